Source: an optimization exercise on an open RTL-to-GDS flow (aim: small area and a short achievable clock period). Production flows keep margins and buffers that such runs may drop. Function was checked by simulation only, so behaviour that the tests miss may differ from the original. Order is by start time. A run may have started before the one above it ended, and the first run may already hold edits. Some runs may be left out. An edit can pass the tests and still lose a function that they never use. Power is estimated from default activity; no workload was simulated.

$ cat config.mk
export PLATFORM = sky130hd
export DESIGN_NAME = Processor
export DESIGN_NICKNAME = Processor
export VERILOG_FILES = /design/flow/design.v
export SDC_FILE = /design/flow/constraint.sdc
export NUM_CORES = 4
export LEC_CHECK = 0
export CAP_MARGIN = 20
export CORE_MARGIN = 2
export CORE_UTILIZATION = 30
export PLACE_DENSITY = 0.4
export SLEW_MARGIN = 20
$ cat constraint.sdc
create_clock -name core_clock -period 30.0 [get_ports {clk}]
set_input_delay 6.0000 -clock core_clock [delete_from_list [all_inputs] [get_ports {clk}]]
set_output_delay 6.0000 -clock core_clock [all_outputs]
set_load 0.01 [all_outputs]
$ cat design.v
`timescale 1ns / 1ps
module carry_lookahead_adder(
    input [3:0] a,
    input [3:0] b,
    input cin,
    output [3:0] sum,
    output cout
    );
	wire [3:0] t;
	wire [3:0] d;
	wire [3:0] c;
	assign t[0]=a[0]&b[0],t[1]=a[1]&b[1],t[2]=a[2]&b[2],t[3]=a[3]&b[3]; 
	assign d[0]=a[0]^b[0],d[1]=a[1]^b[1],d[2]=a[2]^b[2],d[3]=a[3]^b[3]; 
	assign c[0]=cin,c[1]=t[0]|(d[0]&cin),c[2]=t[1]|(d[1]&t[0])|(d[1]&d[0]&cin),c[3]=t[2]|(d[2]&t[1])|(d[2]&d[1]&t[0])|(d[2]&d[1]&d[0]&cin),
	cout=t[3]|(d[3]&t[2])|(d[3]&d[2]&t[1])|(d[3]&d[2]&d[1]&t[0])|(d[3]&d[2]&d[1]&d[0]&cin);  
	assign sum[0]=d[0]^c[0],sum[1]=d[1]^c[1],sum[2]=d[2]^c[2],sum[3]=d[3]^c[3];  
endmodule
`timescale 1ns / 1ps
module hybrid_adder(
    input [31:0] a,
    input [31:0] b,
    input cin,
    output [31:0] sum,
    output cout
    );
	wire c1,c2,c3,c4,c5,c6,c7;
	carry_lookahead_adder a1(.a(a[3:0]),.b(b[3:0]),.cin(cin),.sum(sum[3:0]),.cout(c1));  
	carry_lookahead_adder a2(.a(a[7:4]),.b(b[7:4]),.cin(c1),.sum(sum[7:4]),.cout(c2));
	carry_lookahead_adder a3(.a(a[11:8]),.b(b[11:8]),.cin(c2),.sum(sum[11:8]),.cout(c3));
	carry_lookahead_adder a4(.a(a[15:12]),.b(b[15:12]),.cin(c3),.sum(sum[15:12]),.cout(c4));
	carry_lookahead_adder a5(.a(a[19:16]),.b(b[19:16]),.cin(c4),.sum(sum[19:16]),.cout(c5));
	carry_lookahead_adder a6(.a(a[23:20]),.b(b[23:20]),.cin(c5),.sum(sum[23:20]),.cout(c6));
	carry_lookahead_adder a7(.a(a[27:24]),.b(b[27:24]),.cin(c6),.sum(sum[27:24]),.cout(c7));
	carry_lookahead_adder a8(.a(a[31:28]),.b(b[31:28]),.cin(c7),.sum(sum[31:28]),.cout(cout));
endmodule
`timescale 1ns / 1ps
module hybrid_adder_64(
    input [63:0] a,
    input [63:0] b,
    input cin,
    output [63:0] sum,
    output cout
    );
	 wire c1;
	 hybrid_adder f1(a[31:0],b[31:0],cin,sum[31:0],c1);
	 hybrid_adder f2(a[63:32],b[63:32],c1,sum[63:32],cout);
endmodule
`timescale 1ns / 1ps
module array_multiplier(a, b, y);
	parameter width = 32;
	input [width-1:0] a, b;
	output [2*width-1:0] y;
	wire [2*width*width-1:0] partials;
	genvar i;
	assign partials[2*width-1 : 0] = a[0] ? b : 0;
	generate for (i = 1; i < width; i = i+1) begin:gen
		 assign partials[2*width*(i+1)-1 : 2*width*i] = (a[i] ? b << i : 0) +
												  partials[2*width*i-1 : 2*width*(i-1)];
	end endgenerate
	assign y = partials[2*width*width-1 : 2*width*(width-1)];
endmodule
`timescale 1ns / 1ps
module signed_multiplier(
    input [31:0] a,
    input [31:0] b,
    output [63:0] product
    );
	wire [63:0] P1;
	wire [63:0] P2;
	wire [63:0] P3;
	wire [63:0] P4;
	wire [63:0] P5;
	wire [63:0] P6;
	assign P1=((a[31]&b[31])<<62);
	assign P2 = (a[31]?((b[30:0]<<31)):64'd0);
	assign P3 = (b[31]?((a[30:0]<<31)):64'd0);
	array_multiplier m1({1'b0,a[30:0]},{1'b0,b[30:0]},P4);
	wire c1,c2,c3;
	hybrid_adder_64 h1(P2,P3,1'b0,P5,c1);
	hybrid_adder_64 h2(P1,((~P5)+1),1'b0,P6,c2);
	hybrid_adder_64 h3(P4,P6,1'b0,product,c3);
endmodule
`timescale 1ns / 1ps
module ALU(
    input signed [31:0] a,
    input signed [31:0] b,
    input [5:0] opcode,
    output reg [31:0] result,
	 output reg [31:0] high,
    output reg carryFlag,
    output reg zFlag,
    output reg signFlag,
    output reg overflowFlag
    );
	wire [31:0] sum;
	wire cout;
	wire [63:0] product;
	wire [63:0] signed_product;
	hybrid_adder fastAdder(a,b,1'b0,sum,cout);
	array_multiplier multiplier(a,b,product);
	signed_multiplier m1(a,b,signed_product);
	always @(*) begin
		high=(opcode==6'd2)?signed_product[63:32]:product[63:32];
	end
	always @(*) begin
		if(opcode==6'd0) begin
			carryFlag = cout;
			result = sum;
			zFlag=(result==0);
			signFlag=(result[31]==1);
			overflowFlag=((a[31]^b[31])^result[31])^carryFlag;
		end
		else if(opcode==6'd1) begin
			result = product[31:0];
			carryFlag=0;
			zFlag=(product==0);
			signFlag=0;
			overflowFlag=0;
		end
		else if(opcode==6'd2) begin
			result=signed_product[31:0];
			carryFlag=0;
			zFlag=(signed_product==0);
			signFlag=0;
			overflowFlag=0;
		end
		else if(opcode==6'd3) begin
			result=~b+1;
			carryFlag=0;
			zFlag=(result==0);
			signFlag=(result[31]==1);
			overflowFlag=0;
		end
		else if(opcode==6'd4) begin
			carryFlag = cout;
			result = sum;
			zFlag=(result==0);
			signFlag=(result[31]==1);
			overflowFlag=((a[31]^b[31])^result[31])^carryFlag;
		end
		else if(opcode==6'd5) begin
			result=~b+1;
			carryFlag=0;
			zFlag=(result==0);
			signFlag=(result[31]==1);
			overflowFlag=0;
		end
		else if(opcode==6'd6) begin
			result=a&b;
			carryFlag=0;
			zFlag=(result==0);
			signFlag=(result[31]==1);
			overflowFlag=0;
		end
		else if(opcode==6'd7) begin
			result=a^b;
			carryFlag=0;
			zFlag=(result==0);
			signFlag=(result[31]==1);
			overflowFlag=0;
		end
		else if(opcode==6'd8) begin
			result=a<<b;
			carryFlag=0;
			zFlag=(result==0);
			signFlag=(result[31]==1);
			overflowFlag=0;
		end
		else if(opcode==6'd9) begin
			result=a>>b;
			carryFlag=0;
			zFlag=(result==0);
			signFlag=(result[31]==1);
			overflowFlag=0;
		end
		else if(opcode==6'd10) begin
			result=a<<b;
			carryFlag=0;
			zFlag=(result==0);
			signFlag=(result[31]==1);
			overflowFlag=0;
		end
		else if(opcode==6'd11) begin
			result=a>>b;
			carryFlag=0;
			zFlag=(result==0);
			signFlag=(result[31]==1);
			overflowFlag=0;
		end
		else if(opcode==6'd12) begin
			result=a>>>b;
			carryFlag=0;
			zFlag=(result==0);
			signFlag=(result[31]==1);
			overflowFlag=0;
		end
		else if(opcode==6'd13) begin
			result=a>>>b;
			carryFlag=0;
			zFlag=(result==0);
			signFlag=(result[31]==1);
			overflowFlag=0;
		end
		else if(opcode==6'd16) begin  
			carryFlag = cout;
			result = sum;
			zFlag=(result==0);
			signFlag=(result[31]==1);
			overflowFlag=((a[31]^b[31])^result[31])^carryFlag;
		end
		else if(opcode==6'd32) begin  
			carryFlag = cout;
			result = sum;
			zFlag=(result==0);
			signFlag=(result[31]==1);
			overflowFlag=((a[31]^b[31])^result[31])^carryFlag;
		end
		else begin
			result=32'd0;
			carryFlag=0;
			zFlag=1;
			signFlag=0;
			overflowFlag=0;
		end
	end
endmodule
`timescale 1ns / 1ps
module mux4to1(
    input [31:0] d0,
    input [31:0] d1,
    input [31:0] d2,
    input [31:0] d3,
    input [1:0] select,
    output reg [31:0] out
    );
	always @(*) begin
		if(select==2'b00)
			out=d0;
		else if(select==2'b01)
			out=d1;
		else if(select==2'b10)
			out=d2;
		else
			out=d3;
	end
endmodule
`timescale 1ns / 1ps
module Control(
    input [5:0] opcode,
    output reg [1:0] RegWrite,  
    output reg MemRead,  
    output reg MemWrite,  
    output reg MemtoReg,  
    output reg [1:0] ALUSrc,  
    output reg RegDst  
	);
	always @(*) begin
		if(opcode[5:4]==2'b00) begin
			MemRead=0;
			MemWrite=0;
			MemtoReg=0;
			RegDst=0;
			if(opcode[3:0]==4'b0001) begin
				RegWrite=2'b10;
				ALUSrc=2'b00;	
			end
			else if(opcode[3:0]==4'b0010) begin
				RegWrite=2'b10;
				ALUSrc=2'b00;
			end
			else if(opcode[3:0]==4'b0100) begin
				RegWrite=2'b01;
				ALUSrc=2'b10;
			end
			else if(opcode[3:0]==4'b0101) begin
				RegWrite=2'b01;
				ALUSrc=2'b10;
			end
			else if(opcode[3:0]==4'b1000) begin
				RegWrite=2'b01;
				ALUSrc=2'b01;
			end
			else if(opcode[3:0]==4'b1001) begin
				RegWrite=2'b01;
				ALUSrc=2'b01;
			end
			else if(opcode[3:0]==4'b1100) begin
				RegWrite=2'b01;
				ALUSrc=2'b01;
			end
			else begin
				RegWrite=2'b01;
				ALUSrc=2'b00;			
			end
		end
		else if(opcode[5:4]==2'b01) begin
			RegWrite=2'b01;
			MemRead=1;
			MemWrite=0;
			MemtoReg=1;
			ALUSrc=2'b11;
			RegDst=1;
		end
		else if(opcode[5:4]==2'b10) begin
			RegWrite=0;
			MemRead=0;
			MemWrite=1;
			MemtoReg=0;
			ALUSrc=2'b11;
			RegDst=0;
		end
		else if(opcode[5:4]==2'b11) begin
			RegWrite=0;
			MemRead=0;
			MemWrite=0;
			MemtoReg=0;
			ALUSrc=0;
			RegDst=0;
			if(opcode[3:0]==4'b1010) begin
				RegWrite=2'b11;
			end
		end
		else begin
			RegWrite=0;
			MemRead=0;
			MemWrite=0;
			MemtoReg=0;
			ALUSrc=0;
			RegDst=0;
		end
	end
endmodule
`timescale 1ns / 1ps
module InstructionDecode(
	 input rst,
    input [31:0] instruction,
    output [5:0] opcode,
    output [4:0] rsAdd,
    output [4:0] rtAdd,
    output [4:0] shift,
    output [20:0] immediate,
    output [25:0] label,
	 output [15:0] offset
    );
	assign opcode=rst?6'b000000:instruction[31:26];
	assign rsAdd=rst?5'b00000:instruction[25:21];
	assign rtAdd=rst?5'b00000:instruction[20:16];
	assign shift=rst?5'b00000:instruction[20:16];
	assign immediate=rst?21'b000000000000000000000:instruction[20:0];
	assign label=rst?26'b00000000000000000000000000:instruction[25:0];
	assign offset=rst?26'b00000000000000000000000000:instruction[15:0];
endmodule
`timescale 1ns / 1ps
module branch(
    input [5:0] opcode,
    input [25:0] label,
	 input [31:0] rsVal,
    input carryFlag,
    input zFlag,
    input overflowFlag,
    input signFlag,
    input [11:0] pc,
	 input [31:0] raDataOld,
	 output reg [31:0] raDataNew,
    output reg [11:0] pcLabel,
    output reg isBranch,
    input rst
    );
	always @(*) begin
		raDataNew={20'd0,(pc+12'd4)};  
		if(rst) begin
			pcLabel=0;
			isBranch=0;
		end
		else begin
			if(opcode==6'd48) begin
				pcLabel=label[11:0];
				isBranch=1;
			end
			else if(opcode==6'd49) begin
				pcLabel=rsVal[11:0];
				isBranch=1;
			end
			else if(opcode==6'd50) begin
				pcLabel=(zFlag==1)?label[11:0]:0;
				isBranch=(zFlag==1);
			end
			else if(opcode==6'd51) begin
				pcLabel=(zFlag==0)?label[11:0]:0;
				isBranch=(zFlag==0);
			end
			else if(opcode==6'd52) begin
				pcLabel=(carryFlag==1)?label[11:0]:0;
				isBranch=(carryFlag==1);
			end
			else if(opcode==6'd53) begin
				pcLabel=(carryFlag==0)?label[11:0]:0;
				isBranch=(carryFlag==0);
			end
			else if(opcode==6'd54) begin
				pcLabel=(signFlag==1)?label[11:0]:0;
				isBranch=(signFlag==1);
			end
			else if(opcode==6'd55) begin
				pcLabel=(signFlag==0)?label[11:0]:0;
				isBranch=(signFlag==0);
			end
			else if(opcode==6'd56) begin
				pcLabel=(overflowFlag==1)?label[11:0]:0;
				isBranch=(overflowFlag==1);
			end
			else if(opcode==6'd57) begin
				pcLabel=(overflowFlag==0)?label[11:0]:0;
				isBranch=(overflowFlag==0);
			end
			else if(opcode==6'd58) begin
				pcLabel=label[11:0];
				isBranch=1;
			end
			else if(opcode==6'd59) begin
				pcLabel=raDataOld[11:0];
				isBranch=1;
			end
			else begin
				pcLabel=0;
				isBranch=0;
			end
		end
	end
endmodule
`timescale 1ns / 1ps
module PC_change(
    input clk,
    input rst,
    input isBranch,
    input [11:0] label,
    output reg [11:0] pc
    );
	always @(posedge clk or posedge rst) begin
		if(rst) begin
			pc<=12'd0;
		end
		else begin
			if(isBranch)
				pc<=label;  
			else
				pc<=pc+12'd4;  
		end
	end
endmodule
`timescale 1ns / 1ps
module RegisterBank32(
    input rst,
    input clk,
    input [4:0] readAddA,
    output [31:0] readDataA,
    input [4:0] readAddB,
    output [31:0] readDataB,
    input [1:0] RegWrite,
    input [4:0] writeAdd,
    input [31:0] writeData,  
	 input [31:0] highData,  
	 input [31:0] raDataIn,
	 output [31:0] raDataOut,
	 output [31:0] rOut,
	 input [4:0] dbgAdd,
	 output [31:0] dbgData
    );
	reg [31:0] R[31:0];
	assign readDataA=rst?32'd0:R[readAddA];
	assign readDataB=rst?32'd0:R[readAddB];
	assign raDataOut=rst?32'd0:R[31];   
	assign rOut=rst?32'd0:R[9];  
	assign dbgData=rst?32'd0:R[dbgAdd];
	always @(posedge clk or posedge rst) begin
		if(rst) begin
			R[0]<=32'd0;R[1]<=32'd0;R[2]<=32'd0;R[3]<=32'd0;R[4]<=32'd0;R[5]<=32'd0;R[6]<=32'd0;R[7]<=32'd0;
			R[8]<=32'd0;R[9]<=32'd0;R[10]<=32'd0;R[11]<=32'd0;R[12]<=32'd0;R[13]<=32'd0;R[14]<=32'd0;R[15]<=32'd0;
			R[16]<=32'd0;R[17]<=32'd0;R[18]<=32'd0;R[19]<=32'd0;R[20]<=32'd0;R[21]<=32'd0;R[22]<=32'd0;R[23]<=32'd0;
			R[24]<=32'd0;R[25]<=32'd0;R[26]<=32'd0;R[27]<=32'd0;R[28]<=32'd0;R[29]<=32'd0;R[30]<=32'd0;R[31]<=32'd0;
		end
		else begin
			if(RegWrite==2'b01)
				R[writeAdd]<=writeData;
			else if(RegWrite==2'b10) begin  
				R[19]<=highData;  
				R[20]<=writeData;  
			end
			else if(RegWrite==2'b11) begin
				R[31]<=raDataIn;
			end
		end
	end	
endmodule
`timescale 1ns / 1ps
module DataMemory(
    input clk,
    input rst,
    input [31:0] address,
    output [31:0] readData,
    input [31:0] writeData,
    input MemRead,
    input MemWrite,
    input [2:0] dbgAdd,
    output [31:0] dbgData
    );
	 integer i;
	 reg [31:0] Mem[7:0];
	 assign readData=MemRead?Mem[address[4:2]]:32'd0;
	 assign dbgData=Mem[dbgAdd];
	 always @(posedge clk or posedge rst) begin
		if(rst) begin
			Mem[0]<=32'd7;
			Mem[1]<=32'd8;
			Mem[2]<=32'd5;
			Mem[3]<=32'd4;
			Mem[4]<=32'd1;
			Mem[5]<=32'd3;
			Mem[6]<=32'd2;
			Mem[7]<=32'd5;
		end
		else begin
			if(MemWrite)
				Mem[address[4:2]]<=writeData;
		end
	 end
endmodule
`timescale 1ns / 1ps
module Processor(
    input clk,
    input rst,
    input [31:0] instr,  
    input [5:0] dbgSel,  
    output [11:0] pc,  
    output [31:0] dbgData,
    output [31:0] rOut
);
	wire [31:0] regDbg;
	wire [31:0] memDbg;
	wire isBranch;
	wire [11:0] pcLabel;
	wire [31:0] instruction;
	wire [5:0] opcode;
	wire [4:0] rsAdd;
	wire [4:0] rtAdd;
	wire [4:0] shift;
	wire [20:0] immediate;
	wire [25:0] label;
	wire [15:0] offset;
	wire [4:0] writeAddReg;  
	wire [31:0] writeDataReg;  
	wire [31:0] highData;
	wire [31:0] raDataIn;
	wire [31:0] raDataOut;
	wire [31:0] rsData;
	wire [31:0] rtData;
	wire [1:0] RegWrite;  
	wire MemRead;  
	wire MemWrite;  
	wire MemtoReg;  
	wire [1:0] ALUSrc;  
	wire RegDst;  
	wire carryFlag;
	wire zFlag;
	wire signFlag;
	wire overflowFlag;
	reg carryFlagPrev;
	reg zFlagPrev;
	reg signFlagPrev;
	reg overflowFlagPrev;
	wire [31:0] aluSecond;
	wire [31:0] aluResult;
	wire [31:0] memReadData;
	always @(posedge clk or posedge rst) begin
		if(rst) begin
			overflowFlagPrev<=0;
			carryFlagPrev<=0;
			zFlagPrev<=0;
			signFlagPrev<=0;
		end
		else begin
			overflowFlagPrev<=overflowFlag;
			carryFlagPrev<=carryFlag;
			zFlagPrev<=zFlag;
			signFlagPrev<=signFlag;
		end
	end
	PC_change  pc_assign(
		.clk(clk), 
		.rst(rst), 
		.isBranch(isBranch), 
		.label(pcLabel), 
		.pc(pc)
	);
	assign instruction=instr;
	InstructionDecode instrDecode (
		.rst(rst), 
		.instruction(instruction), 
		.opcode(opcode), 
		.rsAdd(rsAdd), 
		.rtAdd(rtAdd), 
		.shift(shift), 
		.immediate(immediate), 
		.label(label),
		.offset(offset)
	);
	Control ctrl (
		.opcode(opcode), 
		.RegWrite(RegWrite), 
		.MemRead(MemRead), 
		.MemWrite(MemWrite), 
		.MemtoReg(MemtoReg), 
		.ALUSrc(ALUSrc), 
		.RegDst(RegDst)
	);
	branch brnch (
		.opcode(opcode), 
		.label(label), 
		.rsVal(rsData), 
		.carryFlag(carryFlagPrev), 
		.zFlag(zFlagPrev), 
		.overflowFlag(overflowFlagPrev), 
		.signFlag(signFlagPrev), 
		.pc(pc), 
		.raDataOld(raDataOut), 
		.raDataNew(raDataIn), 
		.pcLabel(pcLabel), 
		.isBranch(isBranch), 
		.rst(rst)
	);
	assign writeDataReg=MemtoReg?memReadData:aluResult;
	assign writeAddReg=RegDst?rtAdd:rsAdd;
	RegisterBank32 regBank (
		.rst(rst), 
		.clk(clk), 
		.readAddA(rsAdd), 
		.readDataA(rsData), 
		.readAddB(rtAdd), 
		.readDataB(rtData), 
		.RegWrite(RegWrite), 
		.writeAdd(writeAddReg), 
		.writeData(writeDataReg),
		.highData(highData),
		.raDataIn(raDataIn),
		.raDataOut(raDataOut),
		.rOut(rOut),
		.dbgAdd(dbgSel[4:0]),
		.dbgData(regDbg)
	);
	mux4to1 alu_mux(rtData,{{27{shift[4]}},shift},{{11{immediate[20]}},immediate},{{16{offset[15]}},offset},ALUSrc,aluSecond);
	ALU alu (
		.a(rsData), 
		.b(aluSecond), 
		.opcode(opcode), 
		.result(aluResult), 
		.high(highData), 
		.carryFlag(carryFlag), 
		.zFlag(zFlag), 
		.signFlag(signFlag), 
		.overflowFlag(overflowFlag)
	);
	DataMemory dataMem (
		.clk(clk), 
		.rst(rst), 
		.address(aluResult), 
		.readData(memReadData), 
		.writeData(rtData), 
		.MemRead(MemRead), 
		.MemWrite(MemWrite),
		.dbgAdd(dbgSel[2:0]),
		.dbgData(memDbg)
	);
	assign dbgData=(dbgSel[5]==1'b0)?regDbg:((dbgSel[4:3]==2'b00)?memDbg:32'd0);
endmodule
$ cat run.sh
#!/bin/bash
# synth_recipe.tcl (not shown) runs the flow's synth.tcl, then flattens the netlist and writes it again
# the make line also repeats each setting of config.mk as NAME=value (left out here)
make -C /OpenROAD-flow-scripts/flow DESIGN_CONFIG=/design/flow/config.mk WORK_HOME=/design/flow/orfs CLKGATE_MAP_FILE= SYNTH_SCRIPT=/design/flow/synth_recipe.tcl finish
==> impl_metrics.tcl, run 1 <==
set metrics [dict create \
    run_status "timing/DRC/antenna clean" \
    synth_flop_cell "dfrtp_1" \
    pwr-share-clk_pct 19.3 \
    finalSetupTns_ns 0 \
    drv_cap 0 \
    tightest_slew_ns 1.37 \
    cts_tree "yes" \
    place_area_um2 157000 \
    finClkSkew_ns 0.111 \
    synthCells 17200 \
    clock_latency_ns 0.93 \
    cts_hold_buf 0 \
    area_growth_pct 11.1 \
    cts_buffers 163 \
    reg2reg_slack_ns 10.55 \
    placed_cells 23200 \
    cp_max_fo 38 \
    clock-sinks 1296 \
    first_pass_iters 14 \
    drt_iter0_markers 25400 \
    num_vias 150000 \
    synth-seq-cells 1296 \
    worst_path_most_repeated_cell "fa_1" \
    slowest_delay_ns 0.94 \
    gr-total-overflow 0 \
    synth.largest_area_cell "fa_1" \
    cts_buffer_depth 4 \
    grt_pass1_vias 144000 \
    routabilityCongestion 1.06 \
    rsz0062_at_grt "no" \
    critPathSlowestCell "and4bb_4" \
    critPathArrivalTime_ns 27.44 \
    p_comb_share_pct 56.0 \
    grt_first_pass_wirelength_mm 1330 \
    setup_viol 0 \
    path_delay_family "compound AO/OA/AOI/OAI gates" \
    dieArea_um2 493000 \
    viasPerCell 6.37 \
    fin_cells 23500 \
    path_buf_inv 14 \
    start_kind "input port" \
    core_area_um2 486000 \
    hold-worst-slack_ns 0.494 \
    pre_cts_ws_ns 2.92 \
    seq_power_share_pct 24.7 \
    wirelength_mm 1000 \
    wl_per_cell_um 42.6 \
    finalHoldViolCount 0 \
    slew_headroom_pct 7.65 \
    switching_power_uw 5780 \
    path_clk_slew_ns 0.06 \
    setup_ws_ns 3.38 \
    synth_area_per_cell_um2 8.49 \
    crit_type "in -> reg" \
    h-tree-depth 4 \
    period_share_pct 88.7 \
    fin_nets 19200 \
    p_leak_uw 0.0727 \
    synth.most_common_cell "inv_1" \
    grt_use_total_pct 39.6 \
    synth_nets 19600 \
    post_cts_buffers 0 \
    drc_errors 0 \
    antenna_found_initial 138 \
    io_buffers 115 \
    max_freq_mhz 37.6 \
    endpoint_kind "register" \
    cts_root_buffer "clkbuf_16" \
    p_int_uw 5180 \
    drive_above_1_share_pct 9.43 \
    min_path_type "reg -> reg" \
    ant_nets 0 \
    ys_top_cells_by_area "fa_1 24%, dfrtp_1 22%, nand3_1 5.9%, inv_1 5.6%, nand2_1 5.0%" \
    ys_seq_area_share_pct 22.2 \
    dieHeight_um 702 \
    die_w_um 702 \
    synth_edf_count 0 \
    final_cell_area_um2 163000 \
    synth_top_cells_by_count "2162 x inv_1, 1942 x nand2_1, 1725 x fa_1" \
    synth_top_area_share_pct 23.6 \
    ys_types 128 \
    yosysWarnings 10 \
    io_pins 116 \
    rows 256 \
    grt_max_degree 133 \
    required_ns 30.82 \
    cts_resized 0 \
    ir_drop_mv 0.0902 \
    powerDensity_nw_per_um2 67.5 \
    fillers 51500 \
    synthArstFlopShare_pct 100 \
    start_util_pct 30.1 \
    swShare_pct 52.8 \
    dpl.hpwl_mm 725 \
    fin_crit_ns 26.62 \
    slew_violations 0 \
    syn_area_um2 146000 \
]
[state kept, by name, summed over array words and instances (netlist names)]
signal,cells
pc_assign.pc,12
regBank.R,1024
carryFlagPrev,1
zFlagPrev,1
dataMem.Mem,256
overflowFlagPrev,1
signFlagPrev,1
[metal layers]
| layer | vias up | share of wire (%) | global-route usage, % |
|---|---|---|---|
| li1 | 58700 | - | - |
| met1 | 76800 | 41 | 53.6 |
| met2 | 11300 | 39 | 53.0 |
| met3 | 2941 | 13 | 14.6 |
| met4 | 53 | 7.6 | 24.0 |
| met5 | - | 0.059 | 0.0294 |
[stage by stage]
step | power, uW | utilization [%]
floorplan | 5640 | -
global route | 11300 | 33.4
CTS | 10700 | 33.4
finish | 11000 | 33.4
detailed placement | 8580 | 32.3
global placement | 8590 | 32.3
[final cells by class]
class	count	area, um^2	share of cell area [%]
clock buffers	221	4680	2.88
inverters	2197	8260	5.08
clock inverters	60	737	0.453
diodes	65	163	0.100
well taps	6450	8070	4.97
repair buffers	802	6500	4.00
flip-flops and latches	1296	32400	20.0
multi-input cells	12400	102000	62.6
[layout by cell type (no fill, tap or decap), types with 134 or more instances in the layout]
cell / instances
o21ai_1: 776
a22oi_1: 188
buf_4: 670
a221oi_1: 257
nand2_1: 1904
and3_1: 176
clkbuf_16: 166
nand3_1: 1719
nand4_1: 513
dfrtp_1: 1283
ha_1: 569
xnor2_1: 161
mux2_2: 235
nor4_1: 134
nor2_1: 840
a22o_1: 246
a21oi_1: 402
o21ai_0: 652
fa_1: 1725
nor3_1: 147
inv_1: 2153
[power by group through the flow]
stage	logic [uW]	registers, uW	clock network [uW]
2_1_floorplan	3290	2350	0
3_3_place_gp	5900	2680	0
3_5_place_dp	5900	2680	0
4_1_cts	5930	2650	2130
5_1_grt	6450	2700	2200
6_report	6140	2710	2120
[worst register-to-register path: cells and delay by family (launching register included)]
family,cells,cell delay (ns)
simple gates,23,6.39
buf+inv,4,0.99
flops,1,0.63
xor+xnor,1,0.14
compound gates,16,6.42
fa+ha+maj,12,4.79
[worst paths after layout]
| path | start | cells after the start | endpoint |
|---|---|---|---|
| max in group asynchronous | rst | 7 | regBank.R[15][27]$_DFFE_PP0P_ |
| setup / recovery | instr[18] | 63 | zFlagPrev$_DFF_PP0_ |
| hold / removal | dataMem.Mem[2][10]$_DFFE_PP0P_ | 1 | dataMem.Mem[2][10]$_DFFE_PP0P_ |
| hold reg to reg | dataMem.Mem[2][10]$_DFFE_PP0P_ | 1 | dataMem.Mem[2][10]$_DFFE_PP0P_ |
| setup reg to reg | regBank.R[31][9]$_DFFE_PP0P_ | 56 | zFlagPrev$_DFF_PP0_ |
| min in group asynchronous | rst | 2 | regBank.R[31][8]$_DFFE_PP0P_ |
[cells by family (layout without fill, tap and decap cells)]
| group | Yosys count | after routing | share of synthesized area, % |
|---|---|---|---|
| compound gates | 3593 | 3593 | 16.3 |
| simple gates | 5929 | 5929 | 19.3 |
| mux | 352 | 352 | 2.69 |
| buf+inv | 3510 | 3280 | 9.58 |
| other cells | 0 | 65 | 0 |
| xor+xnor | 244 | 244 | 1.46 |
| fa+ha+maj | 2295 | 2295 | 28.5 |
| flops | 1296 | 1296 | 22.2 |
==> run 2: too many edits to list; what changed since run 1 <==
design.v: 674 -> 3084 lines; modules unchanged: 0
  booth_mul33: new, 2819 lines, shown in part
  ALU: edited, 143 -> 57 lines
  PC_change: edited, 19 -> 40 lines
  RegisterBank32: edited, 43 -> 49 lines
  DataMemory: edited, 32 -> 48 lines
  Processor: edited, 146 -> 65 lines
  removed: carry_lookahead_adder, hybrid_adder, hybrid_adder_64, array_multiplier, signed_multiplier, mux4to1, Control, InstructionDecode, branch
  code outside the modules changed too, not shown
==> module booth_mul33 as of run 2, first 156 of 2819 lines <==
module booth_mul33(
    input [32:0] a,
    input [32:0] b,
    output [63:0] p
    );
	wire s1;
	wire c2;
	wire s3;
	wire c4;
	wire s5;
	wire c6;
	wire s7;
	wire c8;
	wire s9;
	wire c10;
	wire s11;
	wire c12;
	wire s13;
	wire c14;
	wire s15;
	wire c16;
	wire s17;
	wire c18;
	wire s19;
	wire c20;
	wire s21;
	wire c22;
	wire s23;
	wire c24;
	wire s25;
	wire c26;
	wire s27;
	wire c28;
	wire s29;
	wire c30;
	wire s31;
	wire c32;
	wire s33;
	wire c34;
	wire s35;
	wire c36;
	wire s37;
	wire c38;
	wire s39;
	wire c40;
	wire s41;
	wire c42;
	wire s43;
	wire c44;
	wire s45;
	wire c46;
	wire s47;
	wire c48;
	wire s49;
	wire c50;
	wire s51;
	wire c52;
	wire s53;
	wire c54;
	wire s55;
	wire c56;
	wire s57;
	wire c58;
	wire s59;
	wire c60;
	wire s61;
	wire c62;
	wire s63;
	wire c64;
	wire s65;
	wire c66;
	wire s67;
	wire c68;
	wire s69;
	wire c70;
	wire s71;
	wire c72;
	wire s73;
	wire c74;
	wire s75;
	wire c76;
	wire s77;
	wire c78;
	wire s79;
	wire c80;
	wire s81;
	wire c82;
	wire s83;
	wire c84;
	wire s85;
	wire c86;
	wire s87;
	wire c88;
	wire s89;
	wire c90;
	wire s91;
	wire c92;
	wire s93;
	wire c94;
	wire s95;
	wire c96;
	wire s97;
	wire c98;
	wire s99;
	wire c100;
	wire s101;
	wire c102;
	wire s103;
	wire c104;
	wire s105;
	wire c106;
	wire s107;
	wire c108;
	wire s109;
	wire c110;
	wire s111;
	wire c112;
	wire s113;
	wire c114;
	wire s115;
	wire c116;
	wire s117;
	wire c118;
	wire s119;
	wire c120;
	wire s121;
	wire c122;
	wire s123;
	wire c124;
	wire s125;
	wire c126;
	wire s127;
	wire c128;
	wire s129;
	wire c130;
	wire s131;
	wire c132;
	wire s133;
	wire c134;
	wire s135;
	wire c136;
	wire s137;
	wire c138;
	wire s139;
	wire c140;
	wire s141;
	wire c142;
	wire s143;
	wire c144;
	wire s145;
	wire c146;
	wire s147;
	wire c148;
	wire s149;
	wire c150;
	wire s151;
==> module ALU as of run 2 <==
module ALU(
    input [5:0] op,
    input [31:0] instr,
    input [31:0] a,
    input [31:0] b,
    output [31:0] result,
    output [63:0] prod,
    output carryFlag,
    output zFlag,
    output signFlag,
    output overflowFlag
    );
	wire opLow  = (op[5:4] == 2'b00);
	wire isAdd  = (opLow & (op[3:0] == 4'd0 || op[3:0] == 4'd4)) || op == 6'd16 || op == 6'd32;
	wire isNeg  = opLow & (op[3:0] == 4'd3 || op[3:0] == 4'd5);
	wire isAnd  = opLow & (op[3:0] == 4'd6);
	wire isXor  = opLow & (op[3:0] == 4'd7);
	wire isSh   = opLow & (op[3:2] == 2'b10 || op[3:1] == 3'b110);
	wire isMul  = opLow & (op[3:0] == 4'd1 || op[3:0] == 4'd2);
	wire [31:0] imm = {{11{instr[20]}}, instr[20:0]};
	wire [31:0] off = {{16{instr[15]}}, instr[15:0]};
	wire useB   = opLow & ~op[2];
	wire useImm = opLow & op[2];
	wire [31:0] bsel = useB ? b : (useImm ? imm : off);
	wire [31:0] x = isNeg ? 32'd0 : a;
	wire [31:0] y = bsel ^ {32{isNeg}};
	wire [32:0] sum = {1'b0, x} + {1'b0, y} + {32'd0, isNeg};
	wire shImm  = ~op[1] & ~(op[3] & op[2] & op[0]);  
	wire [31:0] amt = shImm ? {{27{instr[20]}}, instr[20:16]} : b;
	wire big    = |amt[31:5];
	wire left   = ~op[2] & ~op[0];                     
	wire arith  = op[2];                               
	wire fill   = arith & a[31];
	wire [31:0] ain;
	wire [31:0] sr;
	wire [31:0] shRes;
	genvar i;
	generate for (i = 0; i < 32; i = i + 1) begin : rev
		assign ain[i] = left ? a[31-i] : a[i];
	end endgenerate
	wire signed [32:0] sx = {fill, ain};
	wire signed [32:0] sxs = sx >>> amt[4:0];
	assign sr = big ? {32{fill}} : sxs[31:0];
	generate for (i = 0; i < 32; i = i + 1) begin : rev2
		assign shRes[i] = left ? sr[31-i] : sr[i];
	end endgenerate
	assign result = ({32{isAdd | isNeg}} & sum[31:0])
	              | ({32{isAnd}} & (a & b))
	              | ({32{isXor}} & (a ^ b))
	              | ({32{isSh}} & shRes);
	wire sgn = (op[1:0] == 2'b10);
	booth_mul33 mul (.a({sgn & a[31], a}), .b({sgn & b[31], b}), .p(prod));
	assign carryFlag    = isAdd & sum[32];
	assign overflowFlag = isAdd & (a[31] ^ bsel[31] ^ sum[31] ^ sum[32]);
	assign signFlag     = result[31];
	assign zFlag        = isMul ? (~|a | ~|b) : ~|result;
endmodule
==> module PC_change as of run 2 <==
module PC_change(
    input clk,
    input rst,
    input [5:0] op,
    input [11:0] label,
    input [11:0] rsVal,
    input [11:0] raVal,
    input cFlag,
    input zFlag,
    input sFlag,
    input vFlag,
    output reg [11:0] pc
    );
	reg flag;
	always @(*) begin
		case (op[2:1])
			2'b01: flag = zFlag;    
			2'b10: flag = cFlag;    
			2'b11: flag = sFlag;    
			default: flag = vFlag;  
		endcase
	end
	wire isBr    = (op[5:4] == 2'b11);
	wire toLabel = isBr & ((op[3:0] == 4'd0) | (op[3:0] == 4'd10) |
	               ((op[3:0] >= 4'd2) & (op[3:0] <= 4'd9) & (flag ^ op[0])));
	wire toRs    = isBr & (op[3:0] == 4'd1);
	wire toRa    = isBr & (op[3:0] == 4'd11);
	always @(posedge clk or posedge rst) begin
		if (rst)
			pc <= 12'd0;
		else if (toLabel)
			pc <= label;
		else if (toRs)
			pc <= rsVal;
		else if (toRa)
			pc <= raVal;
		else
			pc <= pc + 12'd4;
	end
endmodule
==> module RegisterBank32 as of run 2 <==
module RegisterBank32(
    input clk,
    input rst,
    input [4:0] readAddA,
    output reg [31:0] readDataA,
    input [4:0] readAddB,
    output reg [31:0] readDataB,
    input we,
    input [4:0] writeAdd,
    input [31:0] writeData,
    input mulWe,           
    input [31:0] mulHigh,
    input [31:0] mulLow,
    output [31:0] r31,
    output [31:0] rOut,
    input [5:0] dbgAdd,    
    output reg [31:0] dbgData
    );
	reg [31:0] R [0:31];
	reg [31:0] valid;
	wire [31:0] wsel;
	genvar g;
	generate for (g = 0; g < 32; g = g + 1) begin : wr
		assign wsel[g] = (we & (writeAdd == g)) | (mulWe & (g == 19 || g == 20));
		always @(posedge clk) begin
			if (wsel[g])
				R[g] <= (mulWe && g == 19) ? mulHigh : ((mulWe && g == 20) ? mulLow : writeData);
		end
	end endgenerate
	always @(posedge clk or posedge rst) begin
		if (rst)
			valid <= 32'd0;
		else
			valid <= valid | wsel;
	end
	integer i;
	always @(*) begin
		readDataA = 32'd0;
		readDataB = 32'd0;
		dbgData = 32'd0;
		for (i = 0; i < 32; i = i + 1) begin
			readDataA = readDataA | ({32{valid[i] & (readAddA == i)}} & R[i]);
			readDataB = readDataB | ({32{valid[i] & (readAddB == i)}} & R[i]);
			dbgData   = dbgData   | ({32{valid[i] & (dbgAdd == i)}} & R[i]);
		end
	end
	assign r31  = {32{valid[31]}} & R[31];
	assign rOut = {32{valid[9]}} & R[9];
endmodule
==> module DataMemory as of run 2 <==
module DataMemory(
    input clk,
    input rst,
    input [2:0] addr,
    output reg [31:0] readData,
    input [31:0] writeData,
    input write,
    input [5:0] dbgAdd,    
    output reg [31:0] dbgData
    );
	reg [31:0] M [0:7];
	reg [7:0] written;
	function [3:0] init;
		input [2:0] w;
		case (w)
			3'd0: init = 4'd7;
			3'd1: init = 4'd8;
			3'd2: init = 4'd5;
			3'd3: init = 4'd4;
			3'd4: init = 4'd1;
			3'd5: init = 4'd3;
			3'd6: init = 4'd2;
			default: init = 4'd5;
		endcase
	endfunction
	genvar g;
	generate for (g = 0; g < 8; g = g + 1) begin : wr
		always @(posedge clk) begin
			if (write && addr == g)
				M[g] <= writeData;
		end
	end endgenerate
	always @(posedge clk or posedge rst) begin
		if (rst)
			written <= 8'd0;
		else if (write)
			written[addr] <= 1'b1;
	end
	integer i;
	always @(*) begin
		readData = 32'd0;
		dbgData = 32'd0;
		for (i = 0; i < 8; i = i + 1) begin
			readData = readData | ({32{addr == i}} & (written[i] ? M[i] : {28'd0, init(i)}));
			dbgData  = dbgData  | ({32{dbgAdd == 6'd32 + i}} & (written[i] ? M[i] : {28'd0, init(i)}));
		end
	end
endmodule
==> module Processor as of run 2 <==
module Processor(
    input clk,
    input rst,
    input [31:0] instr,  
    input [5:0] dbgSel,  
    output [11:0] pc,  
    output [31:0] dbgData,
    output [31:0] rOut
);
	wire [5:0] op = instr[31:26];
	wire [4:0] rs = instr[25:21];
	wire [4:0] rt = instr[20:16];
	wire opLow   = (op[5:4] == 2'b00);
	wire isMul   = opLow & (op[3:0] == 4'd1 || op[3:0] == 4'd2);
	wire isLw    = (op == 6'd16);
	wire isSw    = (op == 6'd32);
	wire isLoad  = (op[5:4] == 2'b01);
	wire isStore = (op[5:4] == 2'b10);
	wire isCall  = (op == 6'd58);
	wire [31:0] A, B, R31;
	wire [31:0] aluRes;
	wire [63:0] prod;
	wire cFlag, zFlag, sFlag, vFlag;
	wire [31:0] memRead;
	ALU alu (
		.op(op), .instr(instr), .a(A), .b(B),
		.result(aluRes), .prod(prod),
		.carryFlag(cFlag), .zFlag(zFlag), .signFlag(sFlag), .overflowFlag(vFlag)
	);
	reg cPrev, zPrev, sPrev, vPrev;
	always @(posedge clk or posedge rst) begin
		if (rst) begin
			cPrev <= 1'b0; zPrev <= 1'b0; sPrev <= 1'b0; vPrev <= 1'b0;
		end else begin
			cPrev <= cFlag; zPrev <= zFlag; sPrev <= sFlag; vPrev <= vFlag;
		end
	end
	wire [11:0] pcNext;
	PC_change pcu (
		.clk(clk), .rst(rst), .op(op), .label(instr[11:0]), .rsVal(A[11:0]),
		.raVal(R31[11:0]), .cFlag(cPrev), .zFlag(zPrev), .sFlag(sPrev), .vFlag(vPrev),
		.pc(pc)
	);
	wire        we    = (opLow & ~isMul) | isLoad | isCall;
	wire [4:0]  wAdd  = isLoad ? rt : (isCall ? 5'd31 : rs);
	wire [31:0] wData = isLoad ? memRead : (isCall ? {20'd0, pc + 12'd4} : aluRes);
	wire [31:0] regDbg;
	RegisterBank32 regs (
		.clk(clk), .rst(rst),
		.readAddA(rs), .readDataA(A),
		.readAddB(rt), .readDataB(B),
		.we(we), .writeAdd(wAdd), .writeData(wData),
		.mulWe(isMul), .mulHigh(prod[63:32]), .mulLow(prod[31:0]),
		.r31(R31), .rOut(rOut),
		.dbgAdd(dbgSel), .dbgData(regDbg)
	);
	wire [31:0] memDbg;
	DataMemory dmem (
		.clk(clk), .rst(rst),
		.addr(aluRes[4:2]), .readData(memRead),
		.writeData(B), .write(isStore),
		.dbgAdd(dbgSel), .dbgData(memDbg)
	);
	assign dbgData = regDbg | memDbg;
endmodule
removed: run.sh
==> flow/run.sh (new file) <==
#!/bin/bash
set -euo pipefail
export SETUP_SLACK_MARGIN=${FLOW_SETUP_MARGIN:-15}
bash standard.sh > standard.log 2>&1
==> standard.sh (new file) <==
#!/bin/bash
# synth_recipe.tcl (not shown) runs the flow's synth.tcl, then flattens the netlist and writes it again
# the make line also repeats each setting of config.mk as NAME=value (left out here)
make -C /OpenROAD-flow-scripts/flow DESIGN_CONFIG=/design/flow/config.mk WORK_HOME=/design/flow/orfs CLKGATE_MAP_FILE= SYNTH_SCRIPT=/design/flow/synth_recipe.tcl "${@:-finish}"
--- a/config.mk
+++ b/config.mk
@@ -6,7 +6,9 @@
 export NUM_CORES = 4
 export LEC_CHECK = 0
+export ABC_AREA = 1
 export CAP_MARGIN = 20
 export CORE_MARGIN = 2
-export CORE_UTILIZATION = 30
-export PLACE_DENSITY = 0.4
+export CORE_UTILIZATION = 60
+export PLACE_DENSITY = 0.7
 export SLEW_MARGIN = 20
+export TNS_END_PERCENT = 0
==> run 2 against run 1 <==
- the flow now stops in global routing
- area after synthesis is 28% lower
- synthesized cell count is 22% lower
==> impl_metrics.tcl, run 2 <==
set metrics [dict create \
    start_util_pct 60.2 \
    synth_flop_cell "edfxtp_1" \
    synth.most_common_cell "nand2_1" \
    synthCells 13400 \
    synth_nets 14100 \
    clock-sinks 1336 \
    synth_top_area_share_pct 36.3 \
    grt_first_pass_wirelength_mm 1200 \
    pre_cts_ws_ns 12.26 \
    gr-total-overflow 2409 \
    grt_max_degree 61 \
    haltStage "global routing" \
    h-tree-depth 4 \
    synth_area_per_cell_um2 7.88 \
    dieHeight_um 424 \
    yosysWarnings 6 \
    run_status "stopped before the end" \
    cts_root_buffer "clkbuf_16" \
    synth.largest_area_cell "edfxtp_1" \
    ys_top_cells_by_area "edfxtp_1 36%, nand2_1 12%, fa_1 8.8%, nand3_1 8.3%, xor2_1 4.6%" \
    cts_buffer_depth 3 \
    synth-seq-cells 1336 \
    die_w_um 424 \
    cts_buffers 149 \
    synthArstFlopShare_pct 4.19 \
    synth_top_cells_by_count "3286 x nand2_1, 1758 x nand3_1, 1280 x edfxtp_1" \
    grt_use_total_pct 92.9 \
    ys_types 64 \
    routabilityCongestion 1.38 \
    rows 154 \
    syn_area_um2 106000 \
    dpl.hpwl_mm 501 \
    tool.error "[ERROR GRT-0116] Global routing finished with congestion. Check the congestion regions in the DRC Viewer." \
    synth_edf_count 1280 \
    io_pins 116 \
    grt_pass1_vias 139000 \
    io_buffers 115 \
    ys_seq_area_share_pct 37.7 \
]
run 2: worst max path at each step:
stage               cells past startpoint                  endpoint       from
detailed placement                     43  regs.R[19][19]$_DFFE_PP_  instr[17]
CTS                                    16               dbgData[16]  dbgSel[0]
global placement                       39  regs.R[19][22]$_DFFE_PP_  instr[17]
floorplan                              11               dbgData[10]  dbgSel[4]
run 2: kinds of logic after synthesis:
kind of cell               after synthesis  share of synthesized area, %
buffers and inverters                 2155                          7.82
xor gates and xnor gates               614                          5.08
muxes                                    5                        0.0485
adders and majority gates              647                          11.0
AOI/OAI and AO/OA                     1900                          11.1
and+or+nand+nor                       6777                          27.3
DFF                                   1336                          37.7
run 2: metal layers:
metal	global-route usage, %	GRT overflow
met1	92.9	221
met2	98.8	975
met3	87.7	325
met4	92.9	842
met5	74.3	46
run 2: repair_timing:
action | CTS
pin swaps | 48
setup endpoints to repair | 1177
cloned | 9
resized for setup | 449
buffers inserted | 111
hold buffers | 0
run 2: through the flow:
step                      utilization, %  instance area [um^2]  cells
after detailed placement            63.6                112000  15600
after CTS                           68.0                119000  16000
after floorplan                        -                106000  13400
after global placement              63.6                112000  15600
==> inputs of run 3 (changes only) <==
--- a/design.v
+++ b/design.v
@@ -2826,4 +2826,5 @@
     input [31:0] b,
     output [31:0] result,
+    output [2:0] memAddr,   
     output [63:0] prod,
     output carryFlag,
@@ -2848,32 +2849,33 @@
 	wire [32:0] sum = {1'b0, x} + {1'b0, y} + {32'd0, isNeg};
 	wire shImm  = ~op[1] & ~(op[3] & op[2] & op[0]);  
-	wire [31:0] amt = shImm ? {{27{instr[20]}}, instr[20:16]} : b;
-	wire big    = |amt[31:5];
+	wire [4:0] n = shImm ? instr[20:16] : b[4:0];
+	wire big    = shImm ? instr[20] : |b[31:5];        
 	wire left   = ~op[2] & ~op[0];                     
 	wire arith  = op[2];                               
 	wire fill   = arith & a[31];
-	wire [31:0] ain;
-	wire [31:0] sr;
-	wire [31:0] shRes;
 	genvar i;
-	generate for (i = 0; i < 32; i = i + 1) begin : rev
-		assign ain[i] = left ? a[31-i] : a[i];
+	wire [31:0] oh = 32'd1 << n;
+	wire [31:0] pow;
+	assign pow[0] = oh[0];
+	generate for (i = 1; i < 32; i = i + 1) begin : pw
+		assign pow[i] = left ? oh[i] : oh[32-i];
 	end endgenerate
-	wire signed [32:0] sx = {fill, ain};
-	wire signed [32:0] sxs = sx >>> amt[4:0];
-	assign sr = big ? {32{fill}} : sxs[31:0];
-	generate for (i = 0; i < 32; i = i + 1) begin : rev2
-		assign shRes[i] = left ? sr[31-i] : sr[i];
-	end endgenerate
-	assign result = ({32{isAdd | isNeg}} & sum[31:0])
-	              | ({32{isAnd}} & (a & b))
-	              | ({32{isXor}} & (a ^ b))
-	              | ({32{isSh}} & shRes);
+	wire useHigh = ~left & (n != 5'd0);
+	wire [31:0] mask = left ? (32'hffffffff >> n) : (32'hffffffff << n);
+	wire [31:0] shRes = big ? {32{fill}} : (useHigh ? prod[63:32] : prod[31:0]);
+	wire shZero = big ? ~fill : ~|(a & mask);
+	wire [31:0] res0 = ({32{isAdd | isNeg}} & sum[31:0])
+	                 | ({32{isAnd}} & (a & b))
+	                 | ({32{isXor}} & (a ^ b));
+	assign result = res0 | ({32{isSh}} & shRes);
+	assign memAddr = {3{op == 6'd16 || op == 6'd32}} & sum[4:2];
 	wire sgn = (op[1:0] == 2'b10);
-	booth_mul33 mul (.a({sgn & a[31], a}), .b({sgn & b[31], b}), .p(prod));
+	wire [32:0] ma = {(isMul ? sgn : arith) & a[31], a};
+	wire [32:0] mb = isSh ? {1'b0, pow} : {sgn & b[31], b};
+	booth_mul33 mul (.a(ma), .b(mb), .p(prod));
 	assign carryFlag    = isAdd & sum[32];
 	assign overflowFlag = isAdd & (a[31] ^ bsel[31] ^ sum[31] ^ sum[32]);
 	assign signFlag     = result[31];
-	assign zFlag        = isMul ? (~|a | ~|b) : ~|result;
+	assign zFlag        = isMul ? (~|a | ~|b) : (isSh ? shZero : ~|res0);
 endmodule
 `timescale 1ns / 1ps
@@ -3042,7 +3044,8 @@
 	wire cFlag, zFlag, sFlag, vFlag;
 	wire [31:0] memRead;
+	wire [2:0] memAddr;
 	ALU alu (
 		.op(op), .instr(instr), .a(A), .b(B),
-		.result(aluRes), .prod(prod),
+		.result(aluRes), .memAddr(memAddr), .prod(prod),
 		.carryFlag(cFlag), .zFlag(zFlag), .signFlag(sFlag), .overflowFlag(vFlag)
 	);
@@ -3077,5 +3080,5 @@
 	DataMemory dmem (
 		.clk(clk), .rst(rst),
-		.addr(aluRes[4:2]), .readData(memRead),
+		.addr(memAddr), .readData(memRead),
 		.writeData(B), .write(isStore),
 		.dbgAdd(dbgSel), .dbgData(memDbg)
--- a/config.mk
+++ b/config.mk
@@ -9,6 +9,7 @@
 export CAP_MARGIN = 20
 export CORE_MARGIN = 2
-export CORE_UTILIZATION = 60
-export PLACE_DENSITY = 0.7
+export CORE_UTILIZATION = 50
+export CTS_CLUSTER_SIZE = 20
+export PLACE_DENSITY = 0.6
 export SLEW_MARGIN = 20
 export TNS_END_PERCENT = 0
==> run 3 against run 2 <==
- the run again fails in global routing
- synthesized cell count fell by 15%
- area after synthesis fell by 5.5%
==> impl_metrics.tcl, run 3 <==
set metrics [dict create \
    io_buffers 115 \
    synth_area_per_cell_um2 8.73 \
    synth-seq-cells 1336 \
    die_w_um 451 \
    synth_edf_count 1280 \
    io_pins 116 \
    dpl.hpwl_mm 474 \
    synth_nets 12100 \
    tool.error "[ERROR GRT-0232] Routing congestion too high. Check the congestion heatmap in the GUI." \
    synthCells 11400 \
    cts_buffers 149 \
    ys_top_cells_by_area "edfxtp_1 38%, fa_1 9.2%, nand2_1 7.3%, inv_1 6.2%, o22ai_1 6.2%" \
    ys_seq_area_share_pct 39.9 \
    worst-ep-kind "register data pin" \
    clock-sinks 1336 \
    h-tree-depth 4 \
    synthArstFlopShare_pct 4.19 \
    synth_flop_cell "edfxtp_1" \
    postGrtWorstEndpoint "regs.R[17][26]$_DFFE_PP_/D" \
    rows 164 \
    cts_root_buffer "clkbuf_16" \
    gr-total-overflow 4 \
    yosysWarnings 6 \
    haltStage "global routing" \
    synth_top_cells_by_count "1950 x nand2_1, 1659 x inv_1, 1280 x edfxtp_1" \
    grt_use_total_pct 75.7 \
    start_util_pct 50.2 \
    ys_types 83 \
    grt_max_degree 55 \
    synth_top_area_share_pct 38.5 \
    run_status "stopped before the end" \
    syn_area_um2 100000 \
    synth.largest_area_cell "edfxtp_1" \
    cts_buffer_depth 3 \
    synth.most_common_cell "nand2_1" \
    dieHeight_um 451 \
    routabilityCongestion 1.21 \
    cts_hold_buf 0 \
]
## run 3: per-layer routing
metal	overflow	global-route usage [%]
met1	0	76.2
met2	0	89.4
met3	0	63.1
met4	0	73.7
met5	4	38.7
## run 3: through the flow
stage | hold WS (ns) | cells | instance area, um^2 | util, % | setup WS [ns]
2_1_floorplan | 0.451 | 11400 | 100000 | - | 15.19
3_3_place_gp | 0.482 | 14100 | 106000 | 53.3 | 9.78
3_5_place_dp | 0.488 | 14100 | 106000 | 53.4 | 10.25
4_1_cts | 0.505 | 14700 | 120000 | 60.1 | 14.80
## run 3: how the worst max path moves through the flow
stage                    from                 endpoint  slack [ns]  cells past startpoint
CTS                 dbgSel[2]              dbgData[31]       14.80                     22
global placement    instr[18]  regs.R[9][28]$_DFFE_PP_        9.78                     47
floorplan           instr[16]  regs.R[0][28]$_DFFE_PP_       15.19                     44
detailed placement  instr[16]  regs.R[9][28]$_DFFE_PP_       10.25                     48
## run 3: repair_timing
| action | CTS |
|---|---|
| cloned | 34 |
| buffers inserted | 337 |
| pin swaps | 137 |
| setup endpoints to repair | 1057 |
| resized for setup | 1298 |
## run 3: logic make-up after synthesis
group	Yosys count	share of synthesized area (%)
fa+ha+maj	659	11.7
flops	1336	39.9
simple gates	3755	16.2
xor+xnor	635	5.57
buf+inv	2398	9.21
compound gates	2657	17.5
mux	6	0.0613
==> inputs of run 4 (changes only) <==
--- a/design.v
+++ b/design.v
@@ -1,3 +1,208 @@
 `timescale 1ns / 1ps
+module sk_add32(
+    input [31:0] a,
+    input [31:0] b,
+    input cin,
+    output [31:0] s,
+    output cout
+    );
+	wire [31:0] p = a ^ b;
+	wire [31:0] g0 = a & b;
+	wire c0g = g0[0] | (p[0] & cin);
+	wire G0_1 = g0[1] | (p[1] & c0g);
+	wire P0_1 = p[1] & p[0];
+	wire G0_3 = g0[3] | (p[3] & g0[2]);
+	wire P0_3 = p[3] & p[2];
+	wire G0_5 = g0[5] | (p[5] & g0[4]);
+	wire P0_5 = p[5] & p[4];
+	wire G0_7 = g0[7] | (p[7] & g0[6]);
+	wire P0_7 = p[7] & p[6];
+	wire G0_9 = g0[9] | (p[9] & g0[8]);
+	wire P0_9 = p[9] & p[8];
+	wire G0_11 = g0[11] | (p[11] & g0[10]);
+	wire P0_11 = p[11] & p[10];
+	wire G0_13 = g0[13] | (p[13] & g0[12]);
+	wire P0_13 = p[13] & p[12];
+	wire G0_15 = g0[15] | (p[15] & g0[14]);
+	wire P0_15 = p[15] & p[14];
+	wire G0_17 = g0[17] | (p[17] & g0[16]);
+	wire P0_17 = p[17] & p[16];
+	wire G0_19 = g0[19] | (p[19] & g0[18]);
+	wire P0_19 = p[19] & p[18];
+	wire G0_21 = g0[21] | (p[21] & g0[20]);
+	wire P0_21 = p[21] & p[20];
+	wire G0_23 = g0[23] | (p[23] & g0[22]);
+	wire P0_23 = p[23] & p[22];
+	wire G0_25 = g0[25] | (p[25] & g0[24]);
+	wire P0_25 = p[25] & p[24];
+	wire G0_27 = g0[27] | (p[27] & g0[26]);
+	wire P0_27 = p[27] & p[26];
+	wire G0_29 = g0[29] | (p[29] & g0[28]);
+	wire P0_29 = p[29] & p[28];
+	wire G0_31 = g0[31] | (p[31] & g0[30]);
+	wire P0_31 = p[31] & p[30];
+	wire G1_2 = g0[2] | (p[2] & G0_1);
+	wire P1_2 = p[2] & P0_1;
+	wire G1_3 = G0_3 | (P0_3 & G0_1);
+	wire P1_3 = P0_3 & P0_1;
+	wire G1_6 = g0[6] | (p[6] & G0_5);
+	wire P1_6 = p[6] & P0_5;
+	wire G1_7 = G0_7 | (P0_7 & G0_5);
+	wire P1_7 = P0_7 & P0_5;
+	wire G1_10 = g0[10] | (p[10] & G0_9);
+	wire P1_10 = p[10] & P0_9;
+	wire G1_11 = G0_11 | (P0_11 & G0_9);
+	wire P1_11 = P0_11 & P0_9;
+	wire G1_14 = g0[14] | (p[14] & G0_13);
+	wire P1_14 = p[14] & P0_13;
+	wire G1_15 = G0_15 | (P0_15 & G0_13);
+	wire P1_15 = P0_15 & P0_13;
+	wire G1_18 = g0[18] | (p[18] & G0_17);
+	wire P1_18 = p[18] & P0_17;
+	wire G1_19 = G0_19 | (P0_19 & G0_17);
+	wire P1_19 = P0_19 & P0_17;
+	wire G1_22 = g0[22] | (p[22] & G0_21);
+	wire P1_22 = p[22] & P0_21;
+	wire G1_23 = G0_23 | (P0_23 & G0_21);
+	wire P1_23 = P0_23 & P0_21;
+	wire G1_26 = g0[26] | (p[26] & G0_25);
+	wire P1_26 = p[26] & P0_25;
+	wire G1_27 = G0_27 | (P0_27 & G0_25);
+	wire P1_27 = P0_27 & P0_25;
+	wire G1_30 = g0[30] | (p[30] & G0_29);
+	wire P1_30 = p[30] & P0_29;
+	wire G1_31 = G0_31 | (P0_31 & G0_29);
+	wire P1_31 = P0_31 & P0_29;
+	wire G2_4 = g0[4] | (p[4] & G1_3);
+	wire P2_4 = p[4] & P1_3;
+	wire G2_5 = G0_5 | (P0_5 & G1_3);
+	wire P2_5 = P0_5 & P1_3;
+	wire G2_6 = G1_6 | (P1_6 & G1_3);
+	wire P2_6 = P1_6 & P1_3;
+	wire G2_7 = G1_7 | (P1_7 & G1_3);
+	wire P2_7 = P1_7 & P1_3;
+	wire G2_12 = g0[12] | (p[12] & G1_11);
+	wire P2_12 = p[12] & P1_11;
+	wire G2_13 = G0_13 | (P0_13 & G1_11);
+	wire P2_13 = P0_13 & P1_11;
+	wire G2_14 = G1_14 | (P1_14 & G1_11);
+	wire P2_14 = P1_14 & P1_11;
+	wire G2_15 = G1_15 | (P1_15 & G1_11);
+	wire P2_15 = P1_15 & P1_11;
+	wire G2_20 = g0[20] | (p[20] & G1_19);
+	wire P2_20 = p[20] & P1_19;
+	wire G2_21 = G0_21 | (P0_21 & G1_19);
+	wire P2_21 = P0_21 & P1_19;
+	wire G2_22 = G1_22 | (P1_22 & G1_19);
+	wire P2_22 = P1_22 & P1_19;
+	wire G2_23 = G1_23 | (P1_23 & G1_19);
+	wire P2_23 = P1_23 & P1_19;
+	wire G2_28 = g0[28] | (p[28] & G1_27);
+	wire P2_28 = p[28] & P1_27;
+	wire G2_29 = G0_29 | (P0_29 & G1_27);
+	wire P2_29 = P0_29 & P1_27;
+	wire G2_30 = G1_30 | (P1_30 & G1_27);
+	wire P2_30 = P1_30 & P1_27;
+	wire G2_31 = G1_31 | (P1_31 & G1_27);
+	wire P2_31 = P1_31 & P1_27;
+	wire G3_8 = g0[8] | (p[8] & G2_7);
+	wire P3_8 = p[8] & P2_7;
+	wire G3_9 = G0_9 | (P0_9 & G2_7);
+	wire P3_9 = P0_9 & P2_7;
+	wire G3_10 = G1_10 | (P1_10 & G2_7);
+	wire P3_10 = P1_10 & P2_7;
+	wire G3_11 = G1_11 | (P1_11 & G2_7);
+	wire P3_11 = P1_11 & P2_7;
+	wire G3_12 = G2_12 | (P2_12 & G2_7);
+	wire P3_12 = P2_12 & P2_7;
+	wire G3_13 = G2_13 | (P2_13 & G2_7);
+	wire P3_13 = P2_13 & P2_7;
+	wire G3_14 = G2_14 | (P2_14 & G2_7);
+	wire P3_14 = P2_14 & P2_7;
+	wire G3_15 = G2_15 | (P2_15 & G2_7);
+	wire P3_15 = P2_15 & P2_7;
+	wire G3_24 = g0[24] | (p[24] & G2_23);
+	wire P3_24 = p[24] & P2_23;
+	wire G3_25 = G0_25 | (P0_25 & G2_23);
+	wire P3_25 = P0_25 & P2_23;
+	wire G3_26 = G1_26 | (P1_26 & G2_23);
+	wire P3_26 = P1_26 & P2_23;
+	wire G3_27 = G1_27 | (P1_27 & G2_23);
+	wire P3_27 = P1_27 & P2_23;
+	wire G3_28 = G2_28 | (P2_28 & G2_23);
+	wire P3_28 = P2_28 & P2_23;
+	wire G3_29 = G2_29 | (P2_29 & G2_23);
+	wire P3_29 = P2_29 & P2_23;
+	wire G3_30 = G2_30 | (P2_30 & G2_23);
+	wire P3_30 = P2_30 & P2_23;
+	wire G3_31 = G2_31 | (P2_31 & G2_23);
+	wire P3_31 = P2_31 & P2_23;
+	wire G4_16 = g0[16] | (p[16] & G3_15);
+	wire P4_16 = p[16] & P3_15;
+	wire G4_17 = G0_17 | (P0_17 & G3_15);
+	wire P4_17 = P0_17 & P3_15;
+	wire G4_18 = G1_18 | (P1_18 & G3_15);
+	wire P4_18 = P1_18 & P3_15;
+	wire G4_19 = G1_19 | (P1_19 & G3_15);
+	wire P4_19 = P1_19 & P3_15;
+	wire G4_20 = G2_20 | (P2_20 & G3_15);
+	wire P4_20 = P2_20 & P3_15;
+	wire G4_21 = G2_21 | (P2_21 & G3_15);
+	wire P4_21 = P2_21 & P3_15;
+	wire G4_22 = G2_22 | (P2_22 & G3_15);
+	wire P4_22 = P2_22 & P3_15;
+	wire G4_23 = G2_23 | (P2_23 & G3_15);
+	wire P4_23 = P2_23 & P3_15;
+	wire G4_24 = G3_24 | (P3_24 & G3_15);
+	wire P4_24 = P3_24 & P3_15;
+	wire G4_25 = G3_25 | (P3_25 & G3_15);
+	wire P4_25 = P3_25 & P3_15;
+	wire G4_26 = G3_26 | (P3_26 & G3_15);
+	wire P4_26 = P3_26 & P3_15;
+	wire G4_27 = G3_27 | (P3_27 & G3_15);
+	wire P4_27 = P3_27 & P3_15;
+	wire G4_28 = G3_28 | (P3_28 & G3_15);
+	wire P4_28 = P3_28 & P3_15;
+	wire G4_29 = G3_29 | (P3_29 & G3_15);
+	wire P4_29 = P3_29 & P3_15;
+	wire G4_30 = G3_30 | (P3_30 & G3_15);
+	wire P4_30 = P3_30 & P3_15;
+	wire G4_31 = G3_31 | (P3_31 & G3_15);
+	wire P4_31 = P3_31 & P3_15;
+	assign s[0] = p[0] ^ cin;
+	assign s[1] = p[1] ^ c0g;
+	assign s[2] = p[2] ^ G0_1;
+	assign s[3] = p[3] ^ G1_2;
+	assign s[4] = p[4] ^ G1_3;
+	assign s[5] = p[5] ^ G2_4;
+	assign s[6] = p[6] ^ G2_5;
+	assign s[7] = p[7] ^ G2_6;
+	assign s[8] = p[8] ^ G2_7;
+	assign s[9] = p[9] ^ G3_8;
+	assign s[10] = p[10] ^ G3_9;
+	assign s[11] = p[11] ^ G3_10;
+	assign s[12] = p[12] ^ G3_11;
+	assign s[13] = p[13] ^ G3_12;
+	assign s[14] = p[14] ^ G3_13;
+	assign s[15] = p[15] ^ G3_14;
+	assign s[16] = p[16] ^ G3_15;
+	assign s[17] = p[17] ^ G4_16;
+	assign s[18] = p[18] ^ G4_17;
+	assign s[19] = p[19] ^ G4_18;
+	assign s[20] = p[20] ^ G4_19;
+	assign s[21] = p[21] ^ G4_20;
+	assign s[22] = p[22] ^ G4_21;
+	assign s[23] = p[23] ^ G4_22;
+	assign s[24] = p[24] ^ G4_23;
+	assign s[25] = p[25] ^ G4_24;
+	assign s[26] = p[26] ^ G4_25;
+	assign s[27] = p[27] ^ G4_26;
+	assign s[28] = p[28] ^ G4_27;
+	assign s[29] = p[29] ^ G4_28;
+	assign s[30] = p[30] ^ G4_29;
+	assign s[31] = p[31] ^ G4_30;
+	assign cout = G4_31;
+endmodule
+`timescale 1ns / 1ps
 module booth_mul33(
     input [32:0] a,
@@ -2820,167 +3025,55 @@
 endmodule
 `timescale 1ns / 1ps
-module ALU(
-    input [5:0] op,
-    input [31:0] instr,
-    input [31:0] a,
-    input [31:0] b,
-    output [31:0] result,
-    output [2:0] memAddr,   
-    output [63:0] prod,
-    output carryFlag,
-    output zFlag,
-    output signFlag,
-    output overflowFlag
-    );
-	wire opLow  = (op[5:4] == 2'b00);
-	wire isAdd  = (opLow & (op[3:0] == 4'd0 || op[3:0] == 4'd4)) || op == 6'd16 || op == 6'd32;
-	wire isNeg  = opLow & (op[3:0] == 4'd3 || op[3:0] == 4'd5);
-	wire isAnd  = opLow & (op[3:0] == 4'd6);
-	wire isXor  = opLow & (op[3:0] == 4'd7);
-	wire isSh   = opLow & (op[3:2] == 2'b10 || op[3:1] == 3'b110);
-	wire isMul  = opLow & (op[3:0] == 4'd1 || op[3:0] == 4'd2);
-	wire [31:0] imm = {{11{instr[20]}}, instr[20:0]};
-	wire [31:0] off = {{16{instr[15]}}, instr[15:0]};
-	wire useB   = opLow & ~op[2];
-	wire useImm = opLow & op[2];
+module Processor(
+    input clk,
+    input rst,
+    input [31:0] instr,  
+    input [5:0] dbgSel,  
+    output reg [11:0] pc,  
+    output [31:0] dbgData,
+    output [31:0] rOut
+);
+	genvar g;
+	integer i;
+	reg        pV;           
+	reg        isAdd, isNeg, isAnd, isXor, isSh, isMul, isLoad, isStore, isCall;
+	reg        useB, useImm, left, arith, lsAddr, wrReg;
+	reg [4:0]  pD;           
+	reg [20:0] pImm;         
+	reg [32:0] pA;           
+	reg [32:0] pB;           
+	reg [4:0]  pN;           
+	reg        pBig;         
+	wire [31:0] imm = {{11{pImm[20]}}, pImm[20:0]};
+	wire [31:0] off = {{16{pImm[15]}}, pImm[15:0]};
+	wire [31:0] a = pA[31:0];
+	wire [31:0] b = pB[31:0];
 	wire [31:0] bsel = useB ? b : (useImm ? imm : off);
 	wire [31:0] x = isNeg ? 32'd0 : a;
 	wire [31:0] y = bsel ^ {32{isNeg}};
-	wire [32:0] sum = {1'b0, x} + {1'b0, y} + {32'd0, isNeg};
-	wire shImm  = ~op[1] & ~(op[3] & op[2] & op[0]);  
-	wire [4:0] n = shImm ? instr[20:16] : b[4:0];
-	wire big    = shImm ? instr[20] : |b[31:5];        
-	wire left   = ~op[2] & ~op[0];                     
-	wire arith  = op[2];                               
-	wire fill   = arith & a[31];
-	genvar i;
-	wire [31:0] oh = 32'd1 << n;
-	wire [31:0] pow;
-	assign pow[0] = oh[0];
-	generate for (i = 1; i < 32; i = i + 1) begin : pw
-		assign pow[i] = left ? oh[i] : oh[32-i];
-	end endgenerate
-	wire useHigh = ~left & (n != 5'd0);
-	wire [31:0] mask = left ? (32'hffffffff >> n) : (32'hffffffff << n);
-	wire [31:0] shRes = big ? {32{fill}} : (useHigh ? prod[63:32] : prod[31:0]);
-	wire shZero = big ? ~fill : ~|(a & mask);
+	wire [32:0] sum;
+	sk_add32 adder (.a(x), .b(y), .cin(isNeg), .s(sum[31:0]), .cout(sum[32]));
+	wire [63:0] prod;
+	booth_mul33 mul (.a(pA), .b(pB), .p(prod));
+	wire fill    = arith & a[31];
+	wire useHigh = ~left & (pN != 5'd0);
+	wire [31:0] mask = left ? (32'hffffffff >> pN) : (32'hffffffff << pN);
+	wire [31:0] shRes = pBig ? {32{fill}} : (useHigh ? prod[63:32] : prod[31:0]);
+	wire shZero = pBig ? ~fill : ~|(a & mask);
 	wire [31:0] res0 = ({32{isAdd | isNeg}} & sum[31:0])
 	                 | ({32{isAnd}} & (a & b))
 	                 | ({32{isXor}} & (a ^ b));
-	assign result = res0 | ({32{isSh}} & shRes);
-	assign memAddr = {3{op == 6'd16 || op == 6'd32}} & sum[4:2];
-	wire sgn = (op[1:0] == 2'b10);
-	wire [32:0] ma = {(isMul ? sgn : arith) & a[31], a};
-	wire [32:0] mb = isSh ? {1'b0, pow} : {sgn & b[31], b};
-	booth_mul33 mul (.a(ma), .b(mb), .p(prod));
-	assign carryFlag    = isAdd & sum[32];
-	assign overflowFlag = isAdd & (a[31] ^ bsel[31] ^ sum[31] ^ sum[32]);
-	assign signFlag     = result[31];
-	assign zFlag        = isMul ? (~|a | ~|b) : (isSh ? shZero : ~|res0);
-endmodule
-`timescale 1ns / 1ps
-module PC_change(
-    input clk,
-    input rst,
-    input [5:0] op,
-    input [11:0] label,
-    input [11:0] rsVal,
-    input [11:0] raVal,
-    input cFlag,
-    input zFlag,
-    input sFlag,
-    input vFlag,
-    output reg [11:0] pc
-    );
-	reg flag;
-	always @(*) begin
-		case (op[2:1])
-			2'b01: flag = zFlag;    
-			2'b10: flag = cFlag;    
-			2'b11: flag = sFlag;    
-			default: flag = vFlag;  
-		endcase
-	end
-	wire isBr    = (op[5:4] == 2'b11);
-	wire toLabel = isBr & ((op[3:0] == 4'd0) | (op[3:0] == 4'd10) |
-	               ((op[3:0] >= 4'd2) & (op[3:0] <= 4'd9) & (flag ^ op[0])));
-	wire toRs    = isBr & (op[3:0] == 4'd1);
-	wire toRa    = isBr & (op[3:0] == 4'd11);
-	always @(posedge clk or posedge rst) begin
-		if (rst)
-			pc <= 12'd0;
-		else if (toLabel)
-			pc <= label;
-		else if (toRs)
-			pc <= rsVal;
-		else if (toRa)
-			pc <= raVal;
-		else
-			pc <= pc + 12'd4;
-	end
-endmodule
-`timescale 1ns / 1ps
-module RegisterBank32(
-    input clk,
-    input rst,
-    input [4:0] readAddA,
-    output reg [31:0] readDataA,
-    input [4:0] readAddB,
-    output reg [31:0] readDataB,
-    input we,
-    input [4:0] writeAdd,
-    input [31:0] writeData,
-    input mulWe,           
-    input [31:0] mulHigh,
-    input [31:0] mulLow,
-    output [31:0] r31,
-    output [31:0] rOut,
-    input [5:0] dbgAdd,    
-    output reg [31:0] dbgData
-    );
-	reg [31:0] R [0:31];
-	reg [31:0] valid;
-	wire [31:0] wsel;
-	genvar g;
-	generate for (g = 0; g < 32; g = g + 1) begin : wr
-		assign wsel[g] = (we & (writeAdd == g)) | (mulWe & (g == 19 || g == 20));
-		always @(posedge clk) begin
-			if (wsel[g])
-				R[g] <= (mulWe && g == 19) ? mulHigh : ((mulWe && g == 20) ? mulLow : writeData);
-		end
-	end endgenerate
-	always @(posedge clk or posedge rst) begin
-		if (rst)
-			valid <= 32'd0;
-		else
-			valid <= valid | wsel;
-	end
-	integer i;
-	always @(*) begin
-		readDataA = 32'd0;
-		readDataB = 32'd0;
-		dbgData = 32'd0;
-		for (i = 0; i < 32; i = i + 1) begin
-			readDataA = readDataA | ({32{valid[i] & (readAddA == i)}} & R[i]);
-			readDataB = readDataB | ({32{valid[i] & (readAddB == i)}} & R[i]);
-			dbgData   = dbgData   | ({32{valid[i] & (dbgAdd == i)}} & R[i]);
-		end
-	end
-	assign r31  = {32{valid[31]}} & R[31];
-	assign rOut = {32{valid[9]}} & R[9];
-endmodule
-`timescale 1ns / 1ps
-module DataMemory(
-    input clk,
-    input rst,
-    input [2:0] addr,
-    output reg [31:0] readData,
-    input [31:0] writeData,
-    input write,
-    input [5:0] dbgAdd,    
-    output reg [31:0] dbgData
-    );
-	reg [31:0] M [0:7];
+	wire [31:0] aluRes = res0 | ({32{isSh}} & shRes);
+	wire [2:0] memAddr = {3{lsAddr}} & sum[4:2];
+	wire cFlag = pV & isAdd & sum[32];
+	wire vFlag = pV & isAdd & (a[31] ^ bsel[31] ^ sum[31] ^ sum[32]);
+	wire sFlag = pV & aluRes[31];
+	wire zFlag = pV & (isMul ? (~|a | ~|b) : (isSh ? shZero : ~|res0));
+	reg [31:0] Mn [0:7];     
 	reg [7:0] written;
+	wire [31:0] M [0:7];
+	generate for (g = 0; g < 8; g = g + 1) begin : md
+		assign M[g] = ~Mn[g];
+	end endgenerate
 	function [3:0] init;
 		input [2:0] w;
@@ -2996,9 +3089,9 @@
 		endcase
 	endfunction
-	genvar g;
-	generate for (g = 0; g < 8; g = g + 1) begin : wr
+	wire pSt = pV & isStore;    
+	generate for (g = 0; g < 8; g = g + 1) begin : mw
 		always @(posedge clk) begin
-			if (write && addr == g)
-				M[g] <= writeData;
+			if (pSt && memAddr == g)
+				Mn[g] <= ~b;
 		end
 	end endgenerate
@@ -3006,82 +3099,136 @@
 		if (rst)
 			written <= 8'd0;
-		else if (write)
-			written[addr] <= 1'b1;
+		else if (pSt)
+			written[memAddr] <= 1'b1;
 	end
-	integer i;
+	reg [31:0] memRead;
 	always @(*) begin
-		readData = 32'd0;
-		dbgData = 32'd0;
-		for (i = 0; i < 8; i = i + 1) begin
-			readData = readData | ({32{addr == i}} & (written[i] ? M[i] : {28'd0, init(i)}));
-			dbgData  = dbgData  | ({32{dbgAdd == 6'd32 + i}} & (written[i] ? M[i] : {28'd0, init(i)}));
-		end
+		memRead = 32'd0;
+		for (i = 0; i < 8; i = i + 1)
+			memRead = memRead | ({32{memAddr == i}} & (written[i] ? M[i] : {28'd0, init(i)}));
 	end
-endmodule
-`timescale 1ns / 1ps
-module Processor(
-    input clk,
-    input rst,
-    input [31:0] instr,  
-    input [5:0] dbgSel,  
-    output [11:0] pc,  
-    output [31:0] dbgData,
-    output [31:0] rOut
-);
-	wire [5:0] op = instr[31:26];
+	wire dbgMem = (dbgSel[5:3] == 3'b100);
+	reg [31:0] memDbg;
+	always @(*) begin
+		memDbg = {32{dbgMem & pSt & (dbgSel[2:0] == memAddr)}} & b;
+		for (i = 0; i < 8; i = i + 1)
+			memDbg = memDbg | ({32{dbgMem & (dbgSel[2:0] == i) & ~(pSt & memAddr == i)}} &
+			                   (written[i] ? M[i] : {28'd0, init(i)}));
+	end
+	wire        pWr  = pV & wrReg;              
+	wire        pMul = pV & isMul;              
+	wire [31:0] pW   = isMul ? prod[31:0] : (isLoad ? memRead : (isCall ? b : aluRes));
+	wire [31:0] pHi  = prod[63:32];
+	wire [31:0] ovr;
+	generate for (g = 0; g < 32; g = g + 1) begin : ov
+		assign ovr[g] = (pWr & (pD == g)) | (pMul & (g == 19));
+	end endgenerate
+	reg [31:0] Rn [0:31];    
+	reg [31:0] valid;
+	wire [31:0] R [0:31];
+	generate for (g = 0; g < 32; g = g + 1) begin : rd
+		assign R[g] = ~Rn[g];
+	end endgenerate
 	wire [4:0] rs = instr[25:21];
 	wire [4:0] rt = instr[20:16];
-	wire opLow   = (op[5:4] == 2'b00);
-	wire isMul   = opLow & (op[3:0] == 4'd1 || op[3:0] == 4'd2);
-	wire isLw    = (op == 6'd16);
-	wire isSw    = (op == 6'd32);
-	wire isLoad  = (op[5:4] == 2'b01);
-	wire isStore = (op[5:4] == 2'b10);
-	wire isCall  = (op == 6'd58);
-	wire [31:0] A, B, R31;
-	wire [31:0] aluRes;
-	wire [63:0] prod;
-	wire cFlag, zFlag, sFlag, vFlag;
-	wire [31:0] memRead;
-	wire [2:0] memAddr;
-	ALU alu (
-		.op(op), .instr(instr), .a(A), .b(B),
-		.result(aluRes), .memAddr(memAddr), .prod(prod),
-		.carryFlag(cFlag), .zFlag(zFlag), .signFlag(sFlag), .overflowFlag(vFlag)
-	);
-	reg cPrev, zPrev, sPrev, vPrev;
-	always @(posedge clk or posedge rst) begin
-		if (rst) begin
-			cPrev <= 1'b0; zPrev <= 1'b0; sPrev <= 1'b0; vPrev <= 1'b0;
-		end else begin
-			cPrev <= cFlag; zPrev <= zFlag; sPrev <= sFlag; vPrev <= vFlag;
+	reg [31:0] A, B, regDbg;
+	always @(*) begin
+		A      = ({32{pWr & (rs == pD)}} & pW) | ({32{pMul & (rs == 5'd19)}} & pHi);
+		B      = ({32{pWr & (rt == pD)}} & pW) | ({32{pMul & (rt == 5'd19)}} & pHi);
+		regDbg = ({32{pWr & (dbgSel == {1'b0, pD})}} & pW) | ({32{pMul & (dbgSel == 6'd19)}} & pHi);
+		for (i = 0; i < 32; i = i + 1) begin
+			A      = A      | ({32{valid[i] & ~ovr[i] & (rs == i)}} & R[i]);
+			B      = B      | ({32{valid[i] & ~ovr[i] & (rt == i)}} & R[i]);
+			regDbg = regDbg | ({32{valid[i] & ~ovr[i] & (dbgSel == i)}} & R[i]);
 		end
 	end
-	wire [11:0] pcNext;
-	PC_change pcu (
-		.clk(clk), .rst(rst), .op(op), .label(instr[11:0]), .rsVal(A[11:0]),
-		.raVal(R31[11:0]), .cFlag(cPrev), .zFlag(zPrev), .sFlag(sPrev), .vFlag(vPrev),
-		.pc(pc)
-	);
-	wire        we    = (opLow & ~isMul) | isLoad | isCall;
-	wire [4:0]  wAdd  = isLoad ? rt : (isCall ? 5'd31 : rs);
-	wire [31:0] wData = isLoad ? memRead : (isCall ? {20'd0, pc + 12'd4} : aluRes);
-	wire [31:0] regDbg;
-	RegisterBank32 regs (
-		.clk(clk), .rst(rst),
-		.readAddA(rs), .readDataA(A),
-		.readAddB(rt), .readDataB(B),
-		.we(we), .writeAdd(wAdd), .writeData(wData),
-		.mulWe(isMul), .mulHigh(prod[63:32]), .mulLow(prod[31:0]),
-		.r31(R31), .rOut(rOut),
-		.dbgAdd(dbgSel), .dbgData(regDbg)
-	);
-	wire [31:0] memDbg;
-	DataMemory dmem (
-		.clk(clk), .rst(rst),
-		.addr(memAddr), .readData(memRead),
-		.writeData(B), .write(isStore),
-		.dbgAdd(dbgSel), .dbgData(memDbg)
-	);
+	assign rOut = (pWr & (pD == 5'd9)) ? pW : ({32{valid[9]}} & R[9]);
+	wire [31:0] R31 = (pWr & (pD == 5'd31)) ? pW : ({32{valid[31]}} & R[31]);
 	assign dbgData = regDbg | memDbg;
+	generate for (g = 0; g < 32; g = g + 1) begin : rw
+		always @(posedge clk) begin
+			if (pWr && pD == g)
+				Rn[g] <= ~pW;
+			else if (pMul && g == 19)
+				Rn[g] <= ~pHi;
+		end
+	end endgenerate
+	always @(posedge clk or posedge rst) begin
+		if (rst)
+			valid <= 32'd0;
+		else
+			valid <= valid | ovr;
+	end
+	wire [5:0] op = instr[31:26];
+	always @(posedge clk or posedge rst) begin
+		if (rst)
+			pV <= 1'b0;
+		else
+			pV <= 1'b1;
+	end
+	wire cOpLow = (op[5:4] == 2'b00);
+	wire cMul   = cOpLow & (op[3:0] == 4'd1 || op[3:0] == 4'd2);
+	wire cSh    = cOpLow & (op[3:2] == 2'b10 || op[3:1] == 3'b110);
+	wire cLoad  = (op[5:4] == 2'b01);
+	wire cCall  = (op == 6'd58);
+	wire cSgn   = (op[1:0] == 2'b10);
+	wire cLeft  = ~op[2] & ~op[0];                    
+	wire cArith = op[2];                              
+	wire cShImm = ~op[1] & ~(op[3] & op[2] & op[0]);  
+	wire [4:0] cN = cShImm ? instr[20:16] : B[4:0];
+	wire [31:0] oh = 32'd1 << cN;
+	wire [31:0] pow;
+	assign pow[0] = oh[0];
+	generate for (g = 1; g < 32; g = g + 1) begin : pw
+		assign pow[g] = cLeft ? oh[g] : oh[32-g];
+	end endgenerate
+	always @(posedge clk) begin
+		isAdd   <= (cOpLow & (op[3:0] == 4'd0 || op[3:0] == 4'd4)) || op == 6'd16 || op == 6'd32;
+		isNeg   <= cOpLow & (op[3:0] == 4'd3 || op[3:0] == 4'd5);
+		isAnd   <= cOpLow & (op[3:0] == 4'd6);
+		isXor   <= cOpLow & (op[3:0] == 4'd7);
+		isSh    <= cSh;
+		isMul   <= cMul;
+		isLoad  <= cLoad;
+		isStore <= (op[5:4] == 2'b10);
+		isCall  <= cCall;
+		useB    <= cOpLow & ~op[2];
+		useImm  <= cOpLow & op[2];
+		left    <= cLeft;
+		arith   <= cArith;
+		lsAddr  <= (op == 6'd16 || op == 6'd32);
+		wrReg   <= cOpLow | cLoad | cCall;
+		pD      <= cMul ? 5'd20 : (cLoad ? rt : (cCall ? 5'd31 : rs));
+		pImm    <= instr[20:0];
+		pA      <= {(cMul ? cSgn : cArith) & A[31], A};
+		pB      <= cSh ? {1'b0, pow} : (cCall ? {21'd0, pc + 12'd4} : {cSgn & B[31], B});
+		pN      <= cN;
+		pBig    <= cShImm ? instr[20] : |B[31:5];
+	end
+	reg flag;
+	always @(*) begin
+		case (op[2:1])
+			2'b01: flag = zFlag;    
+			2'b10: flag = cFlag;    
+			2'b11: flag = sFlag;    
+			default: flag = vFlag;  
+		endcase
+	end
+	wire isBr    = (op[5:4] == 2'b11);
+	wire toLabel = isBr & ((op[3:0] == 4'd0) | (op[3:0] == 4'd10) |
+	               ((op[3:0] >= 4'd2) & (op[3:0] <= 4'd9) & (flag ^ op[0])));
+	wire toRs    = isBr & (op[3:0] == 4'd1);
+	wire toRa    = isBr & (op[3:0] == 4'd11);
+	always @(posedge clk or posedge rst) begin
+		if (rst)
+			pc <= 12'd0;
+		else if (toLabel)
+			pc <= instr[11:0];
+		else if (toRs)
+			pc <= A[11:0];
+		else if (toRa)
+			pc <= R31[11:0];
+		else
+			pc <= pc + 12'd4;
+	end
 endmodule
==> flow/run.sh (replaced) <==
#!/bin/bash
set -euo pipefail
export SETUP_SLACK_MARGIN=${FLOW_SETUP_MARGIN:-15}
sed 's/"\${@:-finish}"/MATCH_CELL_FOOTPRINT=0 "${@:-finish}"/' standard.sh > standard_nofp.sh
grep -q 'MATCH_CELL_FOOTPRINT=0' standard_nofp.sh
bash standard_nofp.sh > standard.log 2>&1
--- a/config.mk
+++ b/config.mk
@@ -9,7 +9,8 @@
 export CAP_MARGIN = 20
 export CORE_MARGIN = 2
-export CORE_UTILIZATION = 50
-export CTS_CLUSTER_SIZE = 20
-export PLACE_DENSITY = 0.6
+export CORE_UTILIZATION = 40
+export CTS_BUF_LIST = sky130_fd_sc_hd__clkbuf_8
+export CTS_CLUSTER_SIZE = 12
+export PLACE_DENSITY = 0.5
 export SLEW_MARGIN = 20
 export TNS_END_PERCENT = 0
==> run 4 against run 3 <==
- the run now finishes clean
- synthesized cell count increased by 2.3%
- area after synthesis increased by 3.4%
==> impl_metrics.tcl, run 4 <==
set metrics [dict create \
    start_kind "input port" \
    synthArstFlopShare_pct 3.67 \
    yosysWarnings 3 \
    period_share_pct 51.7 \
    grt_pass1_vias 107000 \
    endpoint_kind "output port" \
    grt_use_total_pct 55.5 \
    synth.most_common_cell "nand2_1" \
    grt_first_pass_wirelength_mm 979 \
    start_util_pct 40.2 \
    setup_viol 0 \
    startpoint "dbgSel[3]" \
    synth_edf_count 1280 \
    multi_input_area_um2 55500 \
    slew_violations 0 \
    finalHoldViolCount 0 \
    largest_register "Rn" \
    rsz0062_at_grt "yes" \
    synth_nets 12400 \
    critPathArrivalTime_ns 9.50 \
    cp_max_fo 11 \
    synth_flop_cell "edfxtp_1" \
    ys_top_cells_by_area "edfxtp_1 37%, o22ai_1 9.3%, fa_1 9.1%, nand2_1 6.2%, inv_1 5.0%" \
    grt_max_degree 65 \
    cts_buffers 279 \
    drc_errors 0 \
    clock-sinks 1446 \
    path_clk_slew_ns 0.06 \
    largest_reg_flops 1024 \
    synth_top_cells_by_count "1711 x nand2_1, 1528 x o22ai_1, 1365 x inv_1" \
    area_growth_pct 16.8 \
    holdCritStartpoint "valid[0]$_DFF_PP0_" \
    drv_cap 0 \
    run_status "timing/DRC/antenna clean" \
    finalSetupTns_ns 0 \
    antenna_found_initial 120 \
    drt_iter0_markers 23400 \
    crit_type "in -> out" \
    wl_per_cell_um 48.1 \
    required_ns 24.00 \
    rows 186 \
    cts_buffer_depth 4 \
    core_area_um2 257000 \
    worstReg2RegStart "pB[3]$_DFF_P_" \
    dieHeight_um 512 \
    dpl.hpwl_mm 498 \
    fin_nets 12700 \
    clock_latency_ns 1.07 \
    reg_top3 "Rn x1024, Mn x256" \
    routabilityCongestion 1.11 \
    fin_crit_ns 15.50 \
    fillers 24800 \
    drive_above_1_share_pct 13.6 \
    finClkSkew_ns 0.152 \
    max_freq_mhz 64.5 \
    tightest_slew_ns 1.40 \
    regArea_um2 42100 \
    dieArea_um2 262000 \
    syn_area_um2 103000 \
    first_pass_iters 11 \
    num_vias 117000 \
    io_pins 116 \
    slew_headroom_pct 6.38 \
    synth_area_per_cell_um2 8.82 \
    gr-total-overflow 0 \
    ant_nets 0 \
    mostFrequentLayoutCell "nand2_1" \
    ys_types 79 \
    min_path_type "reg -> reg" \
    die_w_um 512 \
    synth-seq-cells 1446 \
    wirelength_mm 757 \
    synth.largest_area_cell "edfxtp_1" \
    cts_hold_buf 0 \
    mostFrequentLayoutCells "1635 x nand2_1, 1508 x o22ai_1, 1408 x inv_1" \
    synthCells 11700 \
    cts_tree "yes" \
    cts_root_buffer "clkbuf_8" \
    synth_top_area_share_pct 37.2 \
    io_buffers 115 \
    viasPerCell 7.41 \
    ys_seq_area_share_pct 40.7 \
    h-tree-depth 5 \
]
## run 4: worst max-delay path, cell delays in order
cell	delay, ns
buf_2	0.18
inv_1	0.09
nand2_1	0.11
nor2_2	0.10
nand3_2	0.29
buf_4	0.46
clkinvlp_4	0.68
a2111oi_4	0.96
o2111ai_1	0.30
dlymetal6s2s_1	0.25
## run 4: what timing repair did
item                                    CTS  global route
resized for setup                       635           300
endpoints found under the setup margin   64            64
cloned                                   16            11
pin swaps                                58            55
setup buffers                            60            41
## run 4: logic make-up after synthesis
group	Yosys count	share of synthesized area, %
AO/OA/AOI/OAI	2808	17.4
XOR/XNOR	605	5.13
adder cells (fa/ha/maj)	667	11.5
buffers and inverters	2189	8.19
flip-flops	1446	40.7
multiplexers	5	0.0484
other	1	0.00363
AND/OR/NAND/NOR	3990	17.1
## run 4: layout make-up
cell class | instances | area share, %
Multi-Input combinational cell | 8076 | 45.9
Sequential cell | 1446 | 34.8
Timing Repair Buffer | 752 | 6.18
Inverter | 1457 | 4.74
Tap cell | 3384 | 3.51
Clock buffer | 300 | 3.42
Clock inverter | 185 | 1.04
Antenna cell | 149 | 0.309
Timing Repair inverter | 4 | 0.0228
## run 4: worst paths after layout
check / end / cells after the start / slack [ns]
max in group asynchronous: pV$_DFF_PP0_ / 3 / 23.75
worst min register to register: valid[0]$_DFF_PP0_ / 2 / 0.46
worst min-delay path: valid[0]$_DFF_PP0_ / 2 / 0.46
min in group asynchronous: valid[26]$_DFF_PP0_ / 3 / 5.57
worst max register to register: pBig$_DFF_P_ / 37 / 20.11
worst max-delay path: dbgData[15] / 10 / 14.50
## run 4: per-layer routing
layer	global-route usage [%]	vias to the layer above	share of wire, %
li1	-	42600	-
met1	59.4	55900	31
met2	77.1	13300	39
met3	28.9	4957	16
met4	53.4	63	13
met5	4.47	-	0.21
## run 4: stage by stage
step                      util (%)  cells  area [um^2]  hold WS (ns)  setup slack [ns]
after floorplan                  -  11700       103000         0.423             15.78
after global placement        42.9  15000       110000         0.434             11.96
after detailed placement      42.9  15000       110000         0.447             12.36
after CTS                     46.2  15500       119000         0.462             14.61
after global routing          46.9  15600       120000         0.491             14.64
final                         47.0  15800       121000         0.460             14.50
Power of run 4 is not shown: default switching activity piles up to over one toggle a cycle in this logic, so the estimate is an artifact.
## Run 5: large edit since run 4, in outline
design.v: 3234 -> 2692 lines; modules unchanged: 2
  booth_mul33: edited, 2819 -> 2277 lines, shown in part
==> module booth_mul33 as of run 5, first 156 of 2277 lines <==
module booth_mul33(
    input [32:0] a,
    input [32:0] b,
    output [63:0] p
    );
	wire s1;
	wire c2;
	wire s3;
	wire c4;
	wire s5;
	wire c6;
	wire s7;
	wire c8;
	wire s9;
	wire c10;
	wire s11;
	wire c12;
	wire s13;
	wire c14;
	wire s15;
	wire c16;
	wire s17;
	wire c18;
	wire s19;
	wire c20;
	wire s21;
	wire c22;
	wire s23;
	wire c24;
	wire s25;
	wire c26;
	wire s27;
	wire c28;
	wire s29;
	wire c30;
	wire s31;
	wire c32;
	wire s33;
	wire c34;
	wire s35;
	wire c36;
	wire s37;
	wire c38;
	wire s39;
	wire c40;
	wire s41;
	wire c42;
	wire s43;
	wire c44;
	wire s45;
	wire c46;
	wire s47;
	wire c48;
	wire s49;
	wire c50;
	wire s51;
	wire c52;
	wire s53;
	wire c54;
	wire s55;
	wire c56;
	wire s57;
	wire c58;
	wire s59;
	wire c60;
	wire s61;
	wire c62;
	wire s63;
	wire c64;
	wire s65;
	wire c66;
	wire s67;
	wire c68;
	wire s69;
	wire c70;
	wire s71;
	wire c72;
	wire s73;
	wire c74;
	wire s75;
	wire c76;
	wire s77;
	wire c78;
	wire s79;
	wire c80;
	wire s81;
	wire c82;
	wire s83;
	wire c84;
	wire s85;
	wire c86;
	wire s87;
	wire c88;
	wire s89;
	wire c90;
	wire s91;
	wire c92;
	wire s93;
	wire c94;
	wire s95;
	wire c96;
	wire s97;
	wire c98;
	wire s99;
	wire c100;
	wire s101;
	wire c102;
	wire s103;
	wire c104;
	wire s105;
	wire c106;
	wire s107;
	wire c108;
	wire s109;
	wire c110;
	wire s111;
	wire c112;
	wire s113;
	wire c114;
	wire s115;
	wire c116;
	wire s117;
	wire c118;
	wire s119;
	wire c120;
	wire s121;
	wire c122;
	wire s123;
	wire c124;
	wire s125;
	wire c126;
	wire s127;
	wire c128;
	wire s129;
	wire c130;
	wire s131;
	wire c132;
	wire s133;
	wire c134;
	wire s135;
	wire c136;
	wire s137;
	wire c138;
	wire s139;
	wire c140;
	wire s141;
	wire c142;
	wire s143;
	wire c144;
	wire s145;
	wire c146;
	wire s147;
	wire c148;
	wire s149;
	wire c150;
	wire s151;
==> run 5 against run 4 <==
- now fails the layout checks on capacitance limit, slew limit
- global-route usage increased by 2.7 points
- cell area decreased by 1.0%
- count of clock-buffer cells in the layout decreased by 8
- critical path depth increased by 5
- first-iteration DRC count increased by 12%
- clock skew decreased by 0.046 ns
- cell count decreased by 2.1%
- die area decreased by 1.4%
- fmax decreased by 0.52%
- register-to-register slack got worse by 0.33 ns
- routed wire length increased by 3.3%
- non-clock buffer count increased by 64
- largest cell class unchanged
==> impl_metrics.tcl, run 5 <==
set metrics [dict create \
    run_status "finished with violations" \
    so_faults "capacitance limit, slew limit" \
    cts_tree "yes" \
    antenna_found_initial 138 \
    dr_wl_met2_mm 300 \
    synth.largest_area_cell "edfxtp_1" \
    synth.most_common_cell "o22ai_1" \
    synth_nets 12000 \
    fin_nets 12400 \
    h-tree-depth 5 \
    viasPerCell 7.71 \
    wl_per_cell_um 50.7 \
    drt_iter0_markers 26300 \
    largest_register "Rn" \
    drc_errors 0 \
    rsz0062_at_grt "yes" \
    synth_edf_count 1280 \
    path_buf_inv 8 \
    die_w_um 509 \
    synth_top_cells_by_count "1567 x o22ai_1, 1560 x nand2_1, 1280 x edfxtp_1" \
    tightest_slew_ns 1.67 \
    min_path_type "reg -> reg" \
    synth_area_per_cell_um2 9.03 \
    finalHoldViolCount 0 \
    drv_cap 3 \
    area_growth_pct 17.2 \
    io_buffers 115 \
    dieHeight_um 509 \
    path_delay_family "buffers and inverters" \
    finalSetupTns_ns 0 \
    io_pins 116 \
    routabilityCongestion 1.14 \
    utilization_pct 47.1 \
    cts_root_buffer "clkbuf_8" \
    core_area_um2 254000 \
    place_area_um2 109000 \
    grt_first_pass_wirelength_mm 1000 \
    ys_types 78 \
    slowest_delay_ns 0.59 \
    mostFrequentLayoutCells "1554 x o22ai_1, 1495 x nand2_1, 1280 x edfxtp_1" \
    clock-sinks 1446 \
    crit_type "in -> out" \
    start_kind "input port" \
    finClkSkew_ns 0.105 \
    max_freq_mhz 64.2 \
    synth_top_area_share_pct 37.7 \
    met1_length_mm 244 \
    slew_headroom_pct -11.4 \
    ys_seq_area_share_pct 41.2 \
    route.met3.wl_mm 132 \
    dpl.hpwl_mm 514 \
    cts_buffers 270 \
    synthArstFlopShare_pct 3.67 \
    rows 185 \
    grt_max_degree 64 \
    critPathArrivalTime_ns 9.58 \
    yosysWarnings 3 \
    drive_above_1_share_pct 14.3 \
    syn_area_um2 102000 \
    critPathSlowestCell "clkdlybuf4s50_1" \
    cp_cell_sequence "clkbuf_2 > inv_2 > nor2_4 > clkinvlp_4 > nor3_1 > clkbuf_8 > clkinv_1 > buf_4 > buf_12 > or2_2 > o21ai_0 > a2111oi_0 > nand3b_1 > a221o_1 > clkdlybuf4s50_1" \
    cp_max_fo 15 \
    synthCells 11300 \
    gr-total-overflow 0 \
    synth_flop_cell "edfxtp_1" \
    slew_violations 15 \
    reg_top3 "Rn x1024, Mn x256" \
    synth-seq-cells 1446 \
    grt_pass1_vias 106000 \
    dieArea_um2 259000 \
    clock_latency_ns 1.08 \
    wirelength_mm 782 \
    setup_viol 0 \
    ys_top_cells_by_area "edfxtp_1 38%, o22ai_1 9.6%, fa_1 9.3%, nand2_1 5.7%, xor2_1 5.1%" \
    final_cell_area_um2 119000 \
    start_util_pct 40.2 \
    path_clk_slew_ns 0.06 \
    fin_crit_ns 15.58 \
    ant_nets 0 \
    period_share_pct 51.9 \
    endpoint_kind "output port" \
    mostFrequentLayoutCell "o22ai_1" \
    cts_buffer_depth 4 \
    num_vias 119000 \
    required_ns 24.00 \
    dr.max_layer_used "met5" \
    largest_reg_flops 1024 \
    first_pass_iters 12 \
    grt_use_total_pct 58.2 \
]
[run 5: cell count changes in the layout (fill, tap and decap cells not counted), sizes merged, moves of 20 or more]
cell	delta
o221ai	-45
nand2	-156
o21ai	+46
clkinv	+21
buf	+55
a221oi	+20
nor2	-43
o22ai	+39
inv	-326
diode	+42
[run 5: metal layers]
layer | vias to the layer above | GRT usage [%]
li1 | 42000 | -
met2 | 14300 | 78.2
met5 | - | 10.9
met1 | 57000 | 62.1
met4 | 80 | 55.0
met3 | 5493 | 33.9
[run 5: repair_timing]
item                                    4_1_cts  5_1_grt
buffers inserted                             85       70
resized for setup                           607      256
gates cloned                                 17       13
endpoints found under the setup margin       64       64
hold buffers                                  0        0
pin swaps                                    34       42
[run 5: cell families after synthesis]
logic type	share of synthesized area (%)
other cells	0.00368
buf+inv	7.12
simple gates	16.9
compound gates	17.8
mux	0.0221
xor+xnor	5.19
flops	41.2
fa+ha+maj	11.7
[run 5: final timing paths]
check	startpoint	end	slack, ns	depth (start not counted)
worst max-delay path	dbgSel[4]	dbgData[26]	14.42	15
worst min-delay path	valid[16]$_DFF_PP0_	valid[16]$_DFF_PP0_	0.47	2
worst max register to register	pB[17]$_DFF_P_	pB[21]$_DFF_P_	19.78	34
worst min register to register	valid[16]$_DFF_PP0_	valid[16]$_DFF_PP0_	0.47	2
max in group asynchronous	rst	valid[3]$_DFF_PP0_	23.91	3
min in group asynchronous	rst	valid[22]$_DFF_PP0_	5.53	3
[run 5: layout make-up]
cell class / instances / area, um^2
well taps: 3366 / 4210
clock buffers: 292 / 4020
multi-input cells: 7966 / 54700
flip-flops and latches: 1446 / 42100
diodes: 191 / 478
clock inverters: 179 / 1090
inverters: 1156 / 4530
repair inverters: 9 / 50.0
fillers: 24500 / 134000
repair buffers: 816 / 8260
[run 5: stage by stage]
| step | setup slack (ns) | std cells | hold WS (ns) |
|---|---|---|---|
| 2_1_floorplan | 15.69 | 11300 | 0.423 |
| 3_3_place_gp | 12.31 | 14600 | 0.440 |
| 3_5_place_dp | 12.66 | 14600 | 0.449 |
| 4_1_cts | 14.66 | 15100 | 0.464 |
| 5_1_grt | 14.46 | 15300 | 0.480 |
| 6_report | 14.42 | 15400 | 0.465 |
[run 5: worst reg2reg max path: cells and delay by family, from the launching register on]
kind	cells	cell delay, ns
adders and majority gates	7	3.57
xor gates and xnor gates	1	0.20
AOI/OAI and AO/OA	3	0.83
DFF	1	0.35
and+or+nand+nor	17	4.19
buffers and inverters	6	1.00
Power of run 5 is left out for the same reason.
==> inputs of run 6 (changes only) <==
--- a/config.mk
+++ b/config.mk
@@ -11,4 +11,5 @@
 export CORE_UTILIZATION = 40
 export CTS_BUF_LIST = sky130_fd_sc_hd__clkbuf_8
+export CTS_CLUSTER_DIAMETER = 45
 export CTS_CLUSTER_SIZE = 12
 export PLACE_DENSITY = 0.5
==> run 6 against run 5 <==
- fails the layout checks on antenna rules, capacitance limit, slew limit
- cell count is 0.49% lower
- worst setup slack worse by 0.18 ns
- synthesized cell count stayed put
- first-iteration DRC count is 0.68% higher
- cell area hardly changed
- count of clock-buffer cells in the layout is 76 lower
- utilization hardly changed
- sequential share of layout area hardly changed
- via count is 0.22% lower
- clock skew is 0.031 ns lower
- non-clock buffer count is 7 lower
==> impl_metrics.tcl, run 6 <==
set metrics [dict create \
    run_status "finished with violations" \
    so_faults "antenna rules, capacitance limit, slew limit" \
    antenna_found_initial 134 \
    ys_types 78 \
    h-tree-depth 4 \
    worstReg2RegStart "pB[11]$_DFF_P_" \
    wirelength_mm 780 \
    cts_hold_buf 0 \
    largest_register "Rn" \
    largest_reg_flops 1024 \
    clock-sinks 1446 \
    rows 185 \
    reg2reg_slack_ns 19.63 \
    synth_flop_cell "edfxtp_1" \
    grt_first_pass_wirelength_mm 1000 \
    finalHoldViolCount 0 \
    rsz0062_at_grt "yes" \
    yosysWarnings 3 \
    synth_nets 12000 \
    start_kind "input port" \
    wl_per_cell_um 50.9 \
    ys_seq_area_share_pct 41.2 \
    routabilityCongestion 1.14 \
    dieHeight_um 509 \
    holdCritStartpoint "valid[0]$_DFF_PP0_" \
    synth_top_cells_by_count "1567 x o22ai_1, 1560 x nand2_1, 1280 x edfxtp_1" \
    io_pins 116 \
    path_buf_inv 6 \
    synth.largest_area_cell "edfxtp_1" \
    grt_max_degree 64 \
    max_freq_mhz 63.4 \
    cts_tree "yes" \
    drt_iter0_markers 26500 \
    critPathArrivalTime_ns 9.77 \
    slew_violations 13 \
    synth_edf_count 1280 \
    tightest_slew_ns 1.55 \
    placed_cells 14600 \
    path_delay_family "buffers and inverters" \
    die_w_um 509 \
    cts_buffers 215 \
    num_vias 119000 \
    path_clk_slew_ns 0.07 \
    first_pass_iters 17 \
    drv_cap 1 \
    fin_crit_ns 15.77 \
    reg_top3 "Rn x1024, Mn x256" \
    min_path_type "reg -> reg" \
    synthCells 11300 \
    reg2reg_depth 35 \
    cp_cell_sequence "clkbuf_2 > nor2_4 > clkinvlp_4 > buf_4 > nor2_1 > nand2_2 > buf_4 > inv_1 > nand2_1 > nand4_1 > buf_2" \
    drc_errors 0 \
    synth_top_area_share_pct 37.7 \
    syn_area_um2 102000 \
    drive_above_1_share_pct 14.5 \
    endpoint_kind "output port" \
    crit_type "in -> out" \
    ys_top_cells_by_area "edfxtp_1 38%, o22ai_1 9.6%, fa_1 9.3%, nand2_1 5.7%, xor2_1 5.1%" \
    clock_latency_ns 1.14 \
    period_share_pct 52.6 \
    critPathSlowestCell "buf_4" \
    dieArea_um2 259000 \
    io_buffers 115 \
    grt_pass1_vias 106000 \
    required_ns 24.00 \
    r2r_end "pB[27]$_DFF_P_" \
    cts_buffer_depth 3 \
    area_growth_pct 17.1 \
    gr-total-overflow 0 \
    finClkSkew_ns 0.0740 \
    dpl.hpwl_mm 514 \
    start_util_pct 40.2 \
    cp_max_fo 22 \
    fin_cells 15300 \
    core_area_um2 254000 \
    min_path_cells 2 \
    synth-seq-cells 1446 \
    mostFrequentLayoutCells "1554 x o22ai_1, 1489 x nand2_1, 1280 x edfxtp_1" \
    synth_area_per_cell_um2 9.03 \
    holdPathEnd "valid[0]$_DFF_PP0_" \
    mostFrequentLayoutCell "o22ai_1" \
    synth.most_common_cell "o22ai_1" \
    viasPerCell 7.73 \
    slew_headroom_pct -3.42 \
    slowest_delay_ns 0.81 \
    finalSetupTns_ns 0 \
    worst_path_most_repeated_cell "buf_4" \
    grt_use_total_pct 58.1 \
    ant_nets 2 \
    setup_viol 0 \
    cts_root_buffer "clkbuf_8" \
    fin_nets 12300 \
    synthArstFlopShare_pct 3.67 \
]
## run 6: cell count changes in the layout (fill, tap and decap cells not counted), moves of 15 or more
cell,change
clkinv_2,-19
inv_6,+28
clkinv_1,-35
inv_1,-48
bufinv_16,+15
clkinv_4,+26
inv_8,+22
clkbuf_8,-75
## run 6: stage by stage
| step | instance area, um^2 | util [%] | setup slack [ns] | hold slack [ns] |
|---|---|---|---|---|
| detailed placement | 109000 | 42.9 | 12.66 | 0.449 |
| finish | 119000 | 47.1 | 14.23 | 0.468 |
| global route | 119000 | 46.9 | 14.31 | 0.484 |
| floorplan | 102000 | - | 15.69 | 0.423 |
| global placement | 109000 | 42.9 | 12.31 | 0.440 |
| CTS | 117000 | 46.3 | 14.65 | 0.465 |
## run 6: worst max-delay path by stage
stage	start	end	slack [ns]	cells after the start
after detailed placement	dbgSel[5]	dbgData[13]	12.66	14
after global routing	pB[11]$_DFF_P_	dbgData[26]	14.31	37
after CTS	dbgSel[0]	dbgData[12]	14.65	16
after global placement	dbgSel[1]	dbgData[6]	12.31	14
after floorplan	dbgSel[4]	dbgData[14]	15.69	13
final	dbgSel[5]	dbgData[15]	14.23	11
## run 6: logic make-up (layout without fill, tap and decap cells)
logic type	count (synthesis)	count (layout)	synth area share [%]
simple gates	3828	3828	16.9
compound gates	2864	2864	17.8
mux	2	2	0.0221
xor+xnor	604	604	5.19
fa+ha+maj	667	667	11.7
other cells	1	197	0.00368
flops	1446	1446	41.2
buf+inv	1877	2371	7.12
## run 6: worst min-delay path, stage by stage, from the launching register on
cell and delay [ns]:
dfrtp_1 0.33, inv_1 0.04, o21ai_0 0.06
## run 6: what timing repair did
action / CTS / global route
endpoints found under the setup margin: 64 / 64
cloned: 22 / 8
buffers inserted: 91 / 59
resized for setup: 678 / 168
endpoints found under the hold margin: 0 / 0
pin swaps: 37 / 32
## run 6: cell type report
type,count,area [um^2]
timing repair inverter,9,50.0
sequential,1446,42100
inverter,1156,4530
timing repair buffer,809,8110
clock buffer,216,2970
antenna,196,490
fill,24400,134000
multi-input combinational,7966,54800
tap,3366,4210
clock inverter,181,2120
## run 6: per-layer routing
layer	vias to the layer above	track usage (%)	part of all wire (%)
met5	-	8.52	0.27
li1	41800	-	-
met4	66	55.4	13
met3	5557	33.7	17
met1	56900	62.1	31
met2	14300	78.4	38
Power of run 6 is left out for the same reason.
==> inputs of run 7 (changes only) <==
--- a/config.mk
+++ b/config.mk
@@ -7,5 +7,5 @@
 export LEC_CHECK = 0
 export ABC_AREA = 1
-export CAP_MARGIN = 20
+export CAP_MARGIN = 40
 export CORE_MARGIN = 2
 export CORE_UTILIZATION = 40
@@ -14,4 +14,4 @@
 export CTS_CLUSTER_SIZE = 12
 export PLACE_DENSITY = 0.5
-export SLEW_MARGIN = 20
+export SLEW_MARGIN = 40
 export TNS_END_PERCENT = 0
==> run 7 against run 6 <==
- the run now finishes clean
- die area unchanged
- synthesized cell count unchanged
- clock skew increased by 0.018 ns
- sequential share of layout area decreased by 0.068 points
- critical path depth increased by 1
- utilization increased by 0.094 points
==> impl_metrics.tcl, run 7 <==
set metrics [dict create \
    run_status "timing/DRC/antenna clean" \
    yosysWarnings 3 \
    cts_buffers 221 \
    synth_mux_area_share_pct 0.0221 \
    dieHeight_um 509 \
    grt_use_total_pct 57.9 \
    ys_top_cells_by_area "edfxtp_1 38%, o22ai_1 9.6%, fa_1 9.3%, nand2_1 5.7%, xor2_1 5.1%" \
    antenna_found_initial 123 \
    cts_tree "yes" \
    endpoint_kind "output port" \
    path_clk_slew_ns 0.07 \
    h-tree-depth 4 \
    drv_cap 0 \
    reg_top3 "Rn x1024, Mn x256" \
    crit_type "in -> out" \
    dr_wl_met2_mm 299 \
    min_path_type "reg -> reg" \
    synth_simple_gate_area_share_pct 16.9 \
    slew_violations 0 \
    num_vias 118000 \
    ys_seq_area_share_pct 41.2 \
    fin_nets 12300 \
    dr.max_layer_used "met5" \
    io_buffers 115 \
    cts_root_buffer "clkbuf_8" \
    gr-total-overflow 0 \
    ys_types 78 \
    syn_area_um2 102000 \
    max_freq_mhz 63.8 \
    synth.largest_area_cell "edfxtp_1" \
    route.met3.wl_mm 131 \
    synth-adder-area-share_pct 11.7 \
    fin_crit_ns 15.67 \
    place_area_um2 109000 \
    finalSetupTns_ns 0 \
    largest_reg_flops 1024 \
    wl_per_cell_um 51.0 \
    slew_headroom_pct 25.2 \
    ant_nets 0 \
    clock-sinks 1446 \
    cts_buffer_depth 4 \
    synth_area_per_cell_um2 9.03 \
    met1_length_mm 244 \
    grt_first_pass_wirelength_mm 1000 \
    critPathArrivalTime_ns 9.67 \
    rsz0062_at_grt "yes" \
    synth_nets 12000 \
    utilization_pct 47.1 \
    drive_above_1_share_pct 14.8 \
    grt_pass1_vias 105000 \
    routabilityCongestion 1.14 \
    dieArea_um2 259000 \
    core_area_um2 254000 \
    cp_max_fo 22 \
    grt_max_degree 64 \
    synth_flop_cell "edfxtp_1" \
    final_cell_area_um2 120000 \
    synth-seq-cells 1446 \
    mostFrequentLayoutCells "1553 x o22ai_1, 1490 x nand2_1, 1280 x edfxtp_1" \
    synth_compound_area_share_pct 17.8 \
    wirelength_mm 780 \
    synthCells 11300 \
    finClkSkew_ns 0.0922 \
    mostFrequentLayoutCell "o22ai_1" \
    clock_latency_ns 1.10 \
    drt_iter0_markers 25200 \
    synth.most_common_cell "o22ai_1" \
    finalHoldViolCount 0 \
    viasPerCell 7.73 \
    synth_xor_area_share_pct 5.19 \
    die_w_um 509 \
    required_ns 24.00 \
    setup_viol 0 \
    start_kind "input port" \
    drc_errors 0 \
    synth_top_area_share_pct 37.7 \
    tightest_slew_ns 1.12 \
    start_util_pct 40.2 \
    rows 185 \
    fillers 24300 \
    cts_hold_buf 0 \
    hold-worst-slack_ns 0.467 \
    synth_top_family_by_area "compound AO/OA/AOI/OAI gates" \
    synth_edf_count 1280 \
    period_share_pct 52.2 \
    area_growth_pct 17.4 \
    largest_register "Rn" \
    io_pins 116 \
    synth_top_cells_by_count "1567 x o22ai_1, 1560 x nand2_1, 1280 x edfxtp_1" \
    dpl.hpwl_mm 515 \
    first_pass_iters 14 \
    synthArstFlopShare_pct 3.67 \
]
==> run 7: what timing repair did <==
item / CTS / global route
resized for setup: 627 / 262
pin swaps: 32 / 38
setup buffers: 71 / 71
gates cloned: 15 / 15
endpoints found under the setup margin: 64 / 64
==> run 7: layout make-up <==
class | instances | area (um^2) | area share (%)
flip-flops and latches | 1446 | 42100 | 35.2
clock buffers | 225 | 3100 | 2.59
multi-input cells | 7966 | 55000 | 46.0
well taps | 3366 | 4210 | 3.52
repair buffers | 823 | 8440 | 7.06
diodes | 151 | 378 | 0.316
clock inverters | 170 | 1760 | 1.47
inverters | 1156 | 4560 | 3.81
repair inverters | 5 | 25.0 | 0.0209
==> run 7: worst paths after layout <==
path / from / to / slack [ns] / cells past startpoint
worst max-delay path: dbgSel[4] / dbgData[15] / 14.33 / 12
worst min-delay path: valid[5]$_DFF_PP0_ / valid[5]$_DFF_PP0_ / 0.47 / 2
worst max register to register: pB[15]$_DFF_P_ / pB[29]$_DFF_P_ / 20.13 / 35
worst min register to register: valid[5]$_DFF_PP0_ / valid[5]$_DFF_PP0_ / 0.47 / 2
max in group asynchronous: rst / written[2]$_DFFE_PP0P_ / 24.16 / 3
min in group asynchronous: rst / valid[9]$_DFF_PP0_ / 5.39 / 3
==> run 7: logic make-up (layout without fill, tap and decap cells) <==
kind of cell             count (synthesis)  in the layout
multiplexers                             2              2
flip-flops                            1446           1446
AND/OR/NAND/NOR                       3828           3828
adder cells (fa/ha/maj)                667            667
other                                    1            152
AO/OA/AOI/OAI                         2864           2864
XOR/XNOR                               604            604
buffers and inverters                 1877           2379
==> run 7: routing by layer <==
metal  vias up  global-route usage [%]
li1      41800                       -
met1     56700                    62.4
met2     14300                    78.1
met3      5463                    32.6
met4        74                    56.1
met5         -                    5.74
==> run 7: metrics by stage <==
step / setup slack (ns) / std cells
2_1_floorplan: 15.69 / 11300
3_3_place_gp: 12.31 / 14600
3_5_place_dp: 12.70 / 14600
4_1_cts: 14.67 / 15100
5_1_grt: 14.55 / 15200
6_report: 14.33 / 15300
==> run 7: worst max-delay path: stages <==
cell,delay [ns]
clkbuf_2,0.16
inv_2,0.14
nor2_4,0.07
clkinvlp_4,0.13
buf_4,0.15
nor2_1,0.09
nand2_2,0.37
buf_4,0.75
inv_1,0.49
nand2_1,0.39
nand4_1,0.52
buf_2,0.33
Power of run 7 is left out for the same reason.

-- static timing again, ports no longer ideal --
In the flow no input, the clock included, has a driving cell. The finished layouts below were timed again as built, in two steps. Step 1, drivers: a clkbuf_16 drives clk and a buf_2 each remaining input, both assumed. Step 2, shift: input delay + t, output delay - t, t = (earliest + latest rising clock arrival at the registers) / 2. This alone moves slack from input paths to output paths. Three values: ideal ports, drivers, drivers and shift; two values: the first two.
| run | shift t [ns] | setup WS [ns] | worst setup path after step 2 | worst data-port slew with drivers (ns) |
|---|---|---|---|---|
| run 1 | 0.993 | 3.379 / 3.476 / 2.484 | input to register | 0.40 |
| run 4 | 1.103 | 14.500 / 14.474 / 14.474 | input to output | 0.14 |
| run 5 | 1.118 | 14.419 / 14.302 / 14.302 | input to output | 0.11 |
| run 6 | 1.204 | 14.235 / 14.204 / 14.204 | input to output | 0.11 |
| run 7 | 1.167 | 14.330 / 14.302 / 14.302 | input to output | 0.13 |
The setup slack of run 1, which loses most, moves by +0.097 ns with the drivers and by -0.895 ns with both steps.
